What follows belongs to an exercise in optimizing a design on an open flow for small area; a production flow would make more cautious choices. At most, simulation tests tie the RTL to the original design; equivalence was not proved. The runs stand in the order in which they began. Some may have run side by side, so a run need not build on the results above it, and the first need not be the original design. Some runs may be left out. An edit can pass the tests and still lose a function that they never use. No functional check of the RTL was part of run 12. Power and IR drop assume default switching activity.

File: flow/config.mk
export PLATFORM = sky130hd
export DESIGN_NAME = DUFT_ap_ctrl_chain
export DESIGN_NICKNAME = DUFT_ap_ctrl_chain
export VERILOG_FILES = /design/flow/design.v
export SDC_FILE = /design/flow/constraint.sdc
export NUM_CORES = 4
export LEC_CHECK = 0
export CAP_MARGIN = 20
export CORE_MARGIN = 2
export CORE_UTILIZATION = 40
export SLEW_MARGIN = 20
File: flow/constraint.sdc
create_clock -name core_clock -period 8.0 [get_ports {ap_clk}]
set_input_delay 1.6000 -clock core_clock [delete_from_list [all_inputs] [get_ports {ap_clk}]]
set_output_delay 1.6000 -clock core_clock [all_outputs]
set_load 0.01 [all_outputs]
File: flow/design.v
`timescale 1ns / 100ps
module DUFT_ap_ctrl_chain(
  input [31:0]      addr,
  input [31:0]      wr_data,
  input [1:0]       rd_wr,
  output [31:0]     ap_return,
  input             ap_rst,
  input             ap_start,
  input             ap_continue,
  input             ap_ce,
  output            ap_idle,
  output            ap_ready,
  output            ap_done,
  input             ap_clk
);
  localparam H_IDLE = 3'b000;
  localparam H_ACK  = 3'b001;
  localparam H_RD   = 3'b010;
  localparam H_WR   = 3'b011;
  localparam H_DONE = 3'b100;
  localparam H_RST  = 3'b101;
  reg [2:0] h;
  reg [2:0] h_nx;
  always @(*) begin
    case (h)
      H_IDLE: h_nx = ap_start ? H_ACK : (rd_wr[1] ? H_RST : H_IDLE);
      H_ACK:  h_nx = rd_wr[0] ? H_RD : H_WR;
      H_RD, H_WR, H_RST: h_nx = H_DONE;
      H_DONE: h_nx = ap_continue ? H_IDLE : H_DONE;
      default: h_nx = H_IDLE;
    endcase
  end
  always @(posedge ap_clk)
    if (ap_rst) h <= H_IDLE;
    else        h <= h_nx;
  wire h_idle = (h == H_IDLE);
  wire h_done = (h == H_DONE);
  wire h_rd   = (h == H_RD);
  wire h_wr   = (h == H_WR);
  wire rst    = (h == H_RST);         
  assign ap_idle  = h_idle & ~ap_start;
  assign ap_ready = h_done;
  assign ap_done  = h_done;
  wire up0 = (addr[31:8] == 24'h000000);
  wire upF = (addr[31:8] == 24'hFF0000);
  wire lo00 = (addr[7:0] == 8'h00);
  wire lo01 = (addr[7:0] == 8'h01);
  wire r18 = up0 & (addr[7:3] == 5'b00011);
  wire r20 = up0 & (addr[7:5] == 3'b001);
  wire rlp = upF & lo01;
  wire wop = up0 & lo00;
  wire win = up0 & (addr[7:0] == 8'h10);
  wire wlp = upF & lo00;
  reg [1:0] ac;
  reg       ist;
  always @(posedge ap_clk) begin
    ac[0] <= rd_wr[0] ? (r18 | rlp) : (wop | wlp);
    ac[1] <= rd_wr[0] ? (r20 | rlp) : (win | wlp);
    ist   <= up0 & lo01;
  end
  reg [31:0] R;           
  reg [2:0]  opc;         
  reg [31:0] din;         
  reg [31:0] dout;        
  reg        dout_z;      
  reg [31:0] dft;         
  reg [31:0] tin;         
  localparam IDLE          = 4'd0;
  localparam INPUT_FLATTEN = 4'd1;
  localparam INPUT_DUT     = 4'd2;
  localparam INPUT_RDY     = 4'd3;
  localparam OUTPUT_WAIT   = 4'd4;
  localparam OUTPUT_VAL    = 4'd5;
  localparam OUTPUT_PACK   = 4'd6;
  localparam SCAN_PREP     = 4'd7;
  localparam SCAN          = 4'd8;
  localparam SCAN_RD       = 4'd9;
  localparam TICK          = 4'd10;
  reg [3:0] P;
  localparam D_IDLE   = 2'd0;
  localparam D_START  = 2'd1;
  localparam D_CALC   = 2'd2;
  localparam D_FINISH = 2'd3;
  reg [1:0]  D;
  reg [2:0]  calc;
  reg [31:0] q;           
  reg [5:0] cnt;
  wire op_input = (opc == 3'd1);
  wire op_run   = (opc == 3'd2);
  wire op_endr  = (opc == 3'd3);
  wire op_test  = (opc == 3'd4);
  wire op_next  = (opc == 3'd5);
  wire op_endt  = (opc == 3'd6);
  wire p_flat = (P == INPUT_FLATTEN);
  wire p_pack = (P == OUTPUT_PACK);
  wire p_prep = (P == SCAN_PREP);
  wire p_scan = (P == SCAN);
  wire p_srd  = (P == SCAN_RD);
  wire scan_ack  = cnt[0];                        
  wire scan_dump = cnt[5] & cnt[3] & cnt[0];      
  wire scan_end  = cnt[5] & cnt[3] & cnt[1];      
  wire srd_first = cnt[0];                        
  wire dut_commit_ack = p_pack | (p_srd & op_endt);
  wire dft_op_commit  = (p_scan & scan_end) | (p_srd & srd_first);
  wire sen = (P == INPUT_RDY) | p_prep | p_scan | (p_srd & (~op_endt | srd_first));
  wire [11:0] status = {
    p_prep, p_prep & scan_ack, dft_op_commit, p_srd,
    (P == INPUT_DUT), (D == D_START), (D == D_FINISH), dut_commit_ack,
    P };
  reg [3:0] P_nx;
  always @(*) begin
    case (P)
      IDLE:          P_nx = op_input ? INPUT_FLATTEN : IDLE;
      INPUT_FLATTEN: P_nx = INPUT_DUT;
      INPUT_DUT:     P_nx = (D == D_START) ? INPUT_RDY : INPUT_DUT;
      INPUT_RDY:     P_nx = op_run ? OUTPUT_WAIT : (op_test ? SCAN_PREP : INPUT_RDY);
      OUTPUT_WAIT:   P_nx = (D == D_FINISH) ? OUTPUT_VAL : OUTPUT_WAIT;
      OUTPUT_VAL:    P_nx = op_endr ? OUTPUT_PACK : OUTPUT_VAL;
      OUTPUT_PACK:   P_nx = IDLE;
      SCAN_PREP:     P_nx = scan_ack ? SCAN : SCAN_PREP;
      SCAN:          P_nx = scan_end ? SCAN_RD : SCAN;
      SCAN_RD:       P_nx = op_endt ? IDLE : (op_next ? TICK : SCAN_RD);
      TICK:          P_nx = SCAN_PREP;
      default:       P_nx = IDLE;
    endcase
  end
  always @(posedge ap_clk) begin
    if (rst) P <= IDLE;
    else     P <= P_nx;
    if (rst | ~(p_prep | p_scan)) cnt <= 6'd0;
    else                          cnt <= cnt + 6'd1;
  end
  reg [1:0] D_nx;
  always @(*) begin
    case (D)
      D_IDLE:   D_nx = (P == INPUT_DUT) ? D_START : D_IDLE;
      D_START:  D_nx = D_CALC;
      D_CALC:   D_nx = (calc == 3'd7) ? D_FINISH : D_CALC;
      default:  D_nx = dut_commit_ack ? D_IDLE : D_FINISH;
    endcase
  end
  wire calc_run = (D == D_CALC) & ~sen;
  wire dump = p_scan & scan_dump;
  wire [31:0] q_rot = {q[0], q[31:1]};
  always @(posedge ap_clk) begin
    if (rst)       D <= D_IDLE;
    else if (!sen) D <= D_nx;
    if (D == D_IDLE || D == D_FINISH) calc <= 3'd0;
    else if (calc_run)                calc <= calc + 3'd1;
    if (rst)           q <= 32'd0;
    else if (p_flat)   q <= din;
    else if (dump)     q <= q_rot;
    else if (calc_run) q <= q + 32'd1;
    if (dump) dft <= q_rot;
    if (p_pack) begin
      dout   <= q;
      dout_z <= rst;
    end
  end
  wire wr_go = h_wr & ap_ce;
  always @(posedge ap_clk) begin
    if (wr_go && ac == 2'd1) opc <= (R[31:3] == 29'd0) ? R[2:0] : 3'd0;
    if (wr_go && ac == 2'd2) din <= R;
    if (wr_go && ac == 2'd3) tin <= R;
  end
  wire rd_go = h_rd & ap_ce;
  wire s_st  = rd_go & (ac == 2'd0) & ist;
  wire s_18  = rd_go & (ac == 2'd1) & ~dout_z;
  wire s_20  = rd_go & (ac == 2'd2);
  wire s_lp  = rd_go & (ac == 2'd3);
  wire [31:0] rd_val = ({32{s_st}} & {20'd0, R[11:0]})
                     | ({32{s_18}} & dout)
                     | ({32{s_20}} & dft)
                     | ({32{s_lp}} & tin);
  wire load = (h == H_IDLE) | (h == H_ACK);
  always @(posedge ap_clk) begin
    if (load)         R <= {wr_data[31:12], rd_wr[0] ? status : wr_data[11:0]};
    else if (!h_done) R <= rd_val;
  end
  assign ap_return = R;
endmodule  
File: flow/run.sh
#!/bin/bash
# synth_recipe.tcl (not shown) runs the flow's synth.tcl, then flattens the netlist and writes it again
# the make line also repeats each setting of config.mk as NAME=value (left out here)
make -C /OpenROAD-flow-scripts/flow DESIGN_CONFIG=/design/flow/config.mk WORK_HOME=/design/flow/orfs CLKGATE_MAP_FILE= SYNTH_SCRIPT=/design/flow/synth_recipe.tcl finish
==> flow_summary_export.csv, run 1 <==
group,metric,value,unit
setup_path,crit_top_cell,"clkdlybuf4s50_1",
setup_path,reg2reg_to,"q[30]$_SDFFE_PP0P_",
floorplan,core_area,23300,um2
floorplan,rows,56,
timing,max_freq,228,MHz
setup_path,cp_slowest_stage_delay,0.57,ns
clock_tree,cts-root-buf,"clkbuf_16",
synth,ys_ff_latch,217,
clock_tree,clk_pin_slew,0.06,ns
setup_path,worst-r2r-setup-slack,4.84,ns
worst_hold_path,hold_path_depth,2,
setup_path,arrival,2.79,ns
timing,setup_violations,0,
grt,antenna_found_initial,0,
place,gp_congestion,0.817,
grt,grt_overflow,0,
synth,synthArstFlopShare,0,%
cells_and_area,layout.nets,947,
timing,hold_viol_final,0,
run_status,status,"no timing/DRC/antenna violations",
timing,period_share,54.8,%
timing,slew_viol_final,0,
cells_and_area,multi_input_area,3190,um2
clock_tree,clock_latency,0.51,ns
clock_tree,cts.path.max_buffers,3,
worst_hold_path,hold_path.startpoint,"calc[2]$_SDFFE_PP0P_",
routing,drt-initial-drc-count,844,
synth,yosys_warnings,1,
routing,first_pass_iters,8,
cells_and_area,syn2layout_area_growth,22.4,%
synth,syn-cell-area,9390,um2
setup_path,worstRegToRegCells,8,
cells_and_area,post-route-util,49.4,%
cells_and_area,drive_gt1_share,7.71,%
timing,setup_tns,0,ns
pwr,power_density,244,nW/um2
clock_tree,cts_tree,"built",
synth,syn_avg_cell_area,12.2,um2
clock_tree,h-tree-depth,1,
floorplan,io_pins,106,
timing,rsz0062_at_grt,"no",
synth,netlist_instances,772,
pwr,p_leak,3.72,nW
routing,wl_per_cell,20.4,um
worst_hold_path,whs_endpoint,"calc[2]$_SDFFE_PP0P_",
setup_path,worst_setup_path_end_kind,"output pin",
clock_tree,post_cts_buffers,0,
synth,synth_cell_types,73,
setup_path,cp_slowest_cell,"clkdlybuf4s50_1",
synth,synth.net_count,852,
routing,drt-total-wl,24.5,mm
place,hpwl,15.3,mm
synth,ys.flop_type,"edfxtp_1",
timing,slew_headroom,32.4,%
setup_path,path_cells,"clkdlybuf4s50_1 -> nor3_1 -> clkdlybuf4s50_1",
routing,num_vias,6875,
routing,drcViolationCount,0,
floorplan,dieArea,24700,um2
grt,grt_usage,19.7,%
worst_hold_path,hp-class,"register to register",
grt,grt_pass1_vias,6513,
routing,ant_nets,0,
clock_tree,post_cts_resized,0,
place,port_buffers,105,
synth,yosysSeqAreaShare,63.8,%
routing,viasPerCell,5.72,
setup_path,r2r-start,"P[3]$_SDFF_PP0_",
grt,grt_pass1_wl,37.7,mm
synth,synth-edff-count,164,
grt,grt_max_degree,50,
timing,fin_crit,4.39,ns
clock_tree,cts_buffers,23,
clock_tree,cts_sinks,217,
floorplan,die_w,157,um
cells_and_area,register_area,5990,um2
cells_and_area,diodes,0,
floorplan,initial_core_util,40.4,%
cells_and_area,fillerInstances,2115,
setup_path,critPathMaxFanout,3,
pwr,vdd_drop_max,0.107,mV
run,drv_cap,0,
setup_path,cp.required,6.40,ns
clock_tree,ctsHoldBuffers,0,
floorplan,die_y,157,um
setup_path,start_kind,"primary input",
setup_path,worst-setup-path-type,"primary input to output pin",
timing,worst_slew_pin_slew,1.01,ns
timing,skew,0.0118,ns
## flip-flops by register name, indices dropped and copies added, names as in the netlist, 3 cells and up
signal	cells
q	32
h	3
P	4
tin	32
opc	3
dft	32
R	32
din	32
calc	3
cnt	6
dout	32
## routing by layer
layer	part of all wire [%]	vias to the layer above	track usage (%)
met5	0	-	0
met4	2.4	0	6.45
met3	5.5	45	2.78
met2	47	220	31.3
met1	45	3419	27.9
li1	-	3191	-
## synthesized netlist by cell type, types with 3 or more instances
cell type,instances,share of area [%]
xnor2_1,17,1.6
nor2b_1,14,0.93
a21oi_1,34,1.8
a31oi_1,18,1.2
buf_2,11,0.59
a222oi_1,32,3.4
nand2_1,76,3.0
and2_1,6,0.40
a22oi_1,19,1.5
a211oi_1,15,1.2
xor2_1,14,1.3
o21ai_0,20,1.1
clkbuf_1,26,1.0
nor3_1,20,1.1
nand3b_1,3,0.24
nand3_1,20,1.1
ha_1,9,1.2
dfxtp_1,53,11
nand4_1,12,0.80
o211ai_1,5,0.40
edfxtp_1,164,52
o22ai_1,18,1.2
inv_1,10,0.40
o21ai_1,4,0.21
and3_1,10,0.67
nand2b_1,6,0.40
and4_1,4,0.37
buf_4,4,0.32
o21a_1,3,0.24
nor4_1,14,0.93
nor2_1,59,2.4
## worst max-delay path by stage
stage	from	to
after floorplan	ap_ce	din[0]$_DFFE_PP_
after global placement	ap_start	ap_idle
after detailed placement	ap_start	ap_idle
after CTS	ap_start	ap_idle
after global routing	ap_start	ap_idle
final	ap_start	ap_idle
## per-stage QoR
step / area (um2) / std cells / total power [W] / setup WS [ns] / hold WS [ns]
5_1_grt: 11500 / 1201 / 0.00290 / 3.58 / 0.499
4_1_cts: 11500 / 1200 / 0.00282 / 3.62 / 0.475
3_3_place_gp: 10700 / 1159 / 0.00181 / 3.63 / 0.454
3_5_place_dp: 10800 / 1160 / 0.00182 / 3.61 / 0.466
2_1_floorplan: 9390 / 772 / 0.00160 / 3.40 / 0.447
6_report: 11500 / 1201 / 0.00280 / 3.61 / 0.471
## worst max-delay path, delay by kind of cell
family,cells,cell delay (ns)
buffers and inverters,2,1.00
AND/OR/NAND/NOR,1,0.18
## report_power, final
group	internal (W)	switching (W)
Sequential	0.00131	0.000111
Clock	0.000579	0.000428
Combinational	0.000178	0.000188
## final cells by class
type / count / area share (%)
flip-flops and latches: 217 / 52.1
multi-input cells: 498 / 27.8
repair buffers: 115 / 10.2
clock buffers: 32 / 5.48
well taps: 319 / 3.47
clock inverters: 8 / 0.588
inverters: 12 / 0.392
## cell usage in the layout, fill, tap and decap left out, types with 6 or more instances in the layout
master	n
o21ai_0	20
a222oi_1	32
a22oi_1	19
and2_1	6
dfxtp_1	53
ha_1	9
xnor2_1	17
a21oi_1	34
xor2_1	14
nand3_1	20
edfxtp_1	164
and3_1	10
inv_1	10
o22ai_1	18
buf_4	8
clkbuf_16	23
a31oi_1	18
nand2_1	76
nor2b_1	14
nor3_1	17
nor2_1	55
nand4_1	12
a211oi_1	15
clkdlybuf4s50_1	105
nor4_1	14
clkbuf_1	7
## cell families after synthesis
| group | count (synthesis) | synth area share (%) |
|---|---|---|
| XOR/XNOR | 31 | 2.89 |
| buffers and inverters | 57 | 2.75 |
| adder cells (fa/ha/maj) | 9 | 1.20 |
| multiplexers | 2 | 0.227 |
| flip-flops | 217 | 63.8 |
| AND/OR/NAND/NOR | 266 | 14.6 |
| AO/OA/AOI/OAI | 190 | 14.5 |
==> run 2: changes to the inputs <==
--- a/flow/design.v
+++ b/flow/design.v
@@ -147,10 +147,9 @@
     else if (!sen) D <= D_nx;
     if (D == D_IDLE || D == D_FINISH) calc <= 3'd0;
     else if (calc_run)                calc <= calc + 3'd1;
-    if (rst)           q <= 32'd0;
-    else if (p_flat)   q <= din;
+    if (p_flat)        q <= din;
     else if (dump)     q <= q_rot;
-    else if (calc_run) q <= q + 32'd1;
+    else               q <= q + {31'd0, calc_run};
     if (dump) dft <= q_rot;
     if (p_pack) begin
       dout   <= q;
==> flow/flow/run.sh (new file) <==
#!/bin/bash
# Standard ORFS layout (standard.sh, standard synthesis), except that
# the port buffers inserted at global placement use the smallest buffer cell.
set -euo pipefail
export BUFFER_PORTS_ARGS="-buffer_cell sky130_fd_sc_hd__buf_1"
bash standard.sh > standard_flow.log 2>&1
==> flow/standard.sh (new file) <==
#!/bin/bash
# synth_recipe.tcl (not shown) runs the flow's synth.tcl, then flattens the netlist and writes it again
# the make line also repeats each setting of config.mk as NAME=value (left out here)
make -C /OpenROAD-flow-scripts/flow DESIGN_CONFIG=/design/flow/config.mk WORK_HOME=/design/flow/orfs CLKGATE_MAP_FILE= SYNTH_SCRIPT=/design/flow/synth_recipe.tcl "${@:-finish}"
--- a/flow/config.mk
+++ b/flow/config.mk
@@ -8,4 +8,5 @@
 export CAP_MARGIN = 20
 export CORE_MARGIN = 2
 export CORE_UTILIZATION = 40
+export CTS_BUF_LIST = sky130_fd_sc_hd__clkbuf_4
 export SLEW_MARGIN = 20
removed: flow/run.sh
==> flow_summary_export.csv, run 2 <==
group,metric,value,unit
setup_path,critical_path.top_delay_family,"simple AND/OR/NAND/NOR gates",
synth,netlist_top_cells_area,"edfxtp_1 (54%), dfxtp_1 (12%), a22oi_1 (5.5%), nor2_1 (2.4%), a21oi_1 (2.1%)",
setup_path,arrival,2.11,ns
grt,grt_usage,19.2,%
clock_tree,cts-root-buf,"clkbuf_4",
cells_and_area,fillerInstances,2103,
pwr,p_leak,3.56,nW
pwr,vdd_drop_max,0.156,mV
synth,syn-cell-area,9130,um2
timing,skew,0.0340,ns
routing,ant_nets,0,
worst_hold_path,hp-class,"register to register",
synth,syn_avg_cell_area,12.2,um2
setup_path,worst_setup_path_end_kind,"output pin",
timing,worst_slew_pin_slew,1.03,ns
clock_tree,clock_latency,0.68,ns
routing,viasPerCell,5.47,
timing,rsz0062_at_grt,"no",
synth,yosysSeqAreaShare,65.6,%
grt,grt_overflow,0,
timing,setup_tns,0,ns
place,gp_congestion,0.812,
timing,fin_crit,3.71,ns
timing,slew_headroom,31.3,%
synth,yosysTopAreaCellShare,53.9,%
synth,ys_top_cells_by_count,"edfxtp_1 (164), a22oi_1 (67), nor2_1 (59)",
floorplan,io_pins,106,
floorplan,initial_core_util,40.6,%
cells_and_area,final_common_cell,"edfxtp_1",
routing,first_pass_iters,5,
clock_tree,post_cts_buffers,0,
cells_and_area,post-route-util,47.3,%
routing,drt-initial-drc-count,463,
clock_tree,cts_buffers,57,
routing,drt-total-wl,22.8,mm
grt,antenna_found_initial,1,
setup_path,path_cells,"or2_2 -> nor3_1 -> buf_1",
grt,grt_pass1_vias,6472,
timing,hold_viol_final,0,
synth,ys_ff_latch,217,
grt,grt_pass1_wl,36.0,mm
floorplan,dieArea,24000,um2
setup_path,critPathMaxFanout,33,
cells_and_area,finalNonFillerCells,1218,
setup_path,cp_slowest_cell,"or2_2",
setup_path,path_buf_inv,1,
clock_tree,clk_pin_slew,0.07,ns
synth,synthArstFlopShare,0,%
synth,yosys.area.top_type,"edfxtp_1",
setup_path,cp_slowest_stage_delay,0.62,ns
clock_tree,h-tree-depth,2,
cells_and_area,syn2layout_area_growth,16.6,%
timing,max_freq,269,MHz
timing,slew_viol_final,0,
grt,grt_max_degree,62,
place,dp_cells,1107,
floorplan,die_w,155,um
clock_tree,post_cts_resized,0,
routing,num_vias,6660,
routing,drcViolationCount,0,
synth,synth-edff-count,164,
cells_and_area,layout_common_cells,"edfxtp_1 (164), buf_1 (105), clkbuf_4 (91)",
setup_path,worst-setup-path-type,"register to output pin",
synth,synth.most_common_cell,"edfxtp_1",
floorplan,die_y,155,um
synth,yosys_warnings,1,
setup_path,cp.required,6.40,ns
cells_and_area,layout.nets,963,
pwr,power_density,305,nW/um2
clock_tree,cts_sinks,217,
synth,ys.flop_type,"edfxtp_1",
synth,synth.net_count,826,
floorplan,core_area,22500,um2
synth,netlist_instances,746,
clock_tree,cts.path.max_buffers,3,
clock_tree,ctsHoldBuffers,0,
place,hpwl,14.3,mm
timing,period_share,46.4,%
floorplan,rows,55,
place,port_buffers,105,
run,drv_cap,0,
cells_and_area,drive_gt1_share,13.0,%
setup_path,start_kind,"register",
routing,wl_per_cell,18.7,um
timing,setup_violations,0,
clock_tree,cts_tree,"built",
synth,synth_cell_types,56,
run_status,status,"no timing/DRC/antenna violations",
run 2: logic make-up after synthesis:
family,share of synthesized area (%)
simple gates,13.5
flops,65.6
compound gates,13.8
buf+inv,2.37
xor+xnor,3.26
fa+ha+maj,1.23
mux,0.329
run 2: area by class of cell:
| class | instances | area (um2) | share of cell area (%) |
|---|---|---|---|
| sequential | 217 | 5990 | 56.2 |
| inverter | 13 | 50.0 | 0.470 |
| tap | 285 | 357 | 3.35 |
| multi-input combinational | 480 | 2970 | 27.9 |
| clock inverter | 17 | 96.3 | 0.905 |
| timing repair buffer | 114 | 494 | 4.64 |
| clock buffer | 91 | 683 | 6.42 |
| antenna | 1 | 2.50 | 0.0235 |
run 2: power breakdown:
part	switching, W	internal, W	total, W
combinational	0.000313	0.000212	0.000525
clock	0.000459	0.000548	0.00101
sequential	0.000265	0.00144	0.00171
run 2: worst paths after layout:
path	end	start	cells after the start	slack, ns
worst min register to register	q[3]$_DFF_P_	din[3]$_DFFE_PP_	2	0.45
worst min-delay path	q[3]$_DFF_P_	din[3]$_DFFE_PP_	2	0.45
worst max-delay path	ap_idle	h[1]$_SDFF_PP0_	3	4.29
worst max register to register	q[17]$_DFF_P_	P[0]$_SDFF_PP0_	10	4.62
run 2: stage by stage:
step	cell area, um2	hold WS [ns]	setup WS, ns	total power [W]
final	10600	0.451	4.29	0.00324
after global routing	10600	0.475	4.08	0.00343
after CTS	10600	0.454	4.17	0.00327
after detailed placement	9810	0.438	4.34	0.00226
after global placement	9810	0.428	4.36	0.00225
after floorplan	9130	0.418	3.48	0.00201
run 2: layer usage:
metal | track usage (%) | vias up | share of wire, %
met5 | 0 | - | 0
met4 | 6.75 | 0 | 1.8
met3 | 3.93 | 30 | 6.1
met2 | 30.9 | 203 | 48
met1 | 25.9 | 3230 | 44
li1 | - | 3197 | -
run 2: worst reg2reg max path: cells and delay by family (launching register included):
kind | cells | cell delay (ns)
AO/OA/AOI/OAI | 2 | 0.48
XOR/XNOR | 1 | 0.17
adder cells (fa/ha/maj) | 1 | 0.24
buffers and inverters | 1 | 0.20
flip-flops | 1 | 0.67
AND/OR/NAND/NOR | 5 | 1.57
==> run 3: changes to the inputs <==
==> flow/run.sh (new file) <==
#!/bin/bash
# synth_recipe.tcl (not shown) runs the flow's synth.tcl, then flattens the netlist and writes it again
# the make line also repeats each setting of config.mk as NAME=value (left out here)
make -C /OpenROAD-flow-scripts/flow DESIGN_CONFIG=/design/flow/config.mk WORK_HOME=/design/flow/orfs CLKGATE_MAP_FILE= SYNTH_SCRIPT=/design/flow/synth_recipe.tcl finish
removed: flow/flow/run.sh
removed: flow/standard.sh
==> flow_summary_export.csv, run 3 <==
group,metric,value,unit
grt,met1_usage,26.0,%
setup_path,path_cells,"clkdlybuf4s50_1 -> nor3_1 -> clkdlybuf4s50_1",
clock_tree,cts-root-buf,"clkbuf_4",
clock_tree,post_cts_resized,0,
routing,viasPerCell,5.52,
synth,ys.flop_type,"edfxtp_1",
synth,synth_compound_area_share,13.8,%
place,hpwl,14.6,mm
cells_and_area,layout.nets,959,
setup_path,worst-r2r-setup-slack,4.63,ns
setup_path,cp_slowest_cell,"clkdlybuf4s50_1",
cells_and_area,final_area,11200,um2
cells_and_area,layout_common_cells,"edfxtp_1 (164), clkdlybuf4s50_1 (105), clkbuf_4 (82)",
grt,grt_usage,19.5,%
setup_path,cp.required,6.40,ns
synth,synth_fa_ha_area_share,1.23,%
clock_tree,cts_sinks,217,
setup_path,critical_path.endpoint,"ap_idle",
setup_path,crit_path_start,"ap_start",
floorplan,initial_core_util,40.6,%
synth,syn_avg_cell_area,12.2,um2
timing,worst_slew_pin_slew,1.00,ns
synth,yosys_warnings,1,
cells_and_area,final_common_cell,"edfxtp_1",
synth,netlist_top_cells_area,"edfxtp_1 (54%), dfxtp_1 (12%), a22oi_1 (5.5%), nor2_1 (2.4%), a21oi_1 (2.1%)",
synth,synth.net_count,826,
grt,grt_max_degree,62,
clock_tree,cts.path.max_buffers,3,
cells_and_area,drive_gt1_share,11.9,%
cells_and_area,post-route-util,49.9,%
pwr,pwr-share-comb,18.3,%
timing,whs,0.447,ns
pwr,p_sw_share,31.8,%
setup_path,path_buf_inv,2,
synth,synth_top_family_by_area,"compound AO/OA/AOI/OAI gates",
synth,synth-edff-count,164,
timing,hold_viol_final,0,
pwr,p_int,0.00223,W
setup_path,start_kind,"primary input",
synth,syn-cell-area,9130,um2
setup_path,worst-setup-path-type,"primary input to output pin",
setup_path,worst_setup_path_end_kind,"output pin",
floorplan,core_area,22500,um2
timing,skew,0.0464,ns
grt,antenna_found_initial,0,
routing,wl_per_cell,19.5,um
synth,synth_xor_area_share,3.26,%
synth,synthMuxAreaShare,0.329,%
synth,netlist_instances,746,
timing,slew_headroom,33.1,%
place,port_buffers,105,
timing,fin_crit,4.39,ns
clock_tree,h-tree-depth,2,
setup_path,reg2reg_to,"q[20]$_DFF_P_",
routing,num_vias,6690,
clock_tree,clk_pin_slew,0.07,ns
grt,grtUsageMet2,31.9,%
setup_path,critical_path.top_delay_family,"buffers and inverters",
pwr,finalPower,0.00327,W
pwr,clkPwrFrac,29.2,%
clock_tree,ctsHoldBuffers,0,
grt,grt_use_met3,4.32,%
routing,ant_nets,0,
setup_path,path_depth,3,
clock_tree,cts_tree,"built",
setup_path,worstRegToRegCells,11,
floorplan,io_pins,106,
routing,drt-initial-drc-count,509,
worst_hold_path,hp-class,"register to register",
clock_tree,post_cts_buffers,0,
grt,grt_pass1_vias,6645,
place,dpl_cell_area,10500,um2
place,gp_congestion,0.854,
timing,slew_viol_final,0,
run_status,status,"no timing/DRC/antenna violations",
pwr,vdd_drop_max,0.155,mV
setup_path,cp_slowest_stage_delay,0.57,ns
clock_tree,cts_buffers,55,
synth,yosys.area.top_type,"edfxtp_1",
timing,setup_tns,0,ns
pwr,seqPwrFrac,52.5,%
run,drv_cap,0,
pwr,p_switching,0.00104,W
setup_path,crit_top_cell,"clkdlybuf4s50_1",
grt,grt_overflow,0,
floorplan,die_w,155,um
pwr,power_density,291,nW/um2
synth,ys_top_cells_by_count,"edfxtp_1 (164), a22oi_1 (67), nor2_1 (59)",
floorplan,dieArea,24000,um2
worst_hold_path,hold_path_depth,2,
synth,synthArstFlopShare,0,%
timing,period_share,54.9,%
routing,drt-total-wl,23.6,mm
timing,max_freq,228,MHz
setup_path,r2r-start,"P[0]$_SDFF_PP0_",
setup_path,critPathMaxFanout,3,
routing,first_pass_iters,6,
routing,drcViolationCount,0,
synth,synthSimpleGateAreaFrac,13.5,%
pwr,p_leak,3.80,nW
floorplan,rows,55,
clock_tree,clock_latency,0.68,ns
synth,yosysTopAreaCellShare,53.9,%
synth,synth_cell_types,56,
grt,grt_pass1_wl,36.7,mm
cells_and_area,syn2layout_area_growth,23.1,%
timing,setup_violations,0,
grt,grt-busiest-layer,"met2",
timing,rsz0062_at_grt,"no",
floorplan,die_y,155,um
synth,ys_ff_latch,217,
setup_path,arrival,2.79,ns
synth,yosysSeqAreaShare,65.6,%
synth,synth.most_common_cell,"edfxtp_1",
[run 3: cell counts after synthesis]
No cell type changed its count.
[run 3: layer usage]
| metal | vias up | share of wire [%] |
|---|---|---|
| met5 | - | 0 |
| met4 | 0 | 1.8 |
| met3 | 35 | 6.1 |
| met2 | 221 | 47 |
| met1 | 3259 | 45 |
| li1 | 3175 | - |
[run 3: cell families after synthesis]
logic type,Yosys count
mux,3
xor+xnor,34
buf+inv,49
fa+ha+maj,9
simple gates,239
flops,217
compound gates,195
[run 3: final cells by class]
type                    count  area (um2)
clock buffers              82         616
repair buffers            112        1140
clock inverters            22         115
fillers                  2043       11300
flip-flops and latches    217        5990
inverters                  13        50.0
diodes                      1        2.50
multi-input cells         480        2980
well taps                 285         357
[run 3: through the flow]
| stage | worst slack [ns] | std cells |
|---|---|---|
| floorplan | 3.48 | 746 |
| global placement | 3.62 | 1105 |
| global route | 3.56 | 1211 |
| finish | 3.61 | 1212 |
| CTS | 3.60 | 1209 |
| detailed placement | 3.61 | 1105 |
[run 3: power by group through the flow]
stage,Sequential (W),Combinational [W],Clock [W]
5_1_grt,0.00174,0.000669,0.00105
6_report,0.00172,0.000598,0.000954
4_1_cts,0.00172,0.000601,0.000983
3_5_place_dp,0.00174,0.000597,0
3_3_place_gp,0.00174,0.000589,0
2_1_floorplan,0.00163,0.000379,0
[run 3: worst min-delay path by stage]
stage                      start             to  slack (ns)
6_report       din[27]$_DFFE_PP_  q[27]$_DFF_P_        0.45
3_3_place_gp    din[4]$_DFFE_PP_   q[4]$_DFF_P_        0.43
3_5_place_dp    din[4]$_DFFE_PP_   q[4]$_DFF_P_        0.44
5_1_grt         din[6]$_DFFE_PP_   q[6]$_DFF_P_        0.48
4_1_cts        din[27]$_DFFE_PP_  q[27]$_DFF_P_        0.45
2_1_floorplan  din[27]$_DFFE_PP_  q[27]$_DFF_P_        0.42
[run 3: worst min-delay path, delay by kind of cell, from the launching register on]
kind / cells / cell delay, ns
AO/OA/AOI/OAI: 1 / 0.05
AND/OR/NAND/NOR: 1 / 0.04
flip-flops: 1 / 0.32
==> run 4: changes to the inputs <==
==> flow/flow/run.sh (new file) <==
#!/bin/bash
# Standard ORFS layout (standard.sh, standard synthesis) with smaller
# port buffers and a clock tree built from small buffers without dummy loads.
set -euo pipefail
export BUFFER_PORTS_ARGS="-buffer_cell sky130_fd_sc_hd__buf_1"
export CTS_ARGS="-sink_clustering_enable -repair_clock_nets -dont_use_dummy_load -buf_list sky130_fd_sc_hd__clkbuf_8 -sink_clustering_size 16 -sink_clustering_max_diameter 60"
bash standard.sh > standard_flow.log 2>&1
==> flow/standard.sh (new file) <==
#!/bin/bash
# synth_recipe.tcl (not shown) runs the flow's synth.tcl, then flattens the netlist and writes it again
# the make line also repeats each setting of config.mk as NAME=value (left out here)
make -C /OpenROAD-flow-scripts/flow DESIGN_CONFIG=/design/flow/config.mk WORK_HOME=/design/flow/orfs CLKGATE_MAP_FILE= SYNTH_SCRIPT=/design/flow/synth_recipe.tcl "${@:-finish}"
--- a/flow/config.mk
+++ b/flow/config.mk
@@ -7,6 +7,5 @@
 export LEC_CHECK = 0
 export CAP_MARGIN = 20
 export CORE_MARGIN = 2
-export CORE_UTILIZATION = 40
-export CTS_BUF_LIST = sky130_fd_sc_hd__clkbuf_4
+export CORE_UTILIZATION = 50
 export SLEW_MARGIN = 20
removed: flow/run.sh
==> flow_summary_export.csv, run 4 <==
group,metric,value,unit
place,port_buffers,105,
routing,drt-total-wl,23.1,mm
synth,synth.most_common_cell,"edfxtp_1",
cells_and_area,diodes,0,
routing,viasPerCell,6.11,
synth,ys_ff_latch,217,
synth,synth.net_count,826,
routing,drcViolationCount,0,
synth,synthMuxAreaShare,0.329,%
clock_tree,h-tree-depth,1,
setup_path,path_cells,"buf_1 -> nor3_1 -> buf_1",
cells_and_area,fillerInstances,1559,
setup_path,worst_setup_path_end_kind,"output pin",
synth,synth_fa_ha_area_share,1.23,%
timing,slew_viol_final,0,
clock_tree,cts-root-buf,"clkbuf_8",
synth,synth-edff-count,164,
routing,ant_nets,0,
grt,grt_pass1_wl,36.4,mm
clock_tree,cts_buffers,18,
synth,synth_xor_area_share,3.26,%
synth,netlist_top_cells_area,"edfxtp_1 (54%), dfxtp_1 (12%), a22oi_1 (5.5%), nor2_1 (2.4%), a21oi_1 (2.1%)",
synth,synth_compound_area_share,13.8,%
cells_and_area,drive_gt1_share,5.11,%
floorplan,rows,49,
floorplan,die_w,139,um
timing,worst_slew_pin_slew,0.992,ns
timing,setup_violations,0,
run_status,status,"no timing/DRC/antenna violations",
setup_path,crit_top_cell,"buf_1",
grt,grt_usage,23.8,%
grt,grt_pass1_vias,6390,
setup_path,cp.required,6.40,ns
floorplan,io_pins,106,
clock_tree,clk_pin_slew,0.10,ns
synth,synthSimpleGateAreaFrac,13.5,%
synth,yosysTopAreaCellShare,53.9,%
synth,syn-cell-area,9130,um2
clock_tree,post_cts_buffers,0,
place,gp_congestion,0.898,
timing,period_share,45.5,%
setup_path,cp_slowest_stage_delay,0.18,ns
setup_path,critical_path.endpoint,"ap_idle",
floorplan,dieArea,19400,um2
place,hpwl,14.7,mm
routing,wl_per_cell,21.6,um
timing,rsz0062_at_grt,"no",
grt,grt_max_degree,62,
run,drv_cap,0,
timing,whs,0.461,ns
cells_and_area,layout_common_cells,"edfxtp_1 (164), buf_1 (105), a22oi_1 (67)",
floorplan,core_area,18000,um2
cells_and_area,final_common_cell,"edfxtp_1",
synth,synth_cell_types,56,
clock_tree,clock_latency,0.51,ns
cells_and_area,finalNonFillerCells,1071,
routing,first_pass_iters,5,
synth,synthArstFlopShare,0,%
synth,yosys_warnings,1,
setup_path,worst-r2r-setup-slack,4.55,ns
worst_hold_path,hp-class,"register to register",
setup_path,r2r-start,"P[0]$_SDFF_PP0_",
synth,ys.flop_type,"edfxtp_1",
synth,netlist_instances,746,
synth,ys_top_cells_by_count,"edfxtp_1 (164), a22oi_1 (67), nor2_1 (59)",
timing,fin_crit,3.64,ns
timing,setup_tns,0,ns
setup_path,critPathMaxFanout,3,
setup_path,worst-setup-path-type,"primary input to output pin",
setup_path,start_kind,"primary input",
synth,synth_top_family_by_area,"compound AO/OA/AOI/OAI gates",
timing,slew_headroom,33.6,%
place,dp_cells,1050,
floorplan,die_y,139,um
synth,yosysSeqAreaShare,65.6,%
routing,num_vias,6543,
setup_path,cp_slowest_cell,"nor3_1",
cells_and_area,layout.nets,924,
floorplan,initial_core_util,50.8,%
setup_path,critical_path.top_delay_family,"buffers and inverters",
clock_tree,cts_sinks,217,
clock_tree,cts_tree,"built",
pwr,p_leak,3.24,nW
timing,hold_viol_final,0,
setup_path,path_buf_inv,2,
pwr,vdd_drop_max,0.176,mV
timing,max_freq,274,MHz
synth,syn_avg_cell_area,12.2,um2
clock_tree,post_cts_resized,0,
routing,drt-initial-drc-count,533,
synth,yosys.area.top_type,"edfxtp_1",
setup_path,arrival,2.04,ns
clock_tree,ctsHoldBuffers,0,
cells_and_area,syn2layout_area_growth,10.1,%
setup_path,reg2reg_to,"q[17]$_DFF_P_",
setup_path,worstRegToRegCells,10,
setup_path,crit_path_start,"ap_start",
clock_tree,cts.path.max_buffers,3,
pwr,power_density,278,nW/um2
grt,grt_overflow,0,
setup_path,path_depth,3,
grt,antenna_found_initial,0,
timing,skew,0.0420,ns
run 4: power by group:
part | switching, W | internal, W
Sequential | 0.000268 | 0.00144
Combinational | 0.000321 | 0.000215
Clock | 0.000340 | 0.000203
run 4: layout make-up:
cell class,count,area [um2],share of cell area [%]
clock buffers,18,248,2.46
inverters,13,50.0,0.498
multi-input cells,480,2980,29.7
flip-flops and latches,217,5990,59.6
well taps,229,287,2.85
repair buffers,114,498,4.95
run 4: routing by layer:
layer / global-route usage [%] / vias up / part of all wire [%]
met5: 0 / - / 0
met4: 8.03 / 0 / 2.8
met3: 2.87 / 44 / 6.0
met1: 32.6 / 3233 / 42
met2: 39.7 / 225 / 49
li1: - / 3041 / -
run 4: cells by family after synthesis:
kind of cell,count (synthesis)
multiplexers,3
XOR/XNOR,34
buffers and inverters,49
AO/OA/AOI/OAI,195
flip-flops,217
adder cells (fa/ha/maj),9
AND/OR/NAND/NOR,239
run 4: worst register-to-register path, stage by stage (launching register included):
cell and delay [ns]:
dfxtp_1 0.66, nand2b_1 0.14, o21ai_0 0.38, nand3_1 0.31, inv_1 0.17, ha_1 0.23
nand4_1 0.32, nor4_1 0.71, nand3_1 0.19, xor2_1 0.17, o21ai_0 0.13
run 4: how the worst min path moves through the flow:
stage | startpoint | endpoint | slack [ns] | depth (start not counted)
floorplan | din[27]$_DFFE_PP_ | q[27]$_DFF_P_ | 0.42 | 2
global placement | din[4]$_DFFE_PP_ | q[4]$_DFF_P_ | 0.43 | 2
detailed placement | din[5]$_DFFE_PP_ | q[5]$_DFF_P_ | 0.44 | 2
CTS | din[25]$_DFFE_PP_ | q[25]$_DFF_P_ | 0.47 | 2
global route | din[25]$_DFFE_PP_ | q[25]$_DFF_P_ | 0.48 | 2
finish | din[25]$_DFFE_PP_ | q[25]$_DFF_P_ | 0.46 | 2
run 4: through the flow:
step,setup WS (ns),utilization [%],cell area [um2],power [W]
after floorplan,3.48,-,9130,0.00201
after global placement,4.15,54.2,9740,0.00224
after detailed placement,3.97,54.2,9740,0.00226
after CTS,4.36,55.6,9990,0.00279
after global routing,4.26,56.0,10100,0.00294
final,4.36,56.0,10100,0.00279
==> run 5: changes to the inputs <==
==> flow/flow/run.sh (replaced) <==
#!/bin/bash
# Standard ORFS layout (standard.sh, standard synthesis) with smaller
# port buffers and a clock tree built from small buffers without dummy loads.
set -euo pipefail
export BUFFER_PORTS_ARGS="-buffer_cell sky130_fd_sc_hd__buf_1"
export CTS_ARGS="-sink_clustering_enable -repair_clock_nets -dont_use_dummy_load -buf_list sky130_fd_sc_hd__clkbuf_16 -sink_clustering_size 30 -sink_clustering_max_diameter 80"
bash standard.sh > standard_flow.log 2>&1
==> flow_summary_export.csv, run 5 <==
group,metric,value,unit
synth,synth_xor_area_share,3.26,%
routing,drt-initial-drc-count,523,
cells_and_area,drive_gt1_share,4.43,%
setup_path,worst_setup_path_end_kind,"output pin",
run_status,status,"no timing/DRC/antenna violations",
timing,worst_slew_pin_slew,0.984,ns
timing,fin_crit,3.64,ns
setup_path,cp_slowest_cell,"nor3_1",
timing,slew_headroom,34.2,%
timing,period_share,45.5,%
clock_tree,cts.path.max_buffers,3,
clock_tree,cts_sinks,217,
routing,drt-total-wl,22.9,mm
routing,wl_per_cell,21.5,um
clock_tree,cts-root-buf,"clkbuf_16",
synth,ys.flop_type,"edfxtp_1",
routing,first_pass_iters,5,
synth,ys_top_cells_by_count,"edfxtp_1 (164), a22oi_1 (67), nor2_1 (59)",
synth,synth_top_family_by_area,"compound AO/OA/AOI/OAI gates",
synth,syn_avg_cell_area,12.2,um2
synth,synth.most_common_cell,"edfxtp_1",
synth,yosys_warnings,1,
synth,yosysTopAreaCellShare,53.9,%
synth,synth.net_count,826,
place,hpwl,14.7,mm
run,drv_cap,0,
cells_and_area,final_area,10100,um2
place,port_buffers,105,
cells_and_area,layout_common_cells,"edfxtp_1 (164), buf_1 (105), a22oi_1 (67)",
synth,syn-cell-area,9130,um2
setup_path,crit_top_cell,"buf_1",
clock_tree,ctsHoldBuffers,0,
routing,num_vias,6491,
cells_and_area,final_common_cell,"edfxtp_1",
synth,synthMuxAreaShare,0.329,%
clock_tree,h-tree-depth,1,
clock_tree,clk_pin_slew,0.10,ns
timing,skew,0.0450,ns
setup_path,path_cells,"buf_1 -> nor3_1 -> buf_1",
setup_path,cp.required,6.40,ns
cells_and_area,diodes,0,
synth,synth_cell_types,56,
floorplan,rows,49,
grt,grt_usage,23.5,%
pwr,power_density,282,nW/um2
grt,grt_pass1_vias,6308,
setup_path,critPathMaxFanout,3,
routing,viasPerCell,6.09,
grt,antenna_found_initial,0,
floorplan,core_area,18000,um2
setup_path,arrival,2.04,ns
synth,yosysSeqAreaShare,65.6,%
worst_hold_path,hp-class,"register to register",
clock_tree,clock_latency,0.48,ns
cells_and_area,layout.nets,918,
synth,ys_ff_latch,217,
synth,synthSimpleGateAreaFrac,13.5,%
timing,hold_viol_final,0,
synth,netlist_top_cells_area,"edfxtp_1 (54%), dfxtp_1 (12%), a22oi_1 (5.5%), nor2_1 (2.4%), a21oi_1 (2.1%)",
synth,synth-edff-count,164,
cells_and_area,post-route-util,56.2,%
pwr,vdd_drop_max,0.166,mV
grt,grt_overflow,0,
setup_path,start_kind,"primary input",
clock_tree,post_cts_buffers,0,
synth,synth_compound_area_share,13.8,%
synth,netlist_instances,746,
floorplan,initial_core_util,50.8,%
grt,grt_pass1_wl,36.1,mm
timing,max_freq,275,MHz
floorplan,io_pins,106,
clock_tree,cts_buffers,12,
setup_path,cp_slowest_stage_delay,0.17,ns
synth,synthArstFlopShare,0,%
synth,yosys.area.top_type,"edfxtp_1",
clock_tree,cts_tree,"built",
place,dpl_cell_area,9740,um2
timing,rsz0062_at_grt,"no",
floorplan,die_w,139,um
pwr,p_leak,3.26,nW
cells_and_area,syn2layout_area_growth,10.7,%
floorplan,die_y,139,um
routing,ant_nets,0,
routing,drcViolationCount,0,
timing,slew_viol_final,0,
timing,whs,0.441,ns
timing,setup_tns,0,ns
grt,grt_max_degree,62,
setup_path,worst-setup-path-type,"primary input to output pin",
floorplan,dieArea,19400,um2
clock_tree,post_cts_resized,0,
timing,setup_violations,0,
synth,synth_fa_ha_area_share,1.23,%
place,gp_congestion,0.898,
-- run 5: changes by cell type in the layout (fill, tap and decap cells not counted), sizes merged --
cell,delta
clkbuf,-6
-- run 5: critical path: cells and delay by family --
kind	cells	cell delay, ns
AND/OR/NAND/NOR	1	0.17
buffers and inverters	2	0.26
-- run 5: logic make-up (layout without fill, tap and decap cells) --
kind of cell    count (synthesis)  after routing
fa+ha+maj                       9              9
flops                         217            217
simple gates                  239            239
xor+xnor                       34             34
compound gates                195            195
buf+inv                        49            139
mux                             3              3
-- run 5: final cells by class --
type                       count  area, um2
clock buffer                  12        300
fill                        1555       7860
inverter                      13       50.0
multi-input combinational    480       2980
sequential                   217       5990
tap                          229        287
timing repair buffer         114        498
-- run 5: final timing paths --
path	start	endpoint	slack, ns	cells after the start
setup / recovery	ap_start	ap_idle	4.36	3
hold / removal	din[25]$_DFFE_PP_	q[25]$_DFF_P_	0.44	2
setup reg to reg	P[0]$_SDFF_PP0_	q[17]$_DFF_P_	4.52	10
hold reg to reg	din[25]$_DFFE_PP_	q[25]$_DFF_P_	0.44	2
-- run 5: layer usage --
layer	share of wire, %	routed length, um	up-vias	global-route usage [%]
met5	0	0	-	0
met4	2.3	531	0	6.80
met3	4.8	1100	33	2.42
met2	49	11300	209	39.9
met1	44	10000	3225	32.5
li1	-	-	3024	-
-- run 5: metrics by stage --
step / cells / power, W / worst slack (ns)
6_report: 1065 / 0.00285 / 4.36
5_1_grt: 1065 / 0.00300 / 4.24
4_1_cts: 1062 / 0.00286 / 4.36
3_5_place_dp: 1050 / 0.00226 / 3.97
3_3_place_gp: 1050 / 0.00224 / 4.15
2_1_floorplan: 746 / 0.00201 / 3.48
-- run 5: where the power goes --
part	total [W]	switching (W)	internal (W)
Sequential	0.00171	0.000268	0.00144
Clock	0.000606	0.000335	0.000271
Combinational	0.000535	0.000321	0.000215
==> run 6: changes to the inputs <==
==> flow/flow/run.sh (replaced) <==
#!/bin/bash
# Layout flow: the standard ORFS flow (standard.sh) with three changes
# that only affect how the layout is made:
#  - synthesis is the standard synthesis script, except that the final
#    ABC technology-mapping call uses an area-oriented script (flow/area.abc);
#    registers are mapped before ABC runs, so they are unchanged;
#  - the port buffers inserted at global placement use sky130 buf_1;
#  - the clock tree uses clkbuf_8 buffers, clusters of at most 16 sinks and
#    no dummy loads.
set -euo pipefail
here=$(pwd)
{
  echo "proc abc {args} {"
  echo "  set i [lsearch \$args -script]"
  echo "  if {\$i >= 0} { set args [lreplace \$args \$i [expr {\$i + 1}] -script $here/flow/area.abc] }"
  echo "  yosys abc {*}\$args"
  echo "}"
  cat "$here/synth_recipe.tcl"
} > "$here/area_synth.tcl"
sed "s#SYNTH_SCRIPT=[^ ]*synth_recipe.tcl#SYNTH_SCRIPT=$here/area_synth.tcl#" standard.sh > area_standard.sh
grep -q area_synth.tcl area_standard.sh
export BUFFER_PORTS_ARGS="-buffer_cell sky130_fd_sc_hd__buf_1"
export CTS_ARGS="-sink_clustering_enable -repair_clock_nets -dont_use_dummy_load -buf_list sky130_fd_sc_hd__clkbuf_8 -sink_clustering_size 16 -sink_clustering_max_diameter 60"
bash area_standard.sh > standard_flow.log 2>&1
==> flow/flow/area.abc (new file) <==
strash
dc2
dc2
dch -f
amap
strash
dc2
dc2
dch -f
amap
strash
dc2
dch -f
amap
--- a/flow/config.mk
+++ b/flow/config.mk
@@ -5,7 +5,7 @@
 export SDC_FILE = /design/flow/constraint.sdc
 export NUM_CORES = 4
 export LEC_CHECK = 0
-export CAP_MARGIN = 20
+export CAP_MARGIN = 0
 export CORE_MARGIN = 2
-export CORE_UTILIZATION = 50
-export SLEW_MARGIN = 20
+export CORE_UTILIZATION = 65
+export SLEW_MARGIN = 0
==> flow_summary_export.csv, run 6 <==
group,metric,value,unit
grt,antenna_found_initial,1,
grt,grt_overflow,0,
place,dpl_cell_area,9440,um2
timing,fin_crit,5.82,ns
cells_and_area,layout_common_cells,"edfxtp_1 (164), buf_1 (105), nand2_1 (78)",
floorplan,io_pins,106,
setup_path,crit_top_cell,"nor2_1",
clock_tree,clock_latency,0.51,ns
worst_hold_path,hold_path.startpoint,"din[16]$_DFFE_PP_",
synth,synth.net_count,784,
routing,drcViolationCount,0,
clock_tree,cts_tree,"built",
run,drv_cap,0,
setup_path,cp_slowest_stage_delay,0.42,ns
pwr,vdd_drop_max,0.195,mV
timing,setup_tns,0,ns
timing,period_share,72.8,%
clock_tree,post_cts_resized,0,
floorplan,die_w,120,um
synth,netlist_top_cells_area,"edfxtp_1 (57%), dfxtp_1 (12%), nand2_1 (3.4%), nor2_1 (3.3%), a222oi_1 (2.9%)",
worst_hold_path,hold_path_depth,2,
timing,slew_viol_final,0,
setup_path,arrival,6.17,ns
floorplan,initial_core_util,66.3,%
grt,grt_max_degree,43,
synth,ys.flop_type,"edfxtp_1",
setup_path,path_buf_inv,0,
cells_and_area,syn2layout_area_growth,11.1,%
setup_path,path_depth,32,
cells_and_area,post-route-util,73.6,%
synth,syn_avg_cell_area,12.4,um2
routing,first_pass_iters,7,
cells_and_area,layout.nets,919,
clock_tree,post_cts_buffers,0,
setup_path,critical_path.top_delay_family,"simple AND/OR/NAND/NOR gates",
setup_path,worstRegToRegCells,32,
setup_path,cp.required,8.35,ns
synth,yosysSeqAreaShare,68.7,%
synth,ys_top_cells_by_count,"edfxtp_1 (164), nand2_1 (78), nor2_1 (76)",
setup_path,worst-setup-path-type,"register to register",
clock_tree,ctsHoldBuffers,0,
setup_path,cp_slowest_cell,"dfxtp_1",
cells_and_area,drive_gt1_share,4.30,%
setup_path,critical_path.endpoint,"q[29]$_DFF_P_",
run_status,status,"no timing/DRC/antenna violations",
clock_tree,cts_buffers,17,
timing,skew,0.0202,ns
synth,synth_cell_types,44,
synth,yosysTopAreaCellShare,56.6,%
place,hpwl,14.0,mm
timing,setup_violations,0,
routing,wl_per_cell,21.4,um
synth,yosys.area.top_type,"edfxtp_1",
synth,ys_ff_latch,217,
synth,synthArstFlopShare,0,%
place,port_buffers,105,
pwr,p_leak,3.14,nW
cells_and_area,final_common_cell,"edfxtp_1",
cells_and_area,final_area,9670,um2
clock_tree,cts.path.max_buffers,3,
timing,worst_slew_pin_slew,1.15,ns
clock_tree,h-tree-depth,1,
synth,netlist_instances,704,
place,gp_congestion,0.883,
setup_path,reg2reg_to,"q[29]$_DFF_P_",
setup_path,crit_path_start,"P[3]$_SDFF_PP0_",
timing,rsz0062_at_grt,"no",
setup_path,r2r-start,"P[3]$_SDFF_PP0_",
worst_hold_path,hp-class,"register to register",
clock_tree,clk_pin_slew,0.10,ns
grt,grt_usage,30.3,%
clock_tree,cts-root-buf,"clkbuf_8",
timing,max_freq,172,MHz
grt,grt_pass1_vias,6280,
routing,ant_nets,0,
clock_tree,cts_sinks,217,
setup_path,worst_setup_path_end_kind,"register",
synth,synth-edff-count,164,
grt,grt_pass1_wl,33.6,mm
synth,yosys_warnings,1,
floorplan,dieArea,14300,um2
setup_path,critPathMaxFanout,6,
timing,slew_headroom,23.1,%
pwr,power_density,286,nW/um2
floorplan,die_y,120,um
routing,drt-initial-drc-count,816,
setup_path,start_kind,"register",
floorplan,rows,42,
setup_path,worst-r2r-setup-slack,2.18,ns
floorplan,core_area,13100,um2
synth,synth.most_common_cell,"edfxtp_1",
cells_and_area,diodes,0,
synth,syn-cell-area,8710,um2
timing,hold_viol_final,0,
routing,drt-total-wl,21.7,mm
routing,viasPerCell,6.51,
routing,num_vias,6594,
-- run 6: cell count changes after synthesis, sizes merged, moves of 16 or more --
cell / change
clkinv: +50
clkbuf: -26
nand2: +28
xor2: -18
nor2: +16
a222oi: +25
nand3: -22
nor3: +16
a22oi: -61
-- run 6: area by class of cell --
type | instances | area, um2
Clock buffer | 17 | 234
Sequential cell | 217 | 5990
Fill cell | 873 | 3470
Inverter | 51 | 191
Multi-Input combinational cell | 435 | 2560
Tap cell | 176 | 220
Timing Repair Buffer | 117 | 484
-- run 6: how the worst min path moves through the flow --
stage / to / slack, ns
2_1_floorplan: q[0]$_DFF_P_ / 0.42
3_3_place_gp: q[3]$_DFF_P_ / 0.42
3_5_place_dp: q[9]$_DFF_P_ / 0.43
4_1_cts: q[16]$_DFF_P_ / 0.44
5_1_grt: q[14]$_DFF_P_ / 0.47
6_report: q[16]$_DFF_P_ / 0.43
-- run 6: kinds of logic (layout without fill, tap and decap cells) --
logic type	count (synthesis)	count (layout)	synth area share (%)
simple gates	239	239	12.4
flops	217	217	68.7
compound gates	186	186	15.2
buf+inv	52	185	2.28
fa+ha+maj	9	9	1.29
xor+xnor	1	1	0.101
-- run 6: where the power goes --
group	internal, W	leakage, nW	switching, W	total, W
combinational	0.000221	1.03	0.000333	0.000554
sequential	0.00146	1.99	0.000227	0.00169
clock	0.000192	0.122	0.000326	0.000518
total	0.00188	3.14	0.000886	0.00276
-- run 6: routing by layer --
layer / vias to the layer above / track usage [%] / part of all wire [%]
met2: 386 / 49.9 / 49
met4: 0 / 6.62 / 2.0
met1: 3160 / 43.7 / 39
met5: - / 0 / 0
met3: 44 / 4.42 / 10
li1: 3004 / - / -
-- run 6: tightest hold or removal path: stages (launching register included) --
cell	delay [ns]
edfxtp_1	0.32
nand2_1	0.04
o21ai_0	0.05
-- run 6: stage by stage --
stage,setup slack [ns],total power (W),std cells,hold slack [ns]
4_1_cts,2.25,0.00275,1013,0.440
2_1_floorplan,3.32,0.00199,704,0.418
5_1_grt,1.52,0.00289,1013,0.467
6_report,2.18,0.00276,1013,0.433
3_3_place_gp,2.80,0.00221,996,0.424
3_5_place_dp,2.36,0.00225,996,0.431
==> run 7: changes to the inputs <==
--- a/flow/config.mk
+++ b/flow/config.mk
@@ -5,7 +5,7 @@
 export SDC_FILE = /design/flow/constraint.sdc
 export NUM_CORES = 4
 export LEC_CHECK = 0
-export CAP_MARGIN = 0
+export CAP_MARGIN = 20
 export CORE_MARGIN = 2
-export CORE_UTILIZATION = 65
-export SLEW_MARGIN = 0
+export CORE_UTILIZATION = 50
+export SLEW_MARGIN = 20
==> flow_summary_export.csv, run 7 <==
group,metric,value,unit
timing,skew,0.0275,ns
grt,grt_pass1_vias,6145,
timing,slew_viol_final,0,
grt,grt_overflow,0,
routing,drt-initial-drc-count,604,
floorplan,dieArea,18500,um2
setup_path,cp_slowest_cell,"edfxtp_1",
floorplan,initial_core_util,50.7,%
synth,ys_top_cells_by_count,"edfxtp_1 (164), nand2_1 (78), nor2_1 (76)",
timing,slew_headroom,32.8,%
place,hpwl,14.1,mm
worst_hold_path,hp-class,"register to register",
timing,fin_crit,5.64,ns
clock_tree,cts_buffers,18,
grt,grt_usage,23.8,%
floorplan,die_y,136,um
floorplan,core_area,17200,um2
run_status,status,"no timing/DRC/antenna violations",
cells_and_area,final_common_cell,"edfxtp_1",
synth,netlist_top_cells_area,"edfxtp_1 (57%), dfxtp_1 (12%), nand2_1 (3.4%), nor2_1 (3.3%), a222oi_1 (2.9%)",
pwr,p_sw_share,31.6,%
clock_tree,cts_tree,"built",
place,port_buffers,105,
floorplan,die_w,136,um
pwr,vdd_drop_max,0.159,mV
cells_and_area,drive_gt1_share,4.54,%
routing,drcViolationCount,0,
timing,max_freq,177,MHz
timing,hold_viol_final,0,
setup_path,critical_path.top_delay_family,"simple AND/OR/NAND/NOR gates",
pwr,finalPower,0.00276,W
pwr,p_int,0.00188,W
synth,synth.net_count,784,
setup_path,arrival,6.03,ns
pwr,power_density,283,nW/um2
routing,wl_per_cell,20.7,um
pwr,p_leak,3.14,nW
timing,period_share,70.5,%
clock_tree,h-tree-depth,1,
clock_tree,cts.path.max_buffers,3,
synth,yosysTopAreaCellShare,56.6,%
run,drv_cap,0,
clock_tree,post_cts_buffers,0,
floorplan,rows,48,
pwr,p_switching,0.000872,W
setup_path,crit_top_cell,"nor2_1",
routing,viasPerCell,6.03,
cells_and_area,syn2layout_area_growth,11.9,%
clock_tree,post_cts_resized,0,
pwr,seqPwrFrac,61.3,%
cells_and_area,diodes,0,
setup_path,cp.required,8.39,ns
clock_tree,ctsHoldBuffers,0,
synth,syn_avg_cell_area,12.4,um2
pwr,clkPwrFrac,19.3,%
synth,yosys_warnings,1,
timing,setup_tns,0,ns
cells_and_area,layout.nets,919,
synth,synth-edff-count,164,
place,gp_congestion,0.900,
floorplan,io_pins,106,
setup_path,worst-setup-path-type,"register to register",
synth,syn-cell-area,8710,um2
pwr,pwr-share-comb,19.4,%
synth,netlist_instances,704,
synth,synthArstFlopShare,0,%
routing,drt-total-wl,22.0,mm
setup_path,start_kind,"register",
synth,ys.flop_type,"edfxtp_1",
routing,first_pass_iters,5,
cells_and_area,layout_common_cells,"edfxtp_1 (164), buf_1 (105), nand2_1 (78)",
clock_tree,clock_latency,0.51,ns
grt,grt_max_degree,43,
clock_tree,cts_sinks,217,
grt,grt_pass1_wl,33.7,mm
grt,antenna_found_initial,0,
clock_tree,clk_pin_slew,0.10,ns
setup_path,cp_slowest_stage_delay,0.41,ns
synth,synth_cell_types,44,
clock_tree,cts-root-buf,"clkbuf_8",
setup_path,path_buf_inv,2,
timing,rsz0062_at_grt,"no",
synth,yosysSeqAreaShare,68.7,%
routing,ant_nets,0,
timing,worst_slew_pin_slew,1.00,ns
synth,yosys.area.top_type,"edfxtp_1",
synth,ys_ff_latch,217,
setup_path,worst_setup_path_end_kind,"register",
synth,synth.most_common_cell,"edfxtp_1",
setup_path,critPathMaxFanout,6,
timing,setup_violations,0,
routing,num_vias,6401,
[run 7: worst reg2reg max path, delay by kind of cell, from the launching register on]
kind            cells  cell delay, ns
flops               1            0.41
buf+inv             2            0.24
compound gates      2            0.25
simple gates       27            4.18
fa+ha+maj           2            0.44
[run 7: metal layers]
metal  GRT usage [%]  vias to the layer above  routed length, um
met3            4.59                       30               1610
li1                -                     3000                  -
met4            4.69                        0                375
met2            38.9                      262              10300
met5               0                        -                  0
met1            33.5                     3109               9690
[run 7: cell families after synthesis]
logic type               after synthesis  synth area share (%)
buffers and inverters                 52                  2.28
XOR/XNOR                               1                 0.101
adder cells (fa/ha/maj)                9                  1.29
AND/OR/NAND/NOR                      239                  12.4
AO/OA/AOI/OAI                        186                  15.2
flip-flops                           217                  68.7
[run 7: power by group through the flow]
stage | Clock (W) | Combinational [W] | Sequential (W)
after global routing | 0.000583 | 0.000604 | 0.00171
final | 0.000533 | 0.000534 | 0.00169
after floorplan | 0 | 0.000355 | 0.00164
after detailed placement | 0 | 0.000534 | 0.00171
after global placement | 0 | 0.000519 | 0.00170
after CTS | 0.000551 | 0.000538 | 0.00169
[run 7: final cells by class]
cell class	instances	area [um2]
tap	225	282
clock buffer	18	248
fill	1477	7430
multi-input combinational	435	2560
sequential	217	5990
timing repair buffer	116	477
inverter	51	191
[run 7: final timing paths]
| check | cells past startpoint | endpoint | slack (ns) | startpoint |
|---|---|---|---|---|
| worst max-delay path | 33 | q[30]$_DFF_P_ | 2.36 | opc[2]$_SDFFCE_PP0P_ |
| worst min-delay path | 2 | q[1]$_DFF_P_ | 0.43 | din[1]$_DFFE_PP_ |
| worst max register to register | 33 | q[30]$_DFF_P_ | 2.36 | opc[2]$_SDFFCE_PP0P_ |
| worst min register to register | 2 | q[1]$_DFF_P_ | 0.43 | din[1]$_DFFE_PP_ |
[run 7: through the flow]
step	utilization [%]	setup WS, ns	instance area (um2)	std cells	hold WS, ns
final	56.7	2.36	9740	1062	0.429
after global routing	56.7	1.46	9740	1062	0.472
after CTS	56.7	2.42	9740	1062	0.427
after detailed placement	55.3	2.44	9490	1044	0.432
after global placement	55.3	2.71	9490	1044	0.429
after floorplan	-	3.32	8710	704	0.418
==> run 8: changes to the inputs <==
--- a/flow/flow/run.sh
+++ b/flow/flow/run.sh
@@ -20,5 +20,5 @@
 sed "s#SYNTH_SCRIPT=[^ ]*synth_recipe.tcl#SYNTH_SCRIPT=$here/area_synth.tcl#" standard.sh > area_standard.sh
 grep -q area_synth.tcl area_standard.sh
 export BUFFER_PORTS_ARGS="-buffer_cell sky130_fd_sc_hd__buf_1"
-export CTS_ARGS="-sink_clustering_enable -repair_clock_nets -dont_use_dummy_load -buf_list sky130_fd_sc_hd__clkbuf_8 -sink_clustering_size 16 -sink_clustering_max_diameter 60"
+export CTS_ARGS="-sink_clustering_enable -repair_clock_nets -dont_use_dummy_load -buf_list sky130_fd_sc_hd__clkbuf_8 -sink_clustering_size 20 -sink_clustering_max_diameter 60"
 bash area_standard.sh > standard_flow.log 2>&1
==> flow_summary_export.csv, run 8 <==
group,metric,value,unit
synth,yosys_warnings,1,
timing,slew_headroom,33.9,%
routing,viasPerCell,6.01,
cells_and_area,layout.nets,917,
timing,setup_violations,0,
pwr,power_density,280,nW/um2
setup_path,worst-r2r-setup-slack,2.35,ns
clock_tree,h-tree-depth,1,
synth,syn-cell-area,8710,um2
timing,setup_tns,0,ns
run_status,status,"no timing/DRC/antenna violations",
run,drv_cap,0,
clock_tree,post_cts_resized,0,
setup_path,reg2reg_to,"q[30]$_DFF_P_",
synth,yosysTopAreaCellShare,56.6,%
routing,wl_per_cell,20.5,um
floorplan,rows,48,
setup_path,start_kind,"register",
grt,grt_pass1_vias,6119,
timing,period_share,70.6,%
clock_tree,cts-root-buf,"clkbuf_8",
synth,synth.net_count,784,
routing,ant_nets,0,
pwr,vdd_drop_max,0.174,mV
cells_and_area,diodes,0,
setup_path,worstRegToRegCells,33,
clock_tree,clk_pin_slew,0.11,ns
setup_path,critical_path.endpoint,"q[30]$_DFF_P_",
place,pre_cts_ws,2.44,ns
grt,grt_overflow,0,
synth,ys_top_cells_by_count,"edfxtp_1 (164), nand2_1 (78), nor2_1 (76)",
grt,antenna_found_initial,0,
routing,drt-initial-drc-count,597,
cells_and_area,syn2layout_area_growth,11.6,%
clock_tree,cts_buffers,16,
synth,ys.flop_type,"edfxtp_1",
setup_path,worst-setup-path-type,"register to register",
floorplan,core_area,17200,um2
routing,drt-total-wl,21.7,mm
synth,netlist_top_cells_area,"edfxtp_1 (57%), dfxtp_1 (12%), nand2_1 (3.4%), nor2_1 (3.3%), a222oi_1 (2.9%)",
synth,synth.most_common_cell,"edfxtp_1",
cells_and_area,drive_gt1_share,4.31,%
cells_and_area,layout_common_cells,"edfxtp_1 (164), buf_1 (105), nand2_1 (78)",
cells_and_area,finalNonFillerCells,1060,
grt,grt_pass1_wl,33.7,mm
timing,slew_viol_final,0,
timing,hold_viol_final,0,
setup_path,crit_top_cell,"nor2_1",
timing,max_freq,177,MHz
routing,first_pass_iters,5,
cells_and_area,final_common_cell,"edfxtp_1",
synth,netlist_instances,704,
synth,syn_avg_cell_area,12.4,um2
place,dp_cells,1044,
setup_path,crit_path_start,"opc[2]$_SDFFCE_PP0P_",
floorplan,io_pins,106,
setup_path,cp_slowest_cell,"edfxtp_1",
grt,grt_usage,23.7,%
setup_path,cp_slowest_stage_delay,0.41,ns
floorplan,die_w,136,um
clock_tree,cts_tree,"built",
clock_tree,cts.path.max_buffers,3,
timing,worst_slew_pin_slew,0.984,ns
place,hpwl,14.1,mm
clock_tree,post_cts_buffers,0,
synth,ys_ff_latch,217,
worst_hold_path,hold_path.startpoint,"din[1]$_DFFE_PP_",
routing,drcViolationCount,0,
place,port_buffers,105,
synth,synth-edff-count,164,
setup_path,cp.required,8.39,ns
setup_path,critPathMaxFanout,6,
timing,setup_slack,2.35,ns
timing,fin_crit,5.65,ns
setup_path,arrival,6.04,ns
floorplan,initial_core_util,50.7,%
synth,synth_cell_types,44,
synth,yosys.area.top_type,"edfxtp_1",
timing,rsz0062_at_grt,"no",
place,gp_congestion,0.900,
timing,skew,0.0408,ns
setup_path,r2r-start,"opc[2]$_SDFFCE_PP0P_",
cells_and_area,fillerInstances,1483,
synth,synthArstFlopShare,0,%
floorplan,dieArea,18500,um2
synth,yosysSeqAreaShare,68.7,%
setup_path,worst_setup_path_end_kind,"register",
floorplan,die_y,136,um
clock_tree,cts_sinks,217,
pwr,p_leak,3.13,nW
clock_tree,clock_latency,0.51,ns
grt,grt_max_degree,43,
clock_tree,ctsHoldBuffers,0,
worst_hold_path,hp-class,"register to register",
routing,num_vias,6375,
## run 8: changes by cell type in the layout (fill, tap and decap cells not counted)
| cell | before | now |
|---|---|---|
| clkbuf_8 | 18 | 16 |
## run 8: power by group
part / internal (W) / switching [W]
Combinational: 0.000218 / 0.000316
Sequential: 0.00146 / 0.000223
Clock: 0.000181 / 0.000319
## run 8: worst min path at each step
stage | to | slack [ns] | depth (start not counted)
floorplan | q[0]$_DFF_P_ | 0.42 | 2
global placement | q[0]$_DFF_P_ | 0.43 | 2
detailed placement | q[0]$_DFF_P_ | 0.43 | 2
CTS | q[1]$_DFF_P_ | 0.41 | 2
global route | q[2]$_DFF_P_ | 0.45 | 2
finish | q[1]$_DFF_P_ | 0.41 | 2
## run 8: cell type report
class                   count  area [um2]  area share, %
repair buffers            116         477           4.91
clock buffers              16         220           2.27
multi-input cells         435        2560           26.3
well taps                 225         282           2.90
flip-flops and latches    217        5990           61.6
inverters                  51         191           1.97
## run 8: metrics by stage
| step | hold slack (ns) | instance area (um2) | power [W] | util [%] |
|---|---|---|---|---|
| 2_1_floorplan | 0.418 | 8710 | 0.00199 | - |
| 3_3_place_gp | 0.429 | 9490 | 0.00222 | 55.3 |
| 3_5_place_dp | 0.432 | 9490 | 0.00224 | 55.3 |
| 4_1_cts | 0.410 | 9710 | 0.00274 | 56.5 |
| 5_1_grt | 0.453 | 9710 | 0.00287 | 56.6 |
| 6_report | 0.413 | 9710 | 0.00272 | 56.6 |
## run 8: cells by family after synthesis
kind of cell | count (synthesis) | synth area share (%)
AND/OR/NAND/NOR | 239 | 12.4
flip-flops | 217 | 68.7
AO/OA/AOI/OAI | 186 | 15.2
buffers and inverters | 52 | 2.28
adder cells (fa/ha/maj) | 9 | 1.29
XOR/XNOR | 1 | 0.101
## run 8: layer usage
metal / vias up / GRT usage (%) / wire (um)
met2: 243 / 39.1 / 10300
met4: 0 / 4.40 / 315
li1: 2991 / - / -
met3: 25 / 4.59 / 1560
met5: - / 0 / 0
met1: 3116 / 33.3 / 9590
## run 8: critical path: cells and delay by family, from the launching register on
family | cells | cell delay, ns
and+or+nand+nor | 27 | 4.22
DFF | 1 | 0.41
AOI/OAI and AO/OA | 2 | 0.25
buffers and inverters | 2 | 0.24
adders and majority gates | 2 | 0.44
==> run 9: changes to the inputs <==
--- a/flow/flow/run.sh
+++ b/flow/flow/run.sh
@@ -20,5 +20,5 @@
 sed "s#SYNTH_SCRIPT=[^ ]*synth_recipe.tcl#SYNTH_SCRIPT=$here/area_synth.tcl#" standard.sh > area_standard.sh
 grep -q area_synth.tcl area_standard.sh
 export BUFFER_PORTS_ARGS="-buffer_cell sky130_fd_sc_hd__buf_1"
-export CTS_ARGS="-sink_clustering_enable -repair_clock_nets -dont_use_dummy_load -buf_list sky130_fd_sc_hd__clkbuf_8 -sink_clustering_size 20 -sink_clustering_max_diameter 60"
+export CTS_ARGS="-sink_clustering_enable -repair_clock_nets -dont_use_dummy_load -buf_list sky130_fd_sc_hd__clkbuf_4 -sink_clustering_size 8 -sink_clustering_max_diameter 40"
 bash area_standard.sh > standard_flow.log 2>&1
==> flow_summary_export.csv, run 9 <==
group,metric,value,unit
run_status,status,"no timing/DRC/antenna violations",
clock_tree,h-tree-depth,2,
pwr,vdd_drop_max,0.141,mV
pwr,finalPower,0.00277,W
cells_and_area,drive_gt1_share,6.44,%
cells_and_area,diodes,0,
setup_path,critPathMaxFanout,6,
floorplan,dieArea,18500,um2
place,dp_cells,1044,
grt,grt_usage,24.3,%
timing,skew,0.0326,ns
clock_tree,ctsHoldBuffers,0,
synth,syn-cell-area,8710,um2
grt,grt_max_degree,43,
clock_tree,post_cts_buffers,0,
synth,ys_top_cells_by_count,"edfxtp_1 (164), nand2_1 (78), nor2_1 (76)",
synth,ys_ff_latch,217,
routing,first_pass_iters,5,
routing,num_vias,6516,
setup_path,start_kind,"register",
floorplan,io_pins,106,
synth,syn_avg_cell_area,12.4,um2
place,hpwl,14.1,mm
clock_tree,post_cts_resized,0,
timing,setup_tns,0,ns
setup_path,worst_setup_path_end_kind,"register",
timing,period_share,70.5,%
routing,ant_nets,0,
floorplan,die_w,136,um
clock_tree,cts_sinks,217,
clock_tree,cts_buffers,35,
clock_tree,cts_tree,"built",
grt,grt-busiest-layer,"met2",
cells_and_area,finalNonFillerCells,1079,
grt,met1_usage,33.5,%
clock_tree,clk_pin_slew,0.08,ns
synth,yosysSeqAreaShare,68.7,%
floorplan,die_y,136,um
pwr,p_leak,3.17,nW
timing,slew_viol_final,0,
pwr,power_density,284,nW/um2
synth,synthArstFlopShare,0,%
timing,fin_crit,5.64,ns
floorplan,core_area,17200,um2
floorplan,initial_core_util,50.7,%
grt,grt_use_met3,5.18,%
setup_path,worst-setup-path-type,"register to register",
setup_path,cp_slowest_cell,"edfxtp_1",
place,gp_congestion,0.900,
routing,drcViolationCount,0,
clock_tree,clock_latency,0.61,ns
timing,max_freq,177,MHz
timing,hold_viol_final,0,
timing,setup_slack,2.36,ns
routing,drt-total-wl,22.1,mm
synth,synth-edff-count,164,
setup_path,crit_top_cell,"nor2_1",
grt,grt_pass1_wl,34.1,mm
synth,netlist_top_cells_area,"edfxtp_1 (57%), dfxtp_1 (12%), nand2_1 (3.4%), nor2_1 (3.3%), a222oi_1 (2.9%)",
setup_path,arrival,6.14,ns
synth,synth.most_common_cell,"edfxtp_1",
cells_and_area,register_area,5990,um2
floorplan,rows,48,
setup_path,cp_slowest_stage_delay,0.41,ns
cells_and_area,syn2layout_area_growth,12.0,%
cells_and_area,layout_common_cells,"edfxtp_1 (164), buf_1 (105), nand2_1 (78)",
routing,drt-initial-drc-count,682,
grt,grtUsageMet2,39.0,%
place,port_buffers,105,
cells_and_area,post-route-util,56.8,%
synth,yosys.area.top_type,"edfxtp_1",
synth,synth.net_count,784,
cells_and_area,multi_input_area,2560,um2
cells_and_area,layout.nets,936,
worst_hold_path,hp-class,"register to register",
synth,yosys_warnings,1,
timing,worst_slew_pin_slew,0.932,ns
run,drv_cap,0,
synth,yosysTopAreaCellShare,56.6,%
grt,antenna_found_initial,0,
synth,synth_cell_types,44,
grt,grt_overflow,0,
timing,setup_violations,0,
routing,wl_per_cell,20.4,um
grt,grt_pass1_vias,6295,
timing,rsz0062_at_grt,"no",
synth,ys.flop_type,"edfxtp_1",
routing,viasPerCell,6.04,
cells_and_area,final_common_cell,"edfxtp_1",
cells_and_area,fillerInstances,1493,
clock_tree,cts.path.max_buffers,3,
timing,slew_headroom,37.4,%
clock_tree,cts-root-buf,"clkbuf_4",
synth,netlist_instances,704,
setup_path,cp.required,8.50,ns
place,pre_cts_ws,2.44,ns
==> run 9: cell counts after synthesis <==
Identical to the previous run, type by type.
==> run 9: where the power goes <==
part           internal (W)  switching [W]
registers           0.00146       0.000224
logic              0.000218       0.000317
clock network      0.000202       0.000347
total               0.00188       0.000888
==> run 9: layout make-up <==
cell class,instances,area share (%)
flip-flops and latches,217,61.3
multi-input cells,435,26.2
repair buffers,116,4.89
well taps,225,2.89
clock buffers,35,2.69
inverters,51,1.96
==> run 9: stage by stage <==
| step | area (um2) | hold WS, ns |
|---|---|---|
| 6_report | 9760 | 0.443 |
| 4_1_cts | 9750 | 0.440 |
| 2_1_floorplan | 8710 | 0.418 |
| 3_5_place_dp | 9490 | 0.432 |
| 3_3_place_gp | 9490 | 0.429 |
| 5_1_grt | 9760 | 0.467 |
==> run 9: final timing paths <==
path | startpoint | end | slack [ns] | depth (start not counted)
max | opc[2]$_SDFFCE_PP0P_ | q[30]$_DFF_P_ | 2.36 | 33
min | din[1]$_DFFE_PP_ | q[1]$_DFF_P_ | 0.44 | 2
max reg2reg | opc[2]$_SDFFCE_PP0P_ | q[30]$_DFF_P_ | 2.36 | 33
min reg2reg | din[1]$_DFFE_PP_ | q[1]$_DFF_P_ | 0.44 | 2
==> run 9: worst max-delay path: cells and delay by family (launching register included) <==
kind,cells,cell delay [ns]
AND/OR/NAND/NOR,27,4.21
adder cells (fa/ha/maj),2,0.44
flip-flops,1,0.41
AO/OA/AOI/OAI,2,0.25
buffers and inverters,2,0.23
==> run 9: kinds of logic after synthesis <==
kind of cell	synth area share (%)
simple gates	12.4
fa+ha+maj	1.29
buf+inv	2.28
compound gates	15.2
flops	68.7
xor+xnor	0.101
==> run 9: metal layers <==
layer	up-vias	routed length, um
li1	3040	-
met1	3143	9630
met2	288	10200
met3	45	1780
met4	0	421
met5	-	0
==> run 10: changes to the inputs <==
--- a/flow/flow/run.sh
+++ b/flow/flow/run.sh
@@ -20,5 +20,5 @@
 sed "s#SYNTH_SCRIPT=[^ ]*synth_recipe.tcl#SYNTH_SCRIPT=$here/area_synth.tcl#" standard.sh > area_standard.sh
 grep -q area_synth.tcl area_standard.sh
 export BUFFER_PORTS_ARGS="-buffer_cell sky130_fd_sc_hd__buf_1"
-export CTS_ARGS="-sink_clustering_enable -repair_clock_nets -dont_use_dummy_load -buf_list sky130_fd_sc_hd__clkbuf_4 -sink_clustering_size 8 -sink_clustering_max_diameter 40"
+export CTS_ARGS="-sink_clustering_enable -repair_clock_nets -dont_use_dummy_load -buf_list sky130_fd_sc_hd__clkbuf_8 -sink_clustering_size 16 -sink_clustering_max_diameter 60"
 bash area_standard.sh > standard_flow.log 2>&1
--- a/flow/config.mk
+++ b/flow/config.mk
@@ -8,4 +8,5 @@
 export CAP_MARGIN = 20
 export CORE_MARGIN = 2
 export CORE_UTILIZATION = 50
+export GPL_TIMING_DRIVEN = 0
 export SLEW_MARGIN = 20
==> flow_summary_export.csv, run 10 <==
group,metric,value,unit
synth,netlist_instances,704,
routing,drt-initial-drc-count,547,
routing,first_pass_iters,7,
timing,slew_viol_final,0,
floorplan,dieArea,18500,um2
setup_path,r2r-start,"P[2]$_SDFF_PP0_",
grt,grt_usage,23.9,%
place,gp_congestion,0.922,
clock_tree,cts_sinks,217,
run,drv_cap,0,
clock_tree,cts_buffers,18,
setup_path,start_kind,"register",
grt,grt_max_degree,68,
clock_tree,ctsHoldBuffers,0,
timing,worst_slew_pin_slew,0.892,ns
setup_path,worst-setup-path-type,"register to register",
clock_tree,post_cts_buffers,0,
synth,ys_ff_latch,217,
routing,viasPerCell,6.04,
worst_hold_path,hp-class,"register to register",
pwr,p_leak,3.22,nW
synth,ys.flop_type,"edfxtp_1",
grt,grt_pass1_vias,6303,
routing,num_vias,6482,
timing,whs,0.429,ns
grt,antenna_found_initial,0,
worst_hold_path,hold_path.startpoint,"din[28]$_DFFE_PP_",
floorplan,die_w,136,um
cells_and_area,syn2layout_area_growth,13.7,%
synth,synthSimpleGateAreaFrac,12.4,%
clock_tree,clock_latency,0.53,ns
floorplan,rows,48,
synth,synth-edff-count,164,
place,port_buffers,105,
routing,wl_per_cell,20.3,um
synth,synth_xor_area_share,0.101,%
setup_path,crit_top_cell,"nor2_1",
cells_and_area,drive_gt1_share,6.24,%
clock_tree,clk_pin_slew,0.10,ns
routing,drt-total-wl,21.8,mm
setup_path,cp.required,8.41,ns
synth,syn_avg_cell_area,12.4,um2
cells_and_area,layout_common_cells,"edfxtp_1 (164), buf_1 (105), nand2_1 (78)",
place,hpwl,15.2,mm
setup_path,crit_path_start,"P[2]$_SDFF_PP0_",
clock_tree,cts-root-buf,"clkbuf_8",
synth,synth.most_common_cell,"edfxtp_1",
setup_path,worst_setup_path_end_kind,"register",
routing,ant_nets,0,
setup_path,worstRegToRegCells,33,
place,pre_cts_ws,2.26,ns
synth,synth_fa_ha_area_share,1.29,%
synth,syn-cell-area,8710,um2
synth,synthArstFlopShare,0,%
clock_tree,h-tree-depth,1,
timing,setup_violations,0,
synth,ys_top_cells_by_count,"edfxtp_1 (164), nand2_1 (78), nor2_1 (76)",
synth,synth_top_family_by_area,"compound AO/OA/AOI/OAI gates",
pwr,vdd_drop_max,0.137,mV
synth,netlist_top_cells_area,"edfxtp_1 (57%), dfxtp_1 (12%), nand2_1 (3.4%), nor2_1 (3.3%), a222oi_1 (2.9%)",
place,dp_cells,1056,
floorplan,initial_core_util,50.7,%
timing,skew,0.0438,ns
synth,yosysTopAreaCellShare,56.6,%
timing,rsz0062_at_grt,"no",
cells_and_area,diodes,0,
routing,drcViolationCount,0,
timing,setup_tns,0,ns
synth,yosys_warnings,1,
floorplan,io_pins,106,
synth,yosysSeqAreaShare,68.7,%
synth,synth_compound_area_share,15.2,%
floorplan,core_area,17200,um2
clock_tree,cts.path.max_buffers,3,
worst_hold_path,hold_path_depth,2,
cells_and_area,finalNonFillerCells,1074,
setup_path,arrival,6.31,ns
synth,synth_cell_types,44,
cells_and_area,fillerInstances,1484,
clock_tree,cts_tree,"built",
floorplan,die_y,136,um
timing,setup_slack,2.10,ns
place,dpl_cell_area,9650,um2
pwr,power_density,279,nW/um2
cells_and_area,layout.nets,931,
cells_and_area,final_common_cell,"edfxtp_1",
timing,slew_headroom,40.1,%
synth,synthMuxAreaShare,0,%
timing,period_share,73.7,%
setup_path,worst-r2r-setup-slack,2.10,ns
setup_path,cp_slowest_cell,"nor2b_1",
timing,fin_crit,5.90,ns
setup_path,critPathMaxFanout,6,
cells_and_area,final_area,9900,um2
clock_tree,post_cts_resized,0,
grt,grt_overflow,0,
synth,synth.net_count,784,
synth,yosys.area.top_type,"edfxtp_1",
setup_path,cp_slowest_stage_delay,0.41,ns
timing,hold_viol_final,0,
timing,max_freq,170,MHz
run_status,status,"no timing/DRC/antenna violations",
grt,grt_pass1_wl,34.1,mm
run 10: cell count changes in the layout (fill, tap and decap cells not counted), moves of 2 or more:
cell / change
inv_2: -2
clkbuf_8: +18
clkinv_2: +2
buf_4: +6
clkbuf_4: -35
buf_6: +3
run 10: cells by family (layout without fill, tap and decap cells):
logic type / after synthesis / after routing
adder cells (fa/ha/maj): 9 / 9
flip-flops: 217 / 217
buffers and inverters: 52 / 197
AO/OA/AOI/OAI: 186 / 186
AND/OR/NAND/NOR: 239 / 239
XOR/XNOR: 1 / 1
run 10: critical path, delay by kind of cell, from the launching register on:
kind	cells	cell delay, ns
buffers and inverters	2	0.16
AND/OR/NAND/NOR	27	4.57
adder cells (fa/ha/maj)	2	0.43
flip-flops	1	0.35
AO/OA/AOI/OAI	2	0.29
run 10: metal layers:
metal	vias to the layer above	share of wire, %	track usage (%)
li1	3028	-	-
met1	3135	44	34.2
met2	274	47	38.9
met3	45	6.9	3.02
met4	0	2.3	6.54
met5	-	0	0
run 10: power breakdown:
group | switching (W) | internal, W | total (W)
Clock | 0.000341 | 0.000203 | 0.000544
Sequential | 0.000209 | 0.00146 | 0.00167
Combinational | 0.000324 | 0.000223 | 0.000546
Total | 0.000874 | 0.00189 | 0.00276
run 10: through the flow:
stage          power (W)  utilization [%]
6_report         0.00276             57.7
3_5_place_dp     0.00224             56.2
4_1_cts          0.00277             57.6
2_1_floorplan    0.00199                -
5_1_grt          0.00291             57.7
3_3_place_gp     0.00219             54.6
run 10: cell type report:
| class | instances | area (um2) | area share, % |
|---|---|---|---|
| Sequential cell | 217 | 5990 | 60.4 |
| Multi-Input combinational cell | 435 | 2570 | 26.0 |
| Timing Repair Buffer | 127 | 611 | 6.17 |
| Tap cell | 225 | 282 | 2.84 |
| Clock buffer | 18 | 248 | 2.50 |
| Inverter | 51 | 199 | 2.01 |
| Buffer | 1 | 7.51 | 0.0758 |
run 10: path summary, 6_finish.rpt:
kind / end
max reg2reg: q[30]$_DFF_P_
min reg2reg: q[28]$_DFF_P_
min: q[28]$_DFF_P_
max: q[30]$_DFF_P_
==> run 11: changes to the inputs <==
--- a/flow/design.v
+++ b/flow/design.v
@@ -167,14 +167,14 @@
   wire s_18  = rd_go & (ac == 2'd1) & ~dout_z;
   wire s_20  = rd_go & (ac == 2'd2);
   wire s_lp  = rd_go & (ac == 2'd3);
-  wire [31:0] rd_val = ({32{s_st}} & {20'd0, R[11:0]})
-                     | ({32{s_18}} & dout)
-                     | ({32{s_20}} & dft)
-                     | ({32{s_lp}} & tin);
   wire load = (h == H_IDLE) | (h == H_ACK);
-  always @(posedge ap_clk) begin
-    if (load)         R <= {wr_data[31:12], rd_wr[0] ? status : wr_data[11:0]};
-    else if (!h_done) R <= rd_val;
-  end
+  wire [31:0] ld_val = {wr_data[31:12], rd_wr[0] ? status : wr_data[11:0]};
+  always @(posedge ap_clk)
+    R <= ({32{h_done}} & R)
+       | ({32{load}} & ld_val)
+       | ({32{s_st}} & {20'd0, R[11:0]})
+       | ({32{s_18}} & dout)
+       | ({32{s_20}} & dft)
+       | ({32{s_lp}} & tin);
   assign ap_return = R;
 endmodule  
==> flow/flow/area.abc (replaced) <==
strash
dc2
dc2
dch -f
amap
strash
dc2
dc2
dch -f
amap
strash
dc2
dch -f
amap
strash
dc2
dch -f
amap
strash
dc2
dch -f
amap
--- a/flow/config.mk
+++ b/flow/config.mk
@@ -8,5 +8,4 @@
 export CAP_MARGIN = 20
 export CORE_MARGIN = 2
 export CORE_UTILIZATION = 50
-export GPL_TIMING_DRIVEN = 0
 export SLEW_MARGIN = 20
==> flow_summary_export.csv, run 11 <==
group,metric,value,unit
run_status,status,"no timing/DRC/antenna violations",
cells_and_area,layout.nets,922,
clock_tree,cts_buffers,18,
clock_tree,cts.path.max_buffers,3,
timing,fin_crit,5.84,ns
timing,skew,0.0476,ns
floorplan,io_pins,106,
place,port_buffers,105,
timing,max_freq,171,MHz
grt,grtUsageMet2,38.6,%
setup_path,start_kind,"register",
run,drv_cap,0,
timing,rsz0062_at_grt,"no",
timing,setup_violations,0,
cells_and_area,final_common_cell,"edfxtp_1",
synth,yosys.area.top_type,"edfxtp_1",
place,hpwl,13.6,mm
setup_path,cp_slowest_stage_delay,0.44,ns
synth,synthArstFlopShare,0,%
synth,synth_cell_types,43,
cells_and_area,drive_gt1_share,4.76,%
grt,met1_usage,32.9,%
synth,synth.most_common_cell,"edfxtp_1",
timing,setup_tns,0,ns
setup_path,cp.required,8.41,ns
clock_tree,post_cts_resized,0,
pwr,power_density,289,nW/um2
setup_path,worst_setup_path_end_kind,"register",
routing,num_vias,6409,
synth,ys_top_cells_by_count,"edfxtp_1 (132), dfxtp_1 (85), nand2_1 (67)",
clock_tree,clock_latency,0.51,ns
setup_path,cp_slowest_cell,"nor2b_1",
grt,grt_pass1_wl,33.4,mm
floorplan,core_area,16500,um2
routing,ant_nets,0,
grt,grt_use_met3,4.01,%
pwr,p_leak,3.14,nW
synth,synth.net_count,784,
clock_tree,h-tree-depth,1,
routing,drt-initial-drc-count,615,
grt,grt_pass1_vias,6271,
timing,period_share,73.0,%
setup_path,worst-setup-path-type,"register to register",
clock_tree,cts-root-buf,"clkbuf_8",
clock_tree,cts_sinks,217,
place,gp_congestion,1.01,
setup_path,arrival,6.25,ns
timing,slew_viol_final,0,
synth,yosysTopAreaCellShare,46.9,%
cells_and_area,syn2layout_area_growth,12.9,%
cells_and_area,layout_common_cells,"edfxtp_1 (132), buf_1 (105), dfxtp_1 (85)",
grt,grt_max_degree,38,
setup_path,critPathMaxFanout,6,
grt,antenna_found_initial,0,
routing,first_pass_iters,7,
clock_tree,clk_pin_slew,0.09,ns
cells_and_area,diodes,0,
timing,worst_slew_pin_slew,0.770,ns
floorplan,rows,47,
setup_path,crit_top_cell,"nor2_1",
synth,syn_avg_cell_area,12.0,um2
grt,grt-busiest-layer,"met2",
routing,drt-total-wl,21.1,mm
synth,syn-cell-area,8450,um2
floorplan,initial_core_util,51.1,%
synth,synth-edff-count,132,
timing,whs,0.452,ns
routing,viasPerCell,6.05,
worst_hold_path,hp-class,"register to register",
clock_tree,cts_tree,"built",
floorplan,die_y,134,um
grt,grt_usage,23.6,%
synth,yosys_warnings,1,
synth,ys_ff_latch,217,
grt,grt_overflow,0,
pwr,vdd_drop_max,0.176,mV
synth,ys.flop_type,"edfxtp_1",
routing,drcViolationCount,0,
synth,netlist_instances,704,
timing,slew_headroom,48.3,%
floorplan,dieArea,18000,um2
routing,wl_per_cell,19.9,um
clock_tree,post_cts_buffers,0,
synth,yosysSeqAreaShare,67.0,%
floorplan,die_w,134,um
synth,netlist_top_cells_area,"edfxtp_1 (47%), dfxtp_1 (20%), a222oi_1 (3.7%), nand2_1 (3.0%), o21ai_0 (2.9%)",
timing,hold_viol_final,0,
clock_tree,ctsHoldBuffers,0,
run 11: cell families (layout without fill, tap and decap cells):
family,count (synthesis),count (layout),synth area share [%]
adders and majority gates,9,9,1.33
DFF,217,217,67.0
buffers and inverters,53,189,2.40
AOI/OAI and AO/OA,210,210,17.5
and+or+nand+nor,215,215,11.7
run 11: per-layer routing:
layer / share of wire, % / routed length (um)
met3: 7.6 / 1610
met1: 44 / 9260
met2: 46 / 9710
met4: 2.5 / 538
met5: 0 / 0
run 11: worst max-delay path: cells and delay by family (launching register included):
family / cells / cell delay, ns
flops: 1 / 0.36
buf+inv: 3 / 0.31
simple gates: 26 / 4.21
compound gates: 3 / 0.44
fa+ha+maj: 2 / 0.44
run 11: cell type report:
class / count / area, um2
Timing Repair Buffer: 119 / 532
Inverter: 52 / 195
Tap cell: 220 / 275
Fill cell: 1400 / 6980
Multi-Input combinational cell: 434 / 2630
Sequential cell: 217 / 5670
Clock buffer: 18 / 248
run 11: path summary, 6_finish.rpt:
path                                        start  slack, ns             to  depth (start not counted)
worst max register to register    P[2]$_SDFF_PP0_       2.16  q[30]$_DFF_P_                         34
worst min register to register  din[10]$_DFFE_PP_       0.45  q[10]$_DFF_P_                          2
worst min-delay path            din[10]$_DFFE_PP_       0.45  q[10]$_DFF_P_                          2
worst max-delay path              P[2]$_SDFF_PP0_       2.16  q[30]$_DFF_P_                         34
run 11: where the power goes:
part           internal, W  switching (W)  leakage, nW  total (W)
clock network     0.000203       0.000328        0.129   0.000531
logic             0.000247       0.000361         1.11   0.000609
registers          0.00141       0.000215         1.90    0.00162
run 11: per-stage QoR:
step,total power (W),setup WS (ns),cell area (um2),util (%),cells
final,0.00276,2.16,9540,57.7,1060
after global routing,0.00292,1.27,9540,57.7,1060
after CTS,0.00278,2.22,9490,57.5,1058
after detailed placement,0.00225,2.23,9250,56.0,1040
after global placement,0.00223,2.31,9250,56.0,1040
after floorplan,0.00199,3.03,8450,-,704
==> run 12: changes to the inputs <==
--- a/flow/design.v
+++ b/flow/design.v
@@ -77,12 +77,11 @@
   localparam SCAN_RD       = 4'd9;
   localparam TICK          = 4'd10;
   reg [3:0] P;
-  localparam D_IDLE   = 2'd0;
-  localparam D_START  = 2'd1;
-  localparam D_CALC   = 2'd2;
-  localparam D_FINISH = 2'd3;
-  reg [1:0]  D;
-  reg [2:0]  calc;
+  localparam D_IDLE   = 4'd0;
+  localparam D_START  = 4'd1;
+  localparam D_FINISH = 4'd2;
+  localparam D_CALC0  = 4'd8;
+  reg [3:0]  D;
   reg [31:0] q;           
   reg [5:0] cnt;
   wire op_input = (opc == 3'd1);
@@ -130,23 +129,24 @@
     if (rst | ~(p_prep | p_scan)) cnt <= 6'd0;
     else                          cnt <= cnt + 6'd1;
   end
-  reg [1:0] D_nx;
+  reg [3:0] D_nx;
   always @(*) begin
     case (D)
       D_IDLE:   D_nx = (P == INPUT_DUT) ? D_START : D_IDLE;
-      D_START:  D_nx = D_CALC;
-      D_CALC:   D_nx = (calc == 3'd7) ? D_FINISH : D_CALC;
-      default:  D_nx = dut_commit_ack ? D_IDLE : D_FINISH;
+      D_START:  D_nx = D_CALC0;
+      D_FINISH: D_nx = dut_commit_ack ? D_IDLE : D_FINISH;
+      4'd15:    D_nx = D_FINISH;
+      4'd8, 4'd9, 4'd10, 4'd11, 4'd12, 4'd13, 4'd14:
+                D_nx = D + 4'd1;
+      default:  D_nx = D_IDLE;
     endcase
   end
-  wire calc_run = (D == D_CALC) & ~sen;
+  wire calc_run = D[3] & ~sen;
   wire dump = p_scan & scan_dump;
   wire [31:0] q_rot = {q[0], q[31:1]};
   always @(posedge ap_clk) begin
     if (rst)       D <= D_IDLE;
     else if (!sen) D <= D_nx;
-    if (D == D_IDLE || D == D_FINISH) calc <= 3'd0;
-    else if (calc_run)                calc <= calc + 3'd1;
     if (p_flat)        q <= din;
     else if (dump)     q <= q_rot;
     else               q <= q + {31'd0, calc_run};
==> flow/flow/area.abc (replaced) <==
strash
dc2
dc2
dch -f
amap
strash
dc2
dc2
dch -f
amap
strash
dc2
dch -f
amap
==> flow_summary_export.csv, run 12 <==
group,metric,value,unit
routing,num_vias,6553,
synth,synth.net_count,804,
place,dpl_cell_area,9300,um2
routing,wl_per_cell,20.4,um
clock_tree,h-tree-depth,1,
routing,drcViolationCount,0,
setup_path,critPathMaxFanout,6,
setup_path,arrival,5.73,ns
setup_path,cp_slowest_cell,"dfxtp_1",
run,drv_cap,0,
timing,setup_tns,0,ns
timing,rsz0062_at_grt,"no",
synth,synthArstFlopShare,0,%
timing,hold_viol_final,0,
setup_path,crit_top_cell,"nor2_1",
routing,drt-initial-drc-count,653,
clock_tree,post_cts_buffers,0,
timing,slew_headroom,29.4,%
cells_and_area,diodes,0,
worst_hold_path,hold_path.startpoint,"din[22]$_DFFE_PP_",
cells_and_area,final_common_cell,"edfxtp_1",
grt,grt_pass1_wl,34.3,mm
clock_tree,cts_tree,"built",
clock_tree,clk_pin_slew,0.10,ns
clock_tree,cts_sinks,216,
synth,yosysSeqAreaShare,66.5,%
pwr,power_density,279,nW/um2
synth,netlist_instances,726,
routing,viasPerCell,6.07,
place,hpwl,14.4,mm
floorplan,die_y,134,um
place,port_buffers,105,
synth,ys_ff_latch,216,
timing,skew,0.0599,ns
timing,setup_violations,0,
floorplan,initial_core_util,51.2,%
timing,period_share,66.7,%
floorplan,core_area,16600,um2
grt,grt_pass1_vias,6425,
setup_path,cp_slowest_stage_delay,0.37,ns
timing,slew_viol_final,0,
timing,worst_slew_pin_slew,1.06,ns
grt,grt_overflow,0,
clock_tree,cts-root-buf,"clkbuf_8",
grt,grt_max_degree,43,
cells_and_area,drive_gt1_share,4.53,%
cells_and_area,fillerInstances,1440,
synth,syn_avg_cell_area,11.7,um2
synth,yosys.area.top_type,"edfxtp_1",
floorplan,dieArea,18000,um2
routing,drt-total-wl,22.0,mm
timing,setup_slack,2.66,ns
worst_hold_path,hp-class,"register to register",
synth,synth.most_common_cell,"edfxtp_1",
floorplan,rows,47,
clock_tree,ctsHoldBuffers,0,
place,gp_congestion,0.939,
synth,yosys_warnings,1,
cells_and_area,finalNonFillerCells,1080,
run_status,status,"no timing/DRC/antenna violations",
grt,grt_usage,24.3,%
setup_path,cp.required,8.39,ns
cells_and_area,syn2layout_area_growth,12.5,%
cells_and_area,post-route-util,57.6,%
synth,syn-cell-area,8480,um2
setup_path,r2r-start,"P[1]$_SDFF_PP0_",
cells_and_area,final_area,9550,um2
synth,ys_top_cells_by_count,"edfxtp_1 (132), dfxtp_1 (84), nand2_1 (76), nor2_1 (76), o21ai_0 (55)",
floorplan,die_w,134,um
setup_path,start_kind,"register",
clock_tree,clock_latency,0.52,ns
cells_and_area,layout.nets,940,
clock_tree,cts.path.max_buffers,3,
routing,ant_nets,0,
routing,first_pass_iters,7,
synth,yosysTopAreaCellShare,46.7,%
setup_path,worst-setup-path-type,"register to register",
clock_tree,cts_buffers,18,
cells_and_area,layout_common_cells,"edfxtp_1 (132), buf_1 (105), dfxtp_1 (84)",
timing,fin_crit,5.34,ns
setup_path,crit_path_start,"P[1]$_SDFF_PP0_",
floorplan,io_pins,106,
synth,ys.flop_type,"edfxtp_1",
synth,synth_cell_types,42,
clock_tree,post_cts_resized,0,
setup_path,worst_setup_path_end_kind,"register",
synth,synth-edff-count,132,
place,dp_cells,1062,
synth,netlist_top_cells_area,"edfxtp_1 (47%), dfxtp_1 (20%), a222oi_1 (3.4%), nand2_1 (3.4%), nor2_1 (3.4%)",
place,pre_cts_ws,2.64,ns
timing,max_freq,187,MHz
grt,antenna_found_initial,0,
pwr,vdd_drop_max,0.166,mV
pwr,p_leak,3.16,nW
==> run 12: cell count changes in the layout (fill, tap and decap cells not counted), moves of 4 or more <==
cell      before  now
o221ai_1      18   13
clkinv_1      51   43
nor2_1        59   73
o21ai_0       49   55
nand2_1       67   76
nor3_1        21   25
nand3_1        7   14
==> run 12: area by class of cell <==
cell class / instances / area, um2 / share of cell area, %
inverter: 45 / 169 / 1.77
tap: 220 / 275 / 2.88
sequential: 216 / 5650 / 59.1
timing repair buffer: 117 / 504 / 5.28
clock buffer: 18 / 248 / 2.60
multi-input combinational: 464 / 2700 / 28.3
==> run 12: path summary, 6_finish.rpt <==
path | to | slack [ns] | cells past startpoint
setup / recovery | q[31]$_DFF_P_ | 2.66 | 32
hold / removal | q[22]$_DFF_P_ | 0.45 | 2
setup reg to reg | q[31]$_DFF_P_ | 2.66 | 32
hold reg to reg | q[22]$_DFF_P_ | 0.45 | 2
==> run 12: worst max-delay path, delay by kind of cell (launching register included) <==
kind | cells | cell delay [ns]
DFF | 1 | 0.37
AOI/OAI and AO/OA | 2 | 0.26
adders and majority gates | 1 | 0.20
xor gates and xnor gates | 1 | 0.09
buffers and inverters | 4 | 0.45
and+or+nand+nor | 24 | 3.90
==> run 12: cells by family (layout without fill, tap and decap cells) <==
logic type      after synthesis  in the layout  synth area share, %
compound gates              209            209                 17.0
xor+xnor                      1              1                0.103
fa+ha+maj                     7              7                 1.03
buf+inv                      46            180                 2.08
flops                       216            216                 66.5
simple gates                247            247                 13.3
==> run 12: report_power, final <==
part	internal (W)	leakage, nW	total, W	switching [W]
logic	0.000212	1.13	0.000522	0.000309
registers	0.00139	1.90	0.00161	0.000218
clock network	0.000203	0.129	0.000532	0.000329
==> run 12: routing by layer <==
| layer | GRT usage [%] | vias up | wire, um |
|---|---|---|---|
| met5 | 0 | - | 0 |
| met4 | 7.66 | 0 | 584 |
| met3 | 3.21 | 46 | 1300 |
| met2 | 41.3 | 251 | 10800 |
| met1 | 32.7 | 3185 | 9280 |
| li1 | - | 3071 | - |
==> run 12: per-stage QoR <==
stage          power, W  hold WS [ns]
2_1_floorplan   0.00190         0.417
3_3_place_gp    0.00213         0.420
3_5_place_dp    0.00215         0.430
4_1_cts         0.00267         0.449
5_1_grt         0.00281         0.480
6_report        0.00266         0.447
==> run 13: changes to the inputs <==
--- a/flow/design.v
+++ b/flow/design.v
@@ -144,12 +144,19 @@
   wire calc_run = D[3] & ~sen;
   wire dump = p_scan & scan_dump;
   wire [31:0] q_rot = {q[0], q[31:1]};
+  wire [31:0] q_base = ({32{p_flat}} & din)
+                     | ({32{dump}} & q_rot)
+                     | ({32{~p_flat & ~dump}} & q);
+  wire [31:0] q_carry;
+  assign q_carry[0] = calc_run;
+  genvar gi;
+  generate for (gi = 1; gi < 32; gi = gi + 1) begin : g_carry
+    assign q_carry[gi] = q_carry[gi-1] & q[gi-1];
+  end endgenerate
   always @(posedge ap_clk) begin
     if (rst)       D <= D_IDLE;
     else if (!sen) D <= D_nx;
-    if (p_flat)        q <= din;
-    else if (dump)     q <= q_rot;
-    else               q <= q + {31'd0, calc_run};
+    q <= q_base ^ q_carry;
     if (dump) dft <= q_rot;
     if (p_pack) begin
       dout   <= q;
==> flow_summary_export.csv, run 13 <==
group,metric,value,unit
synth,yosysTopAreaCellShare,48.1,%
routing,drt-initial-drc-count,625,
synth,synth.net_count,736,
synth,ys.flop_type,"edfxtp_1",
place,port_buffers,105,
cells_and_area,diodes,0,
run,drv_cap,0,
setup_path,start_kind,"register",
routing,first_pass_iters,6,
timing,slew_headroom,35.1,%
pwr,p_leak,2.90,nW
setup_path,cp_slowest_stage_delay,0.39,ns
clock_tree,post_cts_buffers,0,
timing,worst_slew_pin_slew,0.968,ns
worst_hold_path,hold_path.startpoint,"dout[22]$_DFFE_PN_",
clock_tree,ctsHoldBuffers,0,
floorplan,io_pins,106,
routing,wl_per_cell,20.3,um
synth,netlist_instances,660,
grt,grt_max_degree,66,
synth,syn-cell-area,8230,um2
clock_tree,cts_sinks,216,
timing,setup_tns,0,ns
timing,skew,0.0444,ns
place,gp_congestion,1.03,
floorplan,rows,46,
clock_tree,clk_pin_slew,0.10,ns
timing,setup_violations,0,
synth,synth_cell_types,41,
synth,ys_top_cells_by_count,"edfxtp_1 (132), dfxtp_1 (84), nor2_1 (79)",
cells_and_area,syn2layout_area_growth,12.6,%
timing,period_share,70.9,%
clock_tree,cts-root-buf,"clkbuf_8",
synth,netlist_top_cells_area,"edfxtp_1 (48%), dfxtp_1 (20%), a222oi_1 (7.2%), nor2_1 (3.6%), nand2_1 (2.8%)",
routing,viasPerCell,6.11,
floorplan,dieArea,17500,um2
timing,fin_crit,5.67,ns
clock_tree,h-tree-depth,1,
cells_and_area,finalNonFillerCells,1010,
routing,num_vias,6167,
floorplan,core_area,16000,um2
synth,ys_ff_latch,216,
floorplan,die_y,132,um
clock_tree,cts_tree,"built",
setup_path,worst_setup_path_end_kind,"register",
clock_tree,cts.path.max_buffers,3,
cells_and_area,fillerInstances,1387,
timing,rsz0062_at_grt,"no",
timing,slew_viol_final,0,
pwr,power_density,291,nW/um2
setup_path,cp.required,8.39,ns
place,hpwl,12.8,mm
setup_path,cp_slowest_cell,"dfxtp_1",
cells_and_area,layout.nets,872,
setup_path,arrival,6.06,ns
synth,yosys.area.top_type,"edfxtp_1",
cells_and_area,post-route-util,58.0,%
timing,hold_viol_final,0,
routing,ant_nets,0,
routing,drcViolationCount,0,
grt,grt_pass1_vias,6044,
timing,max_freq,176,MHz
floorplan,initial_core_util,51.5,%
synth,synth-edff-count,132,
clock_tree,post_cts_resized,0,
synth,synthArstFlopShare,0,%
synth,yosysSeqAreaShare,68.6,%
grt,antenna_found_initial,0,
cells_and_area,final_common_cell,"edfxtp_1",
clock_tree,cts_buffers,17,
synth,synth.most_common_cell,"edfxtp_1",
grt,grt_overflow,0,
worst_hold_path,hp-class,"register to register",
cells_and_area,drive_gt1_share,5.04,%
setup_path,crit_path_start,"P[1]$_SDFF_PP0_",
setup_path,worst-setup-path-type,"register to register",
floorplan,die_w,132,um
setup_path,critPathMaxFanout,6,
pwr,vdd_drop_max,0.147,mV
place,dp_cells,993,
clock_tree,clock_latency,0.51,ns
run_status,status,"no timing/DRC/antenna violations",
routing,drt-total-wl,20.5,mm
grt,grt_usage,23.1,%
synth,syn_avg_cell_area,12.5,um2
synth,yosys_warnings,1,
cells_and_area,layout_common_cells,"edfxtp_1 (132), buf_1 (105), dfxtp_1 (84)",
grt,grt_pass1_wl,32.3,mm
setup_path,r2r-start,"P[1]$_SDFF_PP0_",
==> run 13: changes by cell type after synthesis, sizes merged, moves of 4 or more <==
cell    previous run  this run
o21ai             55        15
a222oi            29        59
nand2             76        62
a22oi             31        20
o21a              13         2
clkinv            45        36
nor3              29        20
o221ai            13         7
and3               7         2
nand4              9        14
nand3             14        18
nor2b              4         8
==> run 13: logic make-up after synthesis <==
| group | count (synthesis) | share of synthesized area, % |
|---|---|---|
| DFF | 216 | 68.6 |
| AOI/OAI and AO/OA | 169 | 16.0 |
| buffers and inverters | 37 | 1.73 |
| adders and majority gates | 5 | 0.760 |
| and+or+nand+nor | 233 | 13.0 |
==> run 13: power breakdown <==
part	total (W)	switching [W]	internal (W)
registers	0.00161	0.000212	0.00140
logic	0.000574	0.000328	0.000246
clock network	0.000515	0.000323	0.000192
==> run 13: per-stage QoR <==
stage | power, W | instance area, um2 | hold slack, ns | worst slack, ns
3_3_place_gp | 0.00218 | 9040 | 0.422 | 2.58
4_1_cts | 0.00272 | 9270 | 0.457 | 2.37
3_5_place_dp | 0.00220 | 9040 | 0.433 | 2.37
2_1_floorplan | 0.00195 | 8230 | 0.418 | 2.61
6_report | 0.00270 | 9270 | 0.452 | 2.33
5_1_grt | 0.00284 | 9270 | 0.472 | 1.55
==> run 13: layout make-up <==
type / count / area, um2 / share of cell area (%)
sequential: 216 / 5650 / 60.9
clock buffer: 17 / 234 / 2.52
timing repair buffer: 118 / 492 / 5.30
multi-input combinational: 407 / 2500 / 26.9
tap: 216 / 270 / 2.91
inverter: 36 / 135 / 1.46
==> run 13: worst paths after layout <==
check / slack [ns] / endpoint / depth (start not counted)
worst max-delay path: 2.33 / q[31]$_DFF_P_ / 26
worst min-delay path: 0.45 / R[22]$_DFF_P_ / 2
worst max register to register: 2.33 / q[31]$_DFF_P_ / 26
worst min register to register: 0.45 / R[22]$_DFF_P_ / 2
==> run 13: routing by layer <==
metal / up-vias / GRT usage [%] / part of all wire (%)
li1: 2906 / - / -
met5: - / 0 / 0
met1: 2983 / 31.3 / 43
met3: 34 / 4.27 / 7.1
met2: 244 / 38.8 / 47
met4: 0 / 5.56 / 2.2
==> run 13: worst max-delay path: cells and delay by family, from the launching register on <==
kind	cells	cell delay (ns)
AO/OA/AOI/OAI	1	0.06
buffers and inverters	3	0.29
flip-flops	1	0.39
AND/OR/NAND/NOR	22	4.83
==> run 14: changes to the inputs <==
--- a/flow/config.mk
+++ b/flow/config.mk
@@ -5,7 +5,7 @@
 export SDC_FILE = /design/flow/constraint.sdc
 export NUM_CORES = 4
 export LEC_CHECK = 0
-export CAP_MARGIN = 20
+export CAP_MARGIN = 5
 export CORE_MARGIN = 2
-export CORE_UTILIZATION = 50
-export SLEW_MARGIN = 20
+export CORE_UTILIZATION = 65
+export SLEW_MARGIN = 5
==> flow_summary_export.csv, run 14 <==
group,metric,value,unit
clock_tree,cts.path.max_buffers,3,
place,port_buffers,105,
timing,setup_violations,0,
synth,synthArstFlopShare,0,%
floorplan,die_w,117,um
synth,netlist_instances,660,
setup_path,arrival,6.21,ns
clock_tree,post_cts_buffers,0,
timing,period_share,72.7,%
setup_path,worstRegToRegCells,25,
worst_hold_path,hp-class,"register to register",
run_status,status,"no timing/DRC/antenna violations",
floorplan,io_pins,106,
clock_tree,clock_latency,0.50,ns
cells_and_area,syn2layout_area_growth,12.0,%
clock_tree,cts_buffers,18,
clock_tree,cts_sinks,216,
synth,yosysTopAreaCellShare,48.1,%
place,pre_cts_ws,2.30,ns
setup_path,cp.required,8.39,ns
run,drv_cap,0,
setup_path,critPathMaxFanout,6,
floorplan,core_area,12500,um2
synth,ys_top_cells_by_count,"edfxtp_1 (132), dfxtp_1 (84), nor2_1 (79)",
synth,ys_ff_latch,216,
place,gp_congestion,0.866,
cells_and_area,diodes,0,
floorplan,dieArea,13600,um2
timing,slew_headroom,27.5,%
synth,synth.most_common_cell,"edfxtp_1",
timing,fin_crit,5.82,ns
grt,grt_usage,30.6,%
setup_path,worst_setup_path_end_kind,"register",
grt,antenna_found_initial,0,
timing,worst_slew_pin_slew,1.08,ns
synth,synth-edff-count,132,
clock_tree,h-tree-depth,1,
timing,hold_viol_final,0,
setup_path,worst-setup-path-type,"register to register",
synth,syn_avg_cell_area,12.5,um2
cells_and_area,layout.nets,872,
grt,grt_pass1_vias,6269,
synth,syn-cell-area,8230,um2
routing,first_pass_iters,7,
routing,viasPerCell,6.59,
grt,grt_pass1_wl,31.8,mm
floorplan,die_y,117,um
pwr,power_density,295,nW/um2
routing,wl_per_cell,21.4,um
setup_path,critical_path.endpoint,"q[31]$_DFF_P_",
cells_and_area,drive_gt1_share,5.04,%
cells_and_area,final_common_cell,"edfxtp_1",
clock_tree,clk_pin_slew,0.10,ns
routing,ant_nets,0,
clock_tree,cts_tree,"built",
grt,grt_overflow,0,
setup_path,reg2reg_to,"q[31]$_DFF_P_",
synth,ys.flop_type,"edfxtp_1",
setup_path,start_kind,"register",
synth,yosysSeqAreaShare,68.6,%
floorplan,rows,41,
pwr,p_leak,2.90,nW
timing,skew,0.0550,ns
routing,drt-initial-drc-count,828,
setup_path,worst-r2r-setup-slack,2.18,ns
clock_tree,ctsHoldBuffers,0,
setup_path,cp_slowest_cell,"dfxtp_1",
clock_tree,post_cts_resized,0,
grt,grt_max_degree,66,
routing,drt-total-wl,20.7,mm
synth,yosys.area.top_type,"edfxtp_1",
timing,rsz0062_at_grt,"no",
timing,max_freq,172,MHz
synth,synth.net_count,736,
clock_tree,cts-root-buf,"clkbuf_8",
setup_path,r2r-start,"P[2]$_SDFF_PP0_",
place,hpwl,13.1,mm
setup_path,cp_slowest_stage_delay,0.42,ns
synth,netlist_top_cells_area,"edfxtp_1 (48%), dfxtp_1 (20%), a222oi_1 (7.2%), nor2_1 (3.6%), nand2_1 (2.8%)",
synth,yosys_warnings,1,
timing,slew_viol_final,0,
cells_and_area,fillerInstances,898,
routing,drcViolationCount,0,
cells_and_area,layout_common_cells,"edfxtp_1 (132), buf_1 (105), dfxtp_1 (84)",
pwr,vdd_drop_max,0.217,mV
floorplan,initial_core_util,65.8,%
setup_path,crit_path_start,"P[2]$_SDFF_PP0_",
synth,synth_cell_types,41,
timing,setup_tns,0,ns
timing,setup_slack,2.18,ns
routing,num_vias,6366,
run 14: cell counts after synthesis:
Identical to the previous run, type by type.
run 14: worst min-delay path by stage:
stage,start,slack (ns),end,cells past startpoint
3_3_place_gp,tin[7]$_DFFE_PP_,0.43,R[7]$_DFF_P_,2
4_1_cts,tin[18]$_DFFE_PP_,0.45,R[18]$_DFF_P_,2
2_1_floorplan,tin[11]$_DFFE_PP_,0.42,R[11]$_DFF_P_,2
3_5_place_dp,tin[7]$_DFFE_PP_,0.43,R[7]$_DFF_P_,2
5_1_grt,tin[18]$_DFFE_PP_,0.47,R[18]$_DFF_P_,2
6_report,tin[18]$_DFFE_PP_,0.44,R[18]$_DFF_P_,2
run 14: logic make-up (layout without fill, tap and decap cells):
group	count (synthesis)	count (layout)	synth area share, %
compound gates	169	169	16.0
buf+inv	37	171	1.73
fa+ha+maj	5	5	0.760
simple gates	233	233	13.0
flops	216	216	68.6
run 14: power breakdown:
| group | internal, W | leakage, nW | total, W | switching, W |
|---|---|---|---|---|
| clock network | 0.000203 | 0.129 | 0.000524 | 0.000322 |
| registers | 0.00140 | 1.90 | 0.00161 | 0.000212 |
| logic | 0.000243 | 0.873 | 0.000584 | 0.000340 |
| total | 0.00184 | 2.90 | 0.00272 | 0.000874 |
run 14: cell type report:
class	count	area [um2]	share of cell area [%]
Clock buffer	18	248	2.69
Inverter	36	135	1.47
Multi-Input combinational cell	407	2500	27.1
Sequential cell	216	5650	61.2
Tap cell	172	215	2.33
Timing Repair Buffer	117	484	5.25
run 14: worst max-delay path: cells and delay by family (launching register included):
family                 cells  cell delay (ns)
and+or+nand+nor           22             5.05
DFF                        1             0.42
buffers and inverters      2             0.17
AOI/OAI and AO/OA          1             0.05
run 14: metrics by stage:
stage	utilization, %	area [um2]	cells	hold slack (ns)	total power, W
4_1_cts	73.7	9220	966	0.448	0.00271
2_1_floorplan	-	8230	660	0.418	0.00195
3_5_place_dp	71.7	8980	948	0.434	0.00220
6_report	73.7	9220	966	0.440	0.00272
5_1_grt	73.7	9220	966	0.469	0.00285
3_3_place_gp	71.7	8980	948	0.426	0.00216
run 14: metal layers:
layer,routed length (um),GRT usage [%],up-vias
met3,1910,4.36,35
met2,10400,52.0,343
met5,0,0,-
li1,-,-,2901
met4,429,9.80,0
met1,7870,41.2,3087
==> run 15: changes to the inputs <==
--- a/flow/flow/run.sh
+++ b/flow/flow/run.sh
@@ -20,5 +20,5 @@
 sed "s#SYNTH_SCRIPT=[^ ]*synth_recipe.tcl#SYNTH_SCRIPT=$here/area_synth.tcl#" standard.sh > area_standard.sh
 grep -q area_synth.tcl area_standard.sh
 export BUFFER_PORTS_ARGS="-buffer_cell sky130_fd_sc_hd__buf_1"
-export CTS_ARGS="-sink_clustering_enable -repair_clock_nets -dont_use_dummy_load -buf_list sky130_fd_sc_hd__clkbuf_8 -sink_clustering_size 16 -sink_clustering_max_diameter 60"
+export CTS_ARGS="-sink_clustering_enable -repair_clock_nets -dont_use_dummy_load -buf_list sky130_fd_sc_hd__clkbuf_8 -sink_clustering_size 14 -sink_clustering_max_diameter 45"
 bash area_standard.sh > standard_flow.log 2>&1
--- a/flow/config.mk
+++ b/flow/config.mk
@@ -5,7 +5,7 @@
 export SDC_FILE = /design/flow/constraint.sdc
 export NUM_CORES = 4
 export LEC_CHECK = 0
-export CAP_MARGIN = 5
+export CAP_MARGIN = 10
 export CORE_MARGIN = 2
-export CORE_UTILIZATION = 65
-export SLEW_MARGIN = 5
+export CORE_UTILIZATION = 50
+export SLEW_MARGIN = 10
==> flow_summary_export.csv, run 15 <==
group,metric,value,unit
synth,yosysTopAreaCellShare,48.1,%
synth,synthArstFlopShare,0,%
synth,ys_top_cells_by_count,"edfxtp_1 (132), dfxtp_1 (84), nor2_1 (79)",
timing,max_freq,177,MHz
setup_path,critPathMaxFanout,6,
setup_path,arrival,6.08,ns
setup_path,crit_path_start,"P[1]$_SDFF_PP0_",
run,drv_cap,0,
clock_tree,cts_buffers,25,
grt,grt_usage,23.3,%
synth,ys.flop_type,"edfxtp_1",
timing,slew_viol_final,0,
floorplan,rows,46,
routing,num_vias,6185,
grt,grt_max_degree,66,
timing,whs,0.444,ns
timing,slew_headroom,36.2,%
setup_path,reg2reg_to,"q[31]$_DFF_P_",
clock_tree,clk_pin_slew,0.09,ns
setup_path,cp.required,8.44,ns
setup_path,worst_setup_path_end_kind,"register",
timing,setup_violations,0,
place,hpwl,12.8,mm
place,gp_congestion,1.03,
synth,synth_cell_types,41,
pwr,power_density,299,nW/um2
place,pre_cts_ws,2.37,ns
floorplan,core_area,16000,um2
worst_hold_path,hold_path.startpoint,"tin[29]$_DFFE_PP_",
routing,wl_per_cell,20.2,um
clock_tree,cts.path.max_buffers,3,
grt,grt_pass1_vias,6130,
run_status,status,"no timing/DRC/antenna violations",
routing,ant_nets,0,
timing,fin_crit,5.64,ns
timing,skew,0.0755,ns
cells_and_area,drive_gt1_share,5.99,%
cells_and_area,final_common_cell,"edfxtp_1",
synth,yosys_warnings,1,
pwr,p_leak,2.96,nW
setup_path,worst-setup-path-type,"register to register",
synth,netlist_top_cells_area,"edfxtp_1 (48%), dfxtp_1 (20%), a222oi_1 (7.2%), nor2_1 (3.6%), nand2_1 (2.8%)",
floorplan,die_w,132,um
synth,synth.most_common_cell,"edfxtp_1",
worst_hold_path,whs_endpoint,"R[29]$_DFF_P_",
timing,period_share,70.5,%
setup_path,start_kind,"register",
routing,drcViolationCount,0,
routing,first_pass_iters,6,
timing,worst_slew_pin_slew,0.951,ns
floorplan,io_pins,106,
cells_and_area,layout.nets,880,
synth,netlist_instances,660,
pwr,finalPower,0.00281,W
grt,grt_overflow,0,
cells_and_area,syn2layout_area_growth,13.9,%
timing,setup_slack,2.36,ns
pwr,vdd_drop_max,0.155,mV
clock_tree,post_cts_buffers,0,
clock_tree,clock_latency,0.55,ns
clock_tree,cts-root-buf,"clkbuf_8",
cells_and_area,diodes,0,
routing,drt-total-wl,20.6,mm
setup_path,worstRegToRegCells,26,
floorplan,initial_core_util,51.5,%
clock_tree,h-tree-depth,1,
grt,antenna_found_initial,0,
timing,setup_tns,0,ns
worst_hold_path,hold_path_depth,2,
clock_tree,post_cts_resized,0,
synth,syn_avg_cell_area,12.5,um2
synth,synth.net_count,736,
synth,yosys.area.top_type,"edfxtp_1",
worst_hold_path,hp-class,"register to register",
synth,yosysSeqAreaShare,68.6,%
place,port_buffers,105,
setup_path,worst-r2r-setup-slack,2.36,ns
grt,grt_pass1_wl,32.6,mm
synth,synth-edff-count,132,
timing,hold_viol_final,0,
clock_tree,cts_tree,"built",
timing,rsz0062_at_grt,"no",
routing,drt-initial-drc-count,565,
routing,viasPerCell,6.08,
floorplan,die_y,132,um
clock_tree,ctsHoldBuffers,0,
clock_tree,cts_sinks,216,
setup_path,r2r-start,"P[1]$_SDFF_PP0_",
synth,ys_ff_latch,216,
floorplan,dieArea,17500,um2
synth,syn-cell-area,8230,um2
cells_and_area,layout_common_cells,"edfxtp_1 (132), buf_1 (105), dfxtp_1 (84)",
run 15: changes by cell type in the layout (fill, tap and decap cells not counted):
cell,delta
o21ai_1,+1
buf_4,+1
clkbuf_8,+7
o21ai_0,-1
run 15: how the worst max path moves through the flow:
stage / slack (ns) / endpoint / cells past startpoint
3_3_place_gp: 2.58 / q[31]$_DFF_P_ / 24
4_1_cts: 2.40 / q[31]$_DFF_P_ / 26
2_1_floorplan: 2.61 / q[13]$_DFF_P_ / 9
3_5_place_dp: 2.37 / q[31]$_DFF_P_ / 26
6_report: 2.36 / q[31]$_DFF_P_ / 26
5_1_grt: 1.61 / q[31]$_DFF_P_ / 26
run 15: report_power, final:
group          total [W]  switching, W  internal, W
Sequential       0.00161      0.000212      0.00140
Clock           0.000620      0.000343     0.000277
Combinational   0.000576      0.000330     0.000246
Total            0.00281      0.000885      0.00192
run 15: critical path: stages, from the launching register on:
cell      delay (ns)
dfxtp_1         0.38
clkinv_1        0.14
nand2_1         0.13
nor2_1          0.08
clkinv_1        0.08
or2_0           0.18
nand3_1         0.21
nor2_1          0.34
nand4_1         0.23
nor2b_1         0.32
nand4_1         0.20
nor2b_1         0.29
nand4_1         0.23
nor2b_1         0.34
nand4_1         0.20
nor2b_1         0.32
nand4_1         0.20
nor2b_1         0.28
nand4_1         0.20
nor2b_1         0.33
nand4_1         0.20
nor2b_1         0.22
nand2_1         0.12
clkinv_1        0.07
nand3_1         0.10
nor2_1          0.14
a21oi_1         0.05
run 15: final cells by class:
| cell class | instances | area, um2 |
|---|---|---|
| Fill cell | 1376 | 6620 |
| Clock buffer | 25 | 344 |
| Multi-Input combinational cell | 407 | 2500 |
| Inverter | 36 | 135 |
| Timing Repair Buffer | 118 | 492 |
| Sequential cell | 216 | 5650 |
| Tap cell | 216 | 270 |
run 15: cell families after synthesis:
group,Yosys count,synth area share (%)
simple gates,233,13.0
flops,216,68.6
compound gates,169,16.0
buf+inv,37,1.73
fa+ha+maj,5,0.760
run 15: through the flow:
step | area, um2 | utilization (%) | instances
after CTS | 9380 | 58.6 | 1018
after global placement | 9040 | 56.5 | 993
after detailed placement | 9040 | 56.5 | 993
after global routing | 9380 | 58.6 | 1018
final | 9380 | 58.6 | 1018
after floorplan | 8230 | - | 660
run 15: layer usage:
layer / up-vias / GRT usage [%] / share of wire, %
met5: - / 0 / 0
met4: 0 / 6.27 / 2.0
met3: 36 / 4.77 / 8.0
met2: 251 / 38.9 / 48
met1: 2973 / 31.3 / 42
li1: 2925 / - / -
==> run 16: changes to the inputs <==
--- a/flow/flow/run.sh
+++ b/flow/flow/run.sh
@@ -20,5 +20,5 @@
 sed "s#SYNTH_SCRIPT=[^ ]*synth_recipe.tcl#SYNTH_SCRIPT=$here/area_synth.tcl#" standard.sh > area_standard.sh
 grep -q area_synth.tcl area_standard.sh
 export BUFFER_PORTS_ARGS="-buffer_cell sky130_fd_sc_hd__buf_1"
-export CTS_ARGS="-sink_clustering_enable -repair_clock_nets -dont_use_dummy_load -buf_list sky130_fd_sc_hd__clkbuf_8 -sink_clustering_size 14 -sink_clustering_max_diameter 45"
+export CTS_ARGS="-sink_clustering_enable -repair_clock_nets -dont_use_dummy_load -buf_list sky130_fd_sc_hd__clkbuf_8 -sink_clustering_size 16 -sink_clustering_max_diameter 100"
 bash area_standard.sh > standard_flow.log 2>&1
--- a/flow/config.mk
+++ b/flow/config.mk
@@ -5,7 +5,7 @@
 export SDC_FILE = /design/flow/constraint.sdc
 export NUM_CORES = 4
 export LEC_CHECK = 0
-export CAP_MARGIN = 10
+export CAP_MARGIN = 20
 export CORE_MARGIN = 2
 export CORE_UTILIZATION = 50
-export SLEW_MARGIN = 10
+export SLEW_MARGIN = 20
==> flow_summary_export.csv, run 16 <==
group,metric,value,unit
run_status,status,"no timing/DRC/antenna violations",
pwr,p_int,0.00184,W
setup_path,cp.required,8.39,ns
clock_tree,h-tree-depth,1,
setup_path,start_kind,"register",
synth,synth.most_common_cell,"edfxtp_1",
timing,slew_headroom,34.9,%
cells_and_area,syn2layout_area_growth,12.6,%
place,dp_cells,993,
grt,grt_pass1_vias,6010,
setup_path,worst-r2r-setup-slack,2.34,ns
cells_and_area,layout_common_cells,"edfxtp_1 (132), buf_1 (105), dfxtp_1 (84)",
floorplan,initial_core_util,51.5,%
synth,yosysTopAreaCellShare,48.1,%
cells_and_area,drive_gt1_share,5.04,%
pwr,p_sw_share,31.9,%
timing,setup_violations,0,
routing,drt-total-wl,20.4,mm
setup_path,worst_setup_path_end_kind,"register",
worst_hold_path,whs_endpoint,"R[22]$_DFF_P_",
timing,slew_viol_final,0,
cells_and_area,final_common_cell,"edfxtp_1",
clock_tree,post_cts_buffers,0,
grt,grt_overflow,0,
pwr,seqPwrFrac,59.6,%
setup_path,worstRegToRegCells,26,
timing,worst_slew_pin_slew,0.970,ns
grt,grt_usage,23.1,%
floorplan,rows,46,
clock_tree,cts_sinks,216,
floorplan,core_area,16000,um2
timing,rsz0062_at_grt,"no",
synth,synth.net_count,736,
place,hpwl,12.8,mm
clock_tree,cts_tree,"built",
timing,setup_tns,0,ns
pwr,clkPwrFrac,19.1,%
synth,yosys_warnings,1,
pwr,finalPower,0.00270,W
timing,skew,0.0353,ns
cells_and_area,diodes,0,
clock_tree,cts-root-buf,"clkbuf_8",
clock_tree,ctsHoldBuffers,0,
synth,ys.flop_type,"edfxtp_1",
grt,antenna_found_initial,0,
synth,synth-edff-count,132,
clock_tree,cts_buffers,17,
routing,viasPerCell,6.11,
worst_hold_path,hold_path.startpoint,"dout[22]$_DFFE_PN_",
routing,num_vias,6168,
timing,max_freq,177,MHz
routing,ant_nets,0,
clock_tree,post_cts_resized,0,
setup_path,reg2reg_to,"q[31]$_DFF_P_",
floorplan,die_y,132,um
clock_tree,clock_latency,0.51,ns
synth,syn_avg_cell_area,12.5,um2
synth,synth_cell_types,41,
floorplan,die_w,132,um
pwr,p_leak,2.90,nW
setup_path,r2r-start,"P[1]$_SDFF_PP0_",
grt,grt_pass1_wl,32.3,mm
synth,yosys.area.top_type,"edfxtp_1",
synth,syn-cell-area,8230,um2
routing,first_pass_iters,8,
place,port_buffers,105,
synth,netlist_instances,660,
setup_path,worst-setup-path-type,"register to register",
worst_hold_path,hp-class,"register to register",
grt,grt_max_degree,66,
timing,hold_viol_final,0,
synth,ys_ff_latch,216,
run,drv_cap,0,
floorplan,io_pins,106,
cells_and_area,layout.nets,872,
routing,wl_per_cell,20.2,um
timing,fin_crit,5.66,ns
routing,drcViolationCount,0,
timing,whs,0.451,ns
synth,yosysSeqAreaShare,68.6,%
timing,period_share,70.8,%
floorplan,dieArea,17500,um2
worst_hold_path,hold_path_depth,2,
pwr,pwr-share-comb,21.3,%
cells_and_area,finalNonFillerCells,1010,
setup_path,arrival,6.06,ns
clock_tree,clk_pin_slew,0.10,ns
place,pre_cts_ws,2.37,ns
pwr,vdd_drop_max,0.149,mV
synth,synthArstFlopShare,0,%
timing,setup_slack,2.34,ns
pwr,power_density,291,nW/um2
setup_path,critPathMaxFanout,6,
synth,ys_top_cells_by_count,"edfxtp_1 (132), dfxtp_1 (84), nor2_1 (79)",
clock_tree,cts.path.max_buffers,3,
routing,drt-initial-drc-count,653,
pwr,p_switching,0.000862,W
synth,netlist_top_cells_area,"edfxtp_1 (48%), dfxtp_1 (20%), a222oi_1 (7.2%), nor2_1 (3.6%), nand2_1 (2.8%)",
place,gp_congestion,1.03,
==> run 16: routing by layer <==
metal | global-route usage (%) | wire length (um) | vias to the layer above
met4 | 5.79 | 342 | 0
met5 | 0 | 0 | -
met2 | 38.1 | 9790 | 236
li1 | - | - | 2905
met3 | 4.42 | 1400 | 31
met1 | 31.7 | 8920 | 2996
==> run 16: layout make-up <==
cell class              count  area [um2]
inverters                  36         135
fillers                  1385        6730
multi-input cells         407        2500
repair buffers            118         492
clock buffers              17         234
flip-flops and latches    216        5650
well taps                 216         270
==> run 16: worst max-delay path by stage <==
stage                         startpoint  slack (ns)            end
detailed placement       P[1]$_SDFF_PP0_        2.37  q[31]$_DFF_P_
CTS                      P[1]$_SDFF_PP0_        2.36  q[31]$_DFF_P_
global placement    opc[2]$_SDFFCE_PP0P_        2.58  q[31]$_DFF_P_
floorplan                P[3]$_SDFF_PP0_        2.61  q[13]$_DFF_P_
finish                   P[1]$_SDFF_PP0_        2.34  q[31]$_DFF_P_
global route             P[1]$_SDFF_PP0_        1.56  q[31]$_DFF_P_
==> run 16: worst max-delay path: stages, from the launching register on <==
cell	delay (ns)
dfxtp_1	0.39
clkinv_1	0.14
nand2_1	0.13
nor2_1	0.08
clkinv_1	0.08
or2_0	0.18
nand3_1	0.21
nor2_1	0.34
nand4_1	0.23
nor2b_1	0.32
nand4_1	0.20
nor2b_1	0.29
nand4_1	0.24
nor2b_1	0.34
nand4_1	0.20
nor2b_1	0.31
nand4_1	0.20
nor2b_1	0.28
nand4_1	0.20
nor2b_1	0.32
nand4_1	0.20
nor2b_1	0.22
nand2_1	0.12
clkinv_1	0.07
nand3_1	0.10
nor2_1	0.14
a21oi_1	0.05
==> run 16: cell families after synthesis <==
group	Yosys count	synth area share [%]
AOI/OAI and AO/OA	169	16.0
adders and majority gates	5	0.760
buffers and inverters	37	1.73
DFF	216	68.6
and+or+nand+nor	233	13.0
==> run 16: stage by stage <==
stage	utilization (%)	instance area, um2
after detailed placement	56.5	9040
after global routing	58.0	9270
after floorplan	-	8230
after global placement	56.5	9040
after CTS	58.0	9270
final	58.0	9270
==> run 16: power by group through the flow <==
stage / clock network [W] / registers, W / logic [W]
5_1_grt: 0.000570 / 0.00163 / 0.000637
6_report: 0.000515 / 0.00161 / 0.000574
2_1_floorplan: 0 / 0.00157 / 0.000383
4_1_cts: 0.000536 / 0.00161 / 0.000574
3_5_place_dp: 0 / 0.00163 / 0.000571
3_3_place_gp: 0 / 0.00162 / 0.000553

## afterwards: timing with drivers on the ports
Ports are ideal in the flow. The routed layouts listed here were re-timed in OpenROAD.
Step 1: set_driving_cell puts a clkbuf_16 on ap_clk and a buf_2 on each other input, an assumption about the parent block.
Step 2 times the ports against the registers' clock, not the clock port: input delays grow and output delays shrink by t, the midpoint of the rising clock arrivals with the driver on.
a / b / c = ideal ports / drivers / drivers and shift; a / b = the first two.
run	t (ns)	setup WS [ns]	worst setup path at the end	clock arrival spread, ns
run 1	0.554	3.613 / 3.591 / 3.591	input to output	0.012 / 0.012
run 2	0.703	4.287 / 4.247 / 4.325	input to output	0.039 / 0.039
run 3	0.698	3.610 / 3.590 / 3.590	input to output	0.047 / 0.047
run 4	0.533	4.356 / 4.330 / 4.196	input to register	0.042 / 0.042
run 5	0.502	4.362 / 4.336 / 4.201	input to register	0.045 / 0.045
run 6	0.527	2.179 / 2.179 / 2.179	register to register	0.022 / 0.022
run 7	0.526	2.362 / 2.362 / 2.362	register to register	0.028 / 0.029
run 8	0.520	2.354 / 2.354 / 2.354	register to register	0.041 / 0.041
run 9	0.627	2.356 / 2.356 / 2.356	register to register	0.032 / 0.033
run 10	0.537	2.104 / 2.104 / 2.104	register to register	0.044 / 0.044
run 11	0.528	2.157 / 2.157 / 2.157	register to register	0.048 / 0.048
run 12	0.535	2.661 / 2.661 / 2.661	register to register	0.060 / 0.060
run 13	0.525	2.330 / 2.330 / 2.330	register to register	0.044 / 0.044
run 14	0.514	2.183 / 2.183 / 2.183	register to register	0.061 / 0.060
run 15	0.554	2.363 / 2.363 / 2.363	register to register	0.076 / 0.075
run 16	0.531	2.337 / 2.337 / 2.337	register to register	0.037 / 0.036
After both steps every run listed still meets setup and hold. For run 5, which loses most, drivers alone change the setup slack by -0.026 ns; drivers and shift together by -0.161 ns.
